This design comes from an exercise in tuning for small area and a short achievable clock period on the open sky130 flow, not from production work.
RTL that was checked went through simulation tests only; none was proved equivalent to the original.
Runs are listed by start time; runs that overlapped did not see each other's results, and the first one shown may already differ from the original design.
The series may have gaps, and a smaller design here may also do less where the tests do not look.
For runs 1 and 2, only the layout was checked, not whether the RTL still works.
Power is estimated from default activity; no workload was simulated.

==> flow/design.v <==
module adder4bit (
output [3:0] sum,
output c_out,
input [3:0] a,
input [3:0] b,
input c_in);
	wire p0, p1, p2, p3;
	wire g0, g1, g2, g3;
	wire c1, c2, c3, c4;
	wire x1, x2, x3, x4;
	wire y1, y2, y3, z0, z1, z2;
	wire temp1, temp2, temp3, temp4, temp5;
	xor xor0 (p0, a[0], b[0]);
	xor xor1 (p1, a[1], b[1]);
	xor xor2 (p2, a[2], b[2]);
	xor xor3 (p3, a[3], b[3]);
	and and0 (g0, a[0], b[0]);
	and and1 (g1, a[1], b[1]);
	and and2 (g2, a[2], b[2]);
	and and3 (g3, a[3], b[3]);
	assign c0 = c_in;
	and and4 (x1, p0, c_in);  
	and and5 (x2, p1, x1);  
	and and6 (x3, p2, x2);  
	and and7 (x4, p3, x3);  
	and and8 (y1, p1, g0);  
	and and9 (y2, p2, y1);  
	and and10 (y3, p3, y2);  
	and and11 (z0, p2, g1);  
	and and12 (z1, p3, z0);  
	and and13 (z2, p3, g2);  
	or or1 (c1, g0, x1); 
	or or2 (temp, y1, x2);
	or or3 (c2, g1, temp);
	or or4 (temp1, y2, x3);
	or or5 (temp2, temp1, z0);
	or or6 (c3, g2, temp2);
	or or7 (temp3, y3, x4);
	or or8 (temp4, z1, temp3);
	or or9 (temp5, z2, temp4);
	or or10 (c4, g3, temp5);
	xor xor4 (sum[0], p0, c0);
	xor xor5 (sum[1], p1, c1);
	xor xor6 (sum[2], p2, c2);
	xor xor7 (sum[3], p3, c3);
	or or11 (c_out, c4, 0);
endmodule
module adder32bit (
output [31:0] sum, 
output c_out, 
input [31:0] a, 
input [31:0] b, 
input cin);
	wire c0, c1, c2, c3, c4, c5, c6;
	adder4bit fa1 (sum[3:0], c0, a[3:0], b[3:0], cin);
	adder4bit fa2 (sum[7:4], c1, a[7:4], b[7:4], c0);
	adder4bit fa3 (sum[11:8], c2, a[11:8], b[11:8], c1);
	adder4bit fa4 (sum[15:12], c3, a[15:12], b[15:12], c2);
	adder4bit fa5 (sum[19:16], c4, a[19:16], b[19:16], c3);
	adder4bit fa6 (sum[23:20], c5, a[23:20], b[23:20], c4);
	adder4bit fa7 (sum[27:24], c6, a[27:24], b[27:24], c5);
	adder4bit fa8 (sum[31:28], c_out, a[31:28], b[31:28], c6);
endmodule
module substract(output [31:0] diff, 
output borrow, 
input [31:0] a, 
input [31:0] b);
	wire [31:0] k;
	not not1 (k[0], b[0]);
	not not2 (k[1], b[1]);
	not not3 (k[2], b[2]);
	not not4 (k[3], b[3]);
	not not5 (k[4], b[4]);
	not not6 (k[5], b[5]);
	not not7 (k[6], b[6]);
	not not8 (k[7], b[7]);
	not not9 (k[8], b[8]);
	not not10 (k[9], b[9]);
	not not11 (k[10], b[10]);
	not not12 (k[11], b[11]);
	not not13 (k[12], b[12]);
	not not14 (k[13], b[13]);
	not not15 (k[14], b[14]);
	not not16 (k[15], b[15]);
	not not17 (k[16], b[16]);
	not not18 (k[17], b[17]);
	not not19 (k[18], b[18]);
	not not20 (k[19], b[19]);
	not not21 (k[20], b[20]);
	not not22 (k[21], b[21]);
	not not23 (k[22], b[22]);
	not not24 (k[23], b[23]);
	not not25 (k[24], b[24]);
	not not26 (k[25], b[25]);
	not not27 (k[26], b[26]);
	not not28 (k[27], b[27]);
	not not29 (k[28], b[28]);
	not not30 (k[29], b[29]);
	not not31 (k[30], b[30]);
	not not32 (k[31], b[31]);
	adder32bit sub_op (diff[31:0], borrow, a[31:0], k[31:0], 1'b1);
endmodule
module set_on_less_than(output [31:0] result, input [31:0] A, input [31:0] B);
  wire [31:0] diff;
  wire borrow;
  substract sub1 (diff[31:0], borrow, A[31:0], B[31:0]);
  not a0(result[0], borrow);
  not a1(result[1], 1'b1);
  not a2(result[2], 1'b1);
  not a3(result[3], 1'b1);
  not a4(result[4], 1'b1);
  not a5(result[5], 1'b1);
  not a6(result[6],1'b1);
  not a7(result[7], 1'b1);
  not a8(result[8], 1'b1);
  not a9(result[9], 1'b1);
  not a10(result[10], 1'b1);
  not a11(result[11], 1'b1);
  not a12(result[12], 1'b1);
  not a13(result[13], 1'b1);
  not a14(result[14], 1'b1);
  not a15(result[15], 1'b1);
  not a16(result[16], 1'b1);
  not a17(result[17],1'b1);
  not a18(result[18],1'b1);
  not a19(result[19], 1'b1);
  not a20(result[20], 1'b1);
  not a21(result[21], 1'b1);
  not a22(result[22], 1'b1);
  not a23(result[23], 1'b1);
  not a24(result[24], 1'b1);
  not a25(result[25],1'b1);
  not a26(result[26],1'b1);
  not a27(result[27], 1'b1);
  not a28(result[28],1'b1);
  not a29(result[29], 1'b1);
  not a30(result[30], 1'b1);
  not a31(result[31], 1'b1);
endmodule
module my_and_32bit (output [31:0] y, input [31:0] a, input [31:0] b);
 and and1 (y[0], a[0], b[0]);
 and and2 (y[1], a[1], b[1]);
 and and3 (y[2], a[2], b[2]);
 and and4 (y[3], a[3], b[3]);
 and and5 (y[4], a[4], b[4]);
 and and6 (y[5], a[5], b[5]);
 and and7 (y[6], a[6], b[6]);
 and and8 (y[7], a[7], b[7]);
 and and9 (y[8], a[8], b[8]);
 and and10 (y[9], a[9], b[9]);
 and and11 (y[10], a[10], b[10]);
 and and12 (y[11], a[11], b[11]);
 and and13 (y[12], a[12], b[12]);
 and and14 (y[13], a[13], b[13]);
 and and15 (y[14], a[14], b[14]);
 and and16 (y[15], a[15], b[15]);
 and and17 (y[16], a[16], b[16]);
 and and18 (y[17], a[17], b[17]);
 and and19 (y[18], a[18], b[18]);
 and and20 (y[19], a[19], b[19]);
 and and21 (y[20], a[20], b[20]);
 and and22 (y[21], a[21], b[21]);
 and and23 (y[22], a[22], b[22]);
 and and24 (y[23], a[23], b[23]);
 and and25 (y[24], a[24], b[24]);
 and and26 (y[25], a[25], b[25]);
 and and27 (y[26], a[26], b[26]);
 and and28 (y[27], a[27], b[27]);
 and and29 (y[28], a[28], b[28]);
 and and30 (y[29], a[29], b[29]);
 and and31 (y[30], a[30], b[30]);
 and and32 (y[31], a[31], b[31]);
endmodule 
module my_or_32bit (output [31:0] y, input [31:0] a, input [31:0] b);
	or or1 (y[0], a[0], b[0]);
	or or2 (y[1], a[1], b[1]);
	or or3 (y[2], a[2], b[2]);
	or or4 (y[3], a[3], b[3]);
	or or5 (y[4], a[4], b[4]);
	or or6 (y[5], a[5], b[5]);
	or or7 (y[6], a[6], b[6]);
	or or8 (y[7], a[7], b[7]);
	or or9 (y[8], a[8], b[8]);
	or or10 (y[9], a[9], b[9]);
	or or11 (y[10], a[10], b[10]);
	or or12 (y[11], a[11], b[11]);
	or or13 (y[12], a[12], b[12]);
	or or14 (y[13], a[13], b[13]);
	or or15 (y[14], a[14], b[14]);
	or or16 (y[15], a[15], b[15]);
	or or17 (y[16], a[16], b[16]);
	or or18 (y[17], a[17], b[17]);
	or or19 (y[18], a[18], b[18]);
	or or20 (y[19], a[19], b[19]);
	or or21 (y[20], a[20], b[20]);
	or or22 (y[21], a[21], b[21]);
	or or23 (y[22], a[22], b[22]);
	or or24 (y[23], a[23], b[23]);
	or or25 (y[24], a[24], b[24]);
	or or26 (y[25], a[25], b[25]);
	or or27 (y[26], a[26], b[26]);
	or or28 (y[27], a[27], b[27]);
	or or29 (y[28], a[28], b[28]);
	or or30 (y[29], a[29], b[29]);
	or or31 (y[30], a[30], b[30]);
	or or32 (y[31], a[31], b[31]);
endmodule
module mux8x1(input D0, D1, D2, D3, D4, D5, D6, S0, S1, S2, output out);
wire t0,t1,t2;
wire [15:0] d;
wire temp1,temp2,temp3,temp4,temp5,temp6,temp7,temp8;
wire or_temp1,or_temp2,or_temp3,or_temp4,or_temp5,or_temp6,or_temp7,or_temp8;
not not1(t0,S0);
not not2(t1,S1);
not not3(t2,S2);
and and0(d[0],D0,t0);
and and1(d[1],t1,t2);
and and2(temp1,d[0],d[1]);
and and3(d[2],D1,S0);
and and4(d[3],t1,t2);
and and5(temp2,d[2],d[3]);
and and6(d[4],D2,t0);
and and7(d[5],S1,t2);
and and8(temp3,d[4],d[5]);
and and9(d[6],D3,S0);
and and10(d[7],S1,t2);
and and11(temp4,d[6],d[7]);
and and12(d[8],D4,t0);
and and13(d[9],t1,S2);
and and14(temp5,d[8],d[9]);
and and15(d[10],D5,S0);
and and16(d[11],t1,S2);
and and17(temp6,d[10],d[11]);
and and18(d[12],D6,t0);
and and19(d[13],S1,S2);
and and20(temp7,d[12],d[13]);
and and21(d[14],1'b0,S0);
and and22(d[15],S1,S2);
and and23(temp8,d[14],d[15]);
or or1(or_temp1,temp1,temp2);
or or2(or_temp2,temp3,temp4);
or or3(or_temp3,temp5,temp6);
or or4(or_temp4,temp7,temp8);
or or5(or_temp5,or_temp1,or_temp2);
or or6(or_temp6,or_temp3,or_temp4);
or or7(out,or_temp5,or_temp6); 
endmodule
module mux32bit (input[31:0] and_result,or_result,xor_result,nor_result,slt_result,add_result,sub_result,
input[2:0] op_code,
output[31:0] out);
mux8x1 m0(and_result[0], or_result[0], xor_result[0], nor_result[0], slt_result[0], add_result[0], sub_result[0], op_code[0], op_code[1], op_code[2], out[0]);
mux8x1 m1(and_result[1], or_result[1], xor_result[1], nor_result[1], slt_result[1], add_result[1], sub_result[1], op_code[0], op_code[1], op_code[2], out[1]);
mux8x1 m2(and_result[2], or_result[2], xor_result[2], nor_result[2], slt_result[2], add_result[2], sub_result[2], op_code[0], op_code[1], op_code[2], out[2]);
mux8x1 m3(and_result[3], or_result[3], xor_result[3], nor_result[3], slt_result[3], add_result[3], sub_result[3], op_code[0], op_code[1], op_code[2], out[3]);
mux8x1 m4(and_result[4], or_result[4], xor_result[4], nor_result[4], slt_result[4], add_result[4], sub_result[4], op_code[0], op_code[1], op_code[2], out[4]);
mux8x1 m5(and_result[5], or_result[5], xor_result[5], nor_result[5], slt_result[5], add_result[5], sub_result[5], op_code[0], op_code[1], op_code[2], out[5]);
mux8x1 m6(and_result[6], or_result[6], xor_result[6], nor_result[6], slt_result[6], add_result[6], sub_result[6], op_code[0], op_code[1], op_code[2], out[6]);
mux8x1 m7(and_result[7], or_result[7], xor_result[7], nor_result[7], slt_result[7], add_result[7], sub_result[7], op_code[0], op_code[1], op_code[2], out[7]);
mux8x1 m8(and_result[8], or_result[8], xor_result[8], nor_result[8], slt_result[8], add_result[8], sub_result[8], op_code[0], op_code[1], op_code[2], out[8]);
mux8x1 m9(and_result[9], or_result[9], xor_result[9], nor_result[9], slt_result[9], add_result[9], sub_result[9], op_code[0], op_code[1], op_code[2], out[9]);
mux8x1 m10(and_result[10], or_result[10], xor_result[10], nor_result[10], slt_result[10], add_result[10], sub_result[10], op_code[0], op_code[1], op_code[2], out[10]);
mux8x1 m11(and_result[11], or_result[11], xor_result[11], nor_result[11], slt_result[11], add_result[11], sub_result[11], op_code[0], op_code[1], op_code[2], out[11]);
mux8x1 m12(and_result[12], or_result[12], xor_result[12], nor_result[12], slt_result[12], add_result[12], sub_result[12], op_code[0], op_code[1], op_code[2], out[12]);
mux8x1 m13(and_result[13], or_result[13], xor_result[13], nor_result[13], slt_result[13], add_result[13], sub_result[13], op_code[0], op_code[1], op_code[2], out[13]);
mux8x1 m14(and_result[14], or_result[14], xor_result[14], nor_result[14], slt_result[14], add_result[14], sub_result[14], op_code[0], op_code[1], op_code[2], out[14]);
mux8x1 m15(and_result[15], or_result[15], xor_result[15], nor_result[15], slt_result[15], add_result[15], sub_result[15], op_code[0], op_code[1], op_code[2], out[15]);
mux8x1 m16(and_result[16], or_result[16], xor_result[16], nor_result[16], slt_result[16], add_result[16], sub_result[16], op_code[0], op_code[1], op_code[2], out[16]);
mux8x1 m17(and_result[17], or_result[17], xor_result[17], nor_result[17], slt_result[17], add_result[17], sub_result[17], op_code[0], op_code[1], op_code[2], out[17]);
mux8x1 m18(and_result[18], or_result[18], xor_result[18], nor_result[18], slt_result[18], add_result[18], sub_result[18], op_code[0], op_code[1], op_code[2], out[18]);
mux8x1 m19(and_result[19], or_result[19], xor_result[19], nor_result[19], slt_result[19], add_result[19], sub_result[19], op_code[0], op_code[1], op_code[2], out[19]);
mux8x1 m20(and_result[20], or_result[20], xor_result[20], nor_result[20], slt_result[20], add_result[20], sub_result[20], op_code[0], op_code[1], op_code[2], out[20]);
mux8x1 m21(and_result[21], or_result[21], xor_result[21], nor_result[21], slt_result[21], add_result[21], sub_result[21], op_code[0], op_code[1], op_code[2], out[21]);
mux8x1 m22(and_result[22], or_result[22], xor_result[22], nor_result[22], slt_result[22], add_result[22], sub_result[22], op_code[0], op_code[1], op_code[2], out[22]);
mux8x1 m23(and_result[23], or_result[23], xor_result[23], nor_result[23], slt_result[23], add_result[23], sub_result[23], op_code[0], op_code[1], op_code[2], out[23]);
mux8x1 m24(and_result[24], or_result[24], xor_result[24], nor_result[24], slt_result[24], add_result[24], sub_result[24], op_code[0], op_code[1], op_code[2], out[24]);
mux8x1 m25(and_result[25], or_result[25], xor_result[25], nor_result[25], slt_result[25], add_result[25], sub_result[25], op_code[0], op_code[1], op_code[2], out[25]);
mux8x1 m26(and_result[26], or_result[26], xor_result[26], nor_result[26], slt_result[26], add_result[26], sub_result[26], op_code[0], op_code[1], op_code[2], out[26]);
mux8x1 m27(and_result[27], or_result[27], xor_result[27], nor_result[27], slt_result[27], add_result[27], sub_result[27], op_code[0], op_code[1], op_code[2], out[27]);
mux8x1 m28(and_result[28], or_result[28], xor_result[28], nor_result[28], slt_result[28], add_result[28], sub_result[28], op_code[0], op_code[1], op_code[2], out[28]);
mux8x1 m29(and_result[29], or_result[29], xor_result[29], nor_result[29], slt_result[29], add_result[29], sub_result[29], op_code[0], op_code[1], op_code[2], out[29]);
mux8x1 m30(and_result[30], or_result[30], xor_result[30], nor_result[30], slt_result[30], add_result[30], sub_result[30], op_code[0], op_code[1], op_code[2], out[30]);
mux8x1 m31(and_result[31], or_result[31], xor_result[31], nor_result[31], slt_result[31], add_result[31], sub_result[31], op_code[0], op_code[1], op_code[2], out[31]);
endmodule
module mux2bit(output Y, input D0, D1, S);
	wire T1, T2, Sbar;
	and (T1, D1, S);
	and (T2, D0, Sbar);
	not (Sbar, S);
	or (Y, T1, T2);
endmodule
module mux32x1(output [31:0] out, input [31:0] in1, in2, input ALUsrc);
	mux2bit m1(out[31], in1[31], in2[31], ALUsrc);
	mux2bit m2(out[30], in1[30], in2[30], ALUsrc);
	mux2bit m3(out[29], in1[29], in2[29], ALUsrc);
	mux2bit m4(out[28], in1[28], in2[28], ALUsrc);
	mux2bit m5(out[27], in1[27], in2[27], ALUsrc);
	mux2bit m6(out[26], in1[26], in2[26], ALUsrc);
	mux2bit m7(out[25], in1[25], in2[25], ALUsrc);
	mux2bit m8(out[24], in1[24], in2[24], ALUsrc);
	mux2bit m9(out[23], in1[23], in2[23], ALUsrc);
	mux2bit m10(out[22], in1[22], in2[22], ALUsrc);
	mux2bit m11(out[21], in1[21], in2[21], ALUsrc);
	mux2bit m12(out[20], in1[20], in2[20], ALUsrc);
	mux2bit m13(out[19], in1[19], in2[19], ALUsrc);
	mux2bit m14(out[18], in1[18], in2[18], ALUsrc);
	mux2bit m15(out[17], in1[17], in2[17], ALUsrc);
	mux2bit m16(out[16], in1[16], in2[16], ALUsrc);
	mux2bit m17(out[15], in1[15], in2[15], ALUsrc);
	mux2bit m18(out[14], in1[14], in2[14], ALUsrc);
	mux2bit m19(out[13], in1[13], in2[13], ALUsrc);
	mux2bit m20(out[12], in1[12], in2[12], ALUsrc);
	mux2bit m21(out[11], in1[11], in2[11], ALUsrc);
	mux2bit m22(out[10], in1[10], in2[10], ALUsrc);
	mux2bit m23(out[9], in1[9], in2[9], ALUsrc);
	mux2bit m24(out[8], in1[8], in2[8], ALUsrc);
	mux2bit m25(out[7], in1[7], in2[7], ALUsrc);
	mux2bit m26(out[6], in1[6], in2[6], ALUsrc);
	mux2bit m27(out[5], in1[5], in2[5], ALUsrc);
	mux2bit m28(out[4], in1[4], in2[4], ALUsrc);
	mux2bit m29(out[3], in1[3], in2[3], ALUsrc);
	mux2bit m30(out[2], in1[2], in2[2], ALUsrc);
	mux2bit m31(out[1], in1[1], in2[1], ALUsrc);
	mux2bit m32(out[0], in1[0], in2[0], ALUsrc);
endmodule
module sign_extend(
output [31:0] sign_ext_imm,
input [15:0] imm);
	and o1(sign_ext_imm[31], 1'b1, 1'b0);
	and o2(sign_ext_imm[30], 1'b1, 1'b0);
	and o3(sign_ext_imm[29], 1'b1, 1'b0);
	and o4(sign_ext_imm[28], 1'b1, 1'b0);
	and o5(sign_ext_imm[27], 1'b1, 1'b0);
	and o6(sign_ext_imm[26], 1'b1, 1'b0);
	and o7(sign_ext_imm[25], 1'b1, 1'b0);
	and o8(sign_ext_imm[24], 1'b1, 1'b0);
	and o9(sign_ext_imm[23], 1'b1, 1'b0);
	and o10(sign_ext_imm[22], 1'b1, 1'b0);
	and o11(sign_ext_imm[21], 1'b1, 1'b0);
	and o12(sign_ext_imm[20], 1'b1, 1'b0);
	and o13(sign_ext_imm[19], 1'b1, 1'b0);
	and o14(sign_ext_imm[18], 1'b1, 1'b0);
	and o15(sign_ext_imm[17], 1'b1, 1'b0);
	and o16(sign_ext_imm[16], 1'b1, 1'b0);
	or o17(sign_ext_imm[15],imm[15], 0);
	or o18(sign_ext_imm[14],imm[14], 0);
	or o19(sign_ext_imm[13],imm[13], 0);
	or o20(sign_ext_imm[12],imm[12], 0);
	or o21(sign_ext_imm[11],imm[11], 0);
	or o22(sign_ext_imm[10],imm[10], 0);
	or o23(sign_ext_imm[9],imm[9], 0);
	or o24(sign_ext_imm[8],imm[8], 0);
	or o25(sign_ext_imm[7],imm[7], 0);
	or o26(sign_ext_imm[6],imm[6], 0);
	or o27(sign_ext_imm[5],imm[5], 0);
	or o28(sign_ext_imm[4],imm[4], 0);
	or o29(sign_ext_imm[3],imm[3], 0);
	or o30(sign_ext_imm[2],imm[2], 0);
	or o31(sign_ext_imm[1],imm[1], 0);
	or o32(sign_ext_imm[0],imm[0], 0);
endmodule
module alu(
output [31:0] alu_result,
output zero_bit,
input [31:0] alu_src1,
input [31:0] alu_src2,
input [2:0] alu_ctr);
	wire [31:0] addResult, subResult, orResult, andResult, xorResult, nor_result;
	wire [31:0] sltResult;
	wire barrow, c_out;
	assign xorResult = alu_src1 ^ alu_src2;
	assign nor_result = ~(alu_src1 | alu_src2);
	my_and_32bit function1 (andResult, alu_src1, alu_src2);
	my_or_32bit function2 (orResult, alu_src1, alu_src2);
	adder32bit function5 (addResult, c_out, alu_src1, alu_src2, 1'b0);
	substract function6 (subResult, barrow, alu_src1, alu_src2);
	set_on_less_than function7 (sltResult, alu_src1, alu_src2); 
   mux32bit mux1(
	.and_result(andResult),
	.or_result(orResult),
	.xor_result(xorResult),
	.nor_result(nor_result),
	.slt_result(sltResult),
	.add_result(addResult),
	.sub_result(subResult),
	.op_code(alu_ctr),
	.out(alu_result));
	nor xor1(zero_bit,alu_result[0],alu_result[1],alu_result[2],alu_result[3],alu_result[4],alu_result[5],alu_result[6],alu_result[7],alu_result[8],alu_result[9]
  ,alu_result[10],alu_result[11],alu_result[12],alu_result[13],alu_result[14],alu_result[15],alu_result[16],alu_result[17],alu_result[18],alu_result[19],alu_result[20]
  ,alu_result[21],alu_result[22],alu_result[23],alu_result[24],alu_result[25],alu_result[26],alu_result[27],alu_result[28],alu_result[29],alu_result[30],alu_result[31]);
endmodule
module alu_control(
output [2:0] alu_ctr,
input [5:0] function_code,
input [2:0] ALUop);
	wire [2:0] ALUop_not;
	wire [5:0] func_not;
	wire rAnd, rAdd, rSub, rOr, rSlt;
	wire addi, andi, subi, ori, beg, bne, slti, lw, sw, lb, sb;
	wire rType, not_rType;
	not alu_op_not0(ALUop_not[0], ALUop[0]);
	not alu_op_not1(ALUop_not[1], ALUop[1]);
	not alu_op_not2(ALUop_not[2], ALUop[2]);
	not func_not0(func_not[0], function_code[0]);
	not func_not1(func_not[1], function_code[1]);
	not func_not2(func_not[2], function_code[2]);
	not func_not3(func_not[3], function_code[3]);
	not func_not4(func_not[4], function_code[4]);
	not func_not5(func_not[5], function_code[5]);
	and isrType(rType, ALUop[2], ALUop[1], ALUop[0]);
	not notrType (not_rType, rType);
	and is_r_and(rAnd, rType, func_not[5], func_not[4], func_not[3], function_code[2], func_not[1], func_not[0]);
	and is_r_add(rAdd, rType, func_not[5], func_not[4], func_not[3], func_not[2], function_code[1], func_not[0]);
	and is_r_sub(rSub, rType, func_not[5], func_not[4], func_not[3], func_not[2], function_code[1], function_code[0]);
	and is_r_or(rOr, rType, func_not[5], func_not[4], func_not[3], function_code[2], func_not[1], function_code[0]);
	and is_r_slt (rSlt, rType, func_not[5], func_not[4], func_not[3], function_code[2], function_code[1], function_code[0]);
	and is_andi(andi, not_rType, ALUop_not[2], ALUop_not[1], ALUop_not[0]);
	and is_ori(ori, not_rType, ALUop_not[2], ALUop_not[1], ALUop[0]);
	and is_slti(slti, not_rType, ALUop[2], ALUop_not[1], ALUop_not[0]);
	and is_addi(addi, not_rType, ALUop[2], ALUop_not[1], ALUop[0]);
	and is_lw(lw, not_rType, ALUop[2], ALUop_not[1], ALUop[0]);
	and is_sw(sw, lw, 1'b1);
	and is_lb(lb, not_rType, ALUop[2], ALUop_not[1], ALUop[0]);
	and is_sb(sb, not_rType, ALUop[2], ALUop_not[1], ALUop[0]);
	and is_subi(subi, not_rType, ALUop[2], ALUop[1], ALUop_not[0]);
	and is_beq(beq, not_rType, ALUop[2], ALUop[1], ALUop_not[0]);
	and is_bne(bne, beq, 1'b1);
or alu_ctr2(alu_ctr[2], slti, rSub, rAdd, addi, lw, sw, lb, sb, subi, rSlt, beq, bne, 1'b0);
or alu_ctr1(alu_ctr[1], subi, rSub, beq, bne, 1'b0);
or alu_ctr0(alu_ctr[0], ori, rOr, rAdd, addi, lw, sw, lb, sb, 1'b0);
endmodule
module control_unit(
output regDst,
output branch,
output memRead,
output memWrite,
output [2:0] ALUop, 
output ALUsrc,
output regWrite,
output jump,
output byteOperations,
output move, 
input [5:0] opcode);
	wire addi, subi, andi, ori,lw, sw, lb, sb, slti, beq, bnq;
	wire r_type, i_type, j_type;
	wire [5:0] opcode_not;
	not not5(opcode_not[5], opcode[5]);
	not not4(opcode_not[4], opcode[4]);
	not not3(opcode_not[3], opcode[3]);
	not not2(opcode_not[2], opcode[2]);
	not not1(opcode_not[1], opcode[1]);
	not not0(opcode_not[0], opcode[0]); 
	and is_r (r_type, opcode_not[5], opcode_not[4], opcode_not[3], opcode_not[2], opcode_not[1], opcode_not[0]);
	and is_addi (addi, opcode_not[5], opcode_not[4], opcode_not[3], opcode_not[2], opcode[1], opcode_not[0]);
	and is_subi (subi, opcode_not[5], opcode_not[4], opcode_not[3], opcode_not[2], opcode_not[1], opcode[0]);
	and is_andi (andi, opcode_not[5], opcode_not[4], opcode_not[3], opcode[2], opcode_not[1], opcode_not[0]);
	and is_ori (ori, opcode_not[5], opcode_not[4], opcode_not[3], opcode[2], opcode_not[1], opcode[0]);
	and is_lw (lw, opcode_not[5], opcode_not[4], opcode[3], opcode_not[2], opcode_not[1], opcode_not[0]);
	and is_sw (sw, opcode_not[5], opcode[4], opcode_not[3], opcode_not[2], opcode_not[1], opcode_not[0]);
	and is_lb (lb, opcode_not[5], opcode_not[4], opcode[3], opcode_not[2], opcode_not[1], opcode[0]);
	and is_sb (sb, opcode_not[5], opcode[4], opcode_not[3], opcode_not[2], opcode_not[1], opcode[0]);
	and is_slti (slti, opcode_not[5], opcode_not[4], opcode_not[3], opcode[2], opcode[1], opcode[0]);
	and is_beq (beq, opcode[5], opcode_not[4], opcode_not[3], opcode_not[2], opcode[1], opcode[0]);
	and is_bnq (bnq, opcode[5], opcode_not[4], opcode_not[3], opcode[2], opcode[1], opcode[0]);
	or is_i(i_type, addi, subi, andi, ori, lw, sw,lb, sb, slti, beq, bnq, 1'b0);
and is_move(move, opcode[5], opcode_not[4], opcode_not[3], opcode_not[2], opcode[1], opcode_not[0]);
and is_regDst(regDst, r_type, 1'b1);
or is_branch(branch, beq, 1'b0);
or is_mem_read(memRead, lw, lb, 1'b0);
or is_mem_write(memWrite, sw, sb, 1'b0);
or is_alu_src(ALUsrc, addi, subi, andi, ori, lw, sw, lb, sb, slti, 1'b0);
or is_reg_write(regWrite, r_type, addi, subi, andi, ori, lw, lb, slti, move, 1'b0);
and is_jump(jump, 1'b0, 1'b0);
or is_byteOperations(byteOperations, sb,lb, 1'b0);
or ALUop2(ALUop[2], slti, addi, lb, sb,lw, sw, r_type, subi, beq, bnq, 1'b0);
or ALUop1(ALUop[1], subi, beq, bnq, r_type, 1'b0);
or ALUop0(ALUop[0], ori, addi, lb, sb, lw, sw, r_type, 1'b0);
endmodule
module register_block(
output [31:0] read_data1,
output [31:0] read_data2,
input clk,
input [31:0] write_data,
input [4:0] read_reg1,
input [4:0] read_reg2,
input [4:0] write_reg,
input regWrite);
reg [31:0] registers [31:1];
	always @(posedge clk) begin
		if (regWrite && write_reg != 5'b0)
			registers[write_reg] <= write_data;
	end
	assign read_data1 = (read_reg1 == 5'b0) ? 32'b0 : registers[read_reg1];
	assign read_data2 = (read_reg2 == 5'b0) ? 32'b0 : registers[read_reg2];
endmodule
module mips(
	input clk,
	input rst,
	output [31:0] imem_addr,
	input [31:0] imem_data,
	output [17:0] dmem_addr,
	output [31:0] dmem_wdata,
	output dmem_we,
	output dmem_re,
	input [31:0] dmem_rdata,
	output wb_en,
	output [4:0] wb_addr,
	output [31:0] wb_data);
	wire [31:0] instruction;
	wire [5:0] opcode, functioncode, not_opcode;
	wire [4:0] rs, rt, rd, shamt;
	wire [17:0] address;
	wire [15:0] immediate_value;
	wire [31:0] sign_ext_imm;
	wire [2:0] ALUop;
	wire regDst, branch, memRead, memWrite, ALUsrc, regWrite, jump, byteOperations, move; 
	wire [4:0] writeRegister;
	wire [31:0] read_data1, read_data2, read_data_temp, write_data;
	wire [2:0] alu_ctr;
	wire [31:0] alu_result;
	wire zero_bit, notzerobit;
	wire cout, cout2;
	wire [31:0] mux_result;
	wire regWriteEn;
	wire [31:0] pc_sum, pc_sum2;
	wire [31:0] alu_src1, alu_src2;
	reg [31:0] pc;
	wire [31:0] new_pc;
	wire [31:0] move_result;
	wire bne;
	wire [31:0] sb_data, sb_or_read_data2, lb_data, lb_or_read_data;
	wire or_branch, zerobne, aa;
	assign instruction = imem_data;
	assign imem_addr = pc;
	or o1(opcode[5], instruction[31], 0);  
	or o2(opcode[4], instruction[30], 0);	
	or o3(opcode[3], instruction[29], 0);	
	or o4(opcode[2], instruction[28], 0);	
	or o5(opcode[1], instruction[27], 0);	
	or o6(opcode[0], instruction[26], 0);
	or o7(rs[4], instruction[25], 0); 
	or o8(rs[3], instruction[24], 0);	
	or o9(rs[2], instruction[23], 0);	
	or o10(rs[1], instruction[22], 0);	
	or o11(rs[0], instruction[21], 0);
	or o12(rt[4], instruction[20], 0); 
	or o13(rt[3], instruction[19], 0);	
	or o14(rt[2], instruction[18], 0);
	or o15(rt[1], instruction[17], 0);	
	or o16(rt[0], instruction[16], 0);
	or o17(rd[4], instruction[15], 0); 
	or o18(rd[3], instruction[14], 0);	
	or o19(rd[2], instruction[13], 0);	
	or o20(rd[1], instruction[12], 0);	
	or o21(rd[0], instruction[11], 0);	
	or o22(shamt[4], instruction[10], 0); 
	or o23(shamt[3], instruction[9], 0);	
	or o24(shamt[2], instruction[8], 0);	
	or o25(shamt[1], instruction[7], 0);	
	or o26(shamt[0], instruction[6], 0);	
	or o27(functioncode[5], instruction[5], 0); 
	or o28(functioncode[4], instruction[4], 0);	
	or o29(functioncode[3], instruction[3], 0);	
	or o30(functioncode[2], instruction[2], 0);	
	or o31(functioncode[1], instruction[1], 0);
	or o32(functioncode[0], instruction[0], 0);
	or o47(immediate_value[15], instruction[15]); 
	or o48(immediate_value[14], instruction[14]);	
	or o33(immediate_value[13], instruction[13]);	
	or o34(immediate_value[12], instruction[12]);
	or o35(immediate_value[11], instruction[11]);	
	or o36(immediate_value[10], instruction[10]);
	or o37(immediate_value[9], instruction[9]); 
	or o38(immediate_value[8], instruction[8]);	
	or o39(immediate_value[7], instruction[7]);	
	or o40(immediate_value[6], instruction[6]);
	or o41(immediate_value[5], instruction[5]);	
	or o42(immediate_value[4], instruction[4]);
	or o43(immediate_value[3], instruction[3]); 
	or o44(immediate_value[2], instruction[2]);	
	or o45(immediate_value[1], instruction[1]);	
	or o46(immediate_value[0], instruction[0]);
	not n1(not_opcode[0], opcode[0]);
	not n2(not_opcode[1], opcode[1]);
	not n3(not_opcode[2], opcode[2]);
	not n4(not_opcode[3], opcode[3]);
	not n5(not_opcode[4], opcode[4]);
	not n6(not_opcode[5], opcode[5]);
	and is_bne(bne, opcode[5], not_opcode[4], not_opcode[3], opcode[2], opcode[1], opcode[0]);
	sign_extend se(sign_ext_imm, immediate_value);
	control_unit ctrl(regDst, branch, memRead, memWrite, ALUop, ALUsrc, regWrite, jump, byteOperations, move, opcode);
	mux2bit m1(writeRegister[4], rt[4], rd[4], regDst);
	mux2bit m2(writeRegister[3], rt[3], rd[3], regDst);
	mux2bit m3(writeRegister[2], rt[2], rd[2], regDst);
	mux2bit m4(writeRegister[1], rt[1], rd[1], regDst);
	mux2bit m5(writeRegister[0], rt[0], rd[0], regDst);
	assign regWriteEn = regWrite & ~rst & (writeRegister != 5'b0);
	assign wb_en = regWriteEn;
	assign wb_addr = writeRegister;
	assign wb_data = move_result;
	register_block registerblck(read_data1, read_data2, clk, move_result, rs, rt, writeRegister, regWriteEn);
	mux32x1 m6(alu_src2, read_data2, sign_ext_imm, ALUsrc);  
	alu_control alu_ctrl(alu_ctr, functioncode, ALUop);	
	alu alu32(alu_result, zero_bit, read_data1, alu_src2, alu_ctr);
	and a1 (address[17], alu_result[17], 1'b1);
	and a2 (address[16], alu_result[16], 1'b1);
	and a3 (address[15], alu_result[15], 1'b1);
	and a4 (address[14], alu_result[14], 1'b1);
	and a5 (address[13], alu_result[13], 1'b1);
	and a6 (address[12], alu_result[12], 1'b1);
	and a7 (address[11], alu_result[11], 1'b1);
	and a8 (address[10], alu_result[10], 1'b1);
	and a9 (address[9], alu_result[9], 1'b1);
	and a10 (address[8], alu_result[8], 1'b1);
	and a11 (address[7], alu_result[7], 1'b1);
	and a12 (address[6], alu_result[6], 1'b1);
	and a13 (address[5], alu_result[5], 1'b1);
	and a14 (address[4], alu_result[4], 1'b1);
	and a15 (address[3], alu_result[3], 1'b1);
	and a16 (address[2], alu_result[2], 1'b1);
	and a17 (address[1], alu_result[1], 1'b1);
	and a18 (address[0], alu_result[0], 1'b1);
	assign sb_data[7:0] = read_data2[7:0];
	assign sb_data[31:8] = 24'b0;
	mux32x1 m8 (sb_or_read_data2, read_data2, sb_data, byteOperations);
	assign dmem_addr = address;
	assign dmem_wdata = sb_or_read_data2;
	assign dmem_we = memWrite & ~rst;
	assign dmem_re = memRead;
	assign read_data_temp = dmem_rdata;
	assign lb_data[7:0] = read_data_temp[7:0];
	assign lb_data[31:8] = 24'b0;
	mux32x1 m9(lb_or_read_data, read_data_temp, lb_data, byteOperations);
	mux32x1 m10(mux_result, alu_result, lb_or_read_data, memRead);
	adder32bit adder1(pc_sum, cout, 32'b1, pc, 1'b0);
	adder32bit adder2(pc_sum2, cout2, sign_ext_imm, pc_sum, 1'b0);
	and andddd(aa, zero_bit, branch);
	not not22(notzerobit, zero_bit);
	and anddd(zerobne, bne, notzerobit);
	or orb(or_branch, zerobne, aa);
	mux32x1 m11 (new_pc, pc_sum, pc_sum2, or_branch);
	mux32x1 m12 (move_result, mux_result, read_data1, move);
	always @(posedge clk) begin
		if (rst)
			pc <= 32'b0;
		else
			pc <= new_pc;
	end
endmodule
==> flow/run.sh <==
#!/bin/bash
# synth_recipe.tcl (not shown) runs the flow's synth.tcl, then flattens the netlist and writes it again
# the make line also repeats each setting of config.mk as NAME=value (left out here)
make -C /OpenROAD-flow-scripts/flow DESIGN_CONFIG=/design/flow/config.mk WORK_HOME=/design/flow/orfs CLKGATE_MAP_FILE= SYNTH_SCRIPT=/design/flow/synth_recipe.tcl finish
==> flow/config.mk <==
export PLATFORM = sky130hd
export DESIGN_NAME = mips
export DESIGN_NICKNAME = mips
export VERILOG_FILES = /design/flow/design.v
export SDC_FILE = /design/flow/constraint.sdc
export NUM_CORES = 4
export LEC_CHECK = 0
export CAP_MARGIN = 20
export CORE_MARGIN = 2
export CORE_UTILIZATION = 40
export SETUP_SLACK_MARGIN = 3
export SLEW_MARGIN = 20
==> flow/constraint.sdc <==
create_clock -name core_clock -period 16.0 [get_ports {clk}]
set_input_delay 3.2000 -clock core_clock [delete_from_list [all_inputs] [get_ports {clk}]]
set_output_delay 3.2000 -clock core_clock [all_outputs]
set_load 0.01 [all_outputs]
==> qor.yml, run 1 <==
outcome:
  status: "finished clean"
timing:
  skew_ns: 0.04737
  min_period_over_period_pct: 94.71
  rsz0062_at_grt: "yes"
  slew_headroom_pct: 2.461
  fin_tns_setup_ns: 0
  setup_viol: 0
  slew_violations: 0
  worst_pin_slew_ns: 1.459
  post-route-min-period_ns: 15.15
  finalHoldViolCount: 0
  fmax_mhz: 65.99
synth:
  yosys.area.top_type: "edfxtp_1"
  ys_types: 84
  synth.most_common_cell: "edfxtp_1"
  ys.flop_type: "edfxtp_1"
  synth_edf_count: 992
  yosys_warnings: 5
  synth-async-reset-ratio_pct: 0
  ys_seq_elements: 1024
  yosysTopAreaCellShare_pct: 54.32
  syn_area_mm2: 0.05484
  syn_inst: 3432
  synth-seq-area-share_pct: 55.49
  synth.area.top_cells: "edfxtp_1 (54%), mux4_2 (20%), ha_1 (4.1%)"
  synth_common_cells: "edfxtp_1 (992), mux4_2 (484), ha_1 (178)"
  syn_avg_cell_area_um2: 15.98
route:
  drt_iter0_markers: 4041
  routed_wirelength_mm: 179.9
  post-route-drc-count: 0
  via_count: 34947
  ant_nets: 0
  viasPerCell: 6.302
  wl_per_cell_um: 32.45
  drt_pass1_iterations: 5
global_route:
  grt_first_pass_wirelength_mm: 253.7
  grt_usage_pct: 25.28
  antenna_found_initial: 7
  grt-ovfl-total: 0
  grt_pass1_vias: 34532
  grt_start_max_net_pins: 66
die:
  die_h_um: 374.3
  initial_core_util_pct: 40.38
  core-area_mm2: 0.1358
  die_area_mm2: 0.1401
  rows: 135
  ios: 188
  die_x_um: 374.3
final_layout:
  fillerInstances: 11604
  multi_input_area_mm2: 0.02312
  finalNetCount: 3944
  drive_gt1_share_pct: 32.91
  final_cells: 5545
  seq_area_mm2: 0.03043
  fin_util_pct: 47.17
  syn2layout_area_growth_pct: 16.83
setup_path:
  cp_max_fo: 6
  cp_data_required_time_ns: 12.80
  worstPathArrival_ns: 11.95
  path_common_cell: "a21o_1"
  crit_path_start_kind: "input port"
  worst-setup-path-type: "in2out"
  end_kind: "output pin"
  max_stage_delay_ns: 0.53
  crit_slowest_cell: "mux4_2"
pwr:
  vdd_ir_drop_max_uv: 93.30
  p_per_area_mw_per_mm2: 106.4
  p_leak_uw: 0.02215
  finalPower_uw: 6817
cts:
  cts_sinks: 1024
  cts_max_level: 3
  cts_root_buffer: "clkbuf_16"
  cts_made_buffers: 110
  clkTransAtPathRegs_ns: 0.07
  clkLatencyLatePin_ns: 0.74
  clockBufferDepth: 3
  cts_tree: "built"
placement:
  gp_congestion: 0.9069
  post-place-cells: 5259
  port_buffers: 187
  dpl.hpwl_mm: 112.9
flow_run:
  max-cap-violations: 0
worst_hold_path:
  hp-class: "reg2reg"
## state kept, by name (all words and copies together), names as in the netlist
register	cells
registerblck.registers	992
pc	32
## per-stage QoR
stage	setup WS, ns	cell area, µm²	hold slack, ns
4_1_cts	0.9196	63720	0.5963
5_1_grt	0.3520	64060	0.6394
6_report	0.8467	64070	0.5840
2_1_floorplan	1.281	55410	0.5332
3_3_place_gp	0.2124	59400	0.5602
3_5_place_dp	0.1435	59400	0.5749
## area by class of cell
cell class / count / share of cell area [%]
repair buffers: 497 / 7.021
clock buffers: 136 / 4.482
flip-flops and latches: 1024 / 47.50
multi-input cells: 1923 / 36.09
inverters: 125 / 0.7324
diodes: 2 / 0.007812
well taps: 1781 / 3.478
clock inverters: 57 / 0.6933
## path summary, 6_finish.rpt
kind	slack [ns]	cells past startpoint	endpoint	startpoint
setup reg to reg	5.92	62	pc[12]	registerblck.registers[24][1]
hold / removal	0.58	2	pc[0]	pc[0]
hold reg to reg	0.58	2	pc[0]	pc[0]
setup / recovery	0.85	57	wb_data[31]	imem_data[16]
## per-layer routing
metal	vias up	wire length [µm]	track usage (%)
li1	14260	-	-
met1	18386	71200	34.62
met2	1948	82790	39.25
met3	349	19130	6.073
met4	4	6775	9.343
met5	-	26	0
## kinds of logic after synthesis
group                      synth area share, %
DFF                                      55.49
muxes                                    24.49
AOI/OAI and AO/OA                        6.081
buffers and inverters                    4.367
and+or+nand+nor                          3.952
adders and majority gates                4.755
xor gates and xnor gates                0.8625
## worst max-delay path, delay by kind of cell
kind            cells  cell delay [ns]
fa+ha+maj           9             1.55
compound gates     25             3.93
mux                 3             1.24
simple gates       14             1.20
xor+xnor            1             0.13
buf+inv             5             0.68
## layout by cell type, fill, tap and decap left out, drive strengths merged, types with 68 or more instances in the layout
cell,synthesis,layout
edfxtp,992,992
mux4,484,484
buf,204,333
ha,178,178
mux2i,176,176
a21oi,166,166
nor2,158,158
clkdlybuf4s50,0,154
clkbuf,157,139
inv,124,129
o21ai,109,109
nand2,84,84
mux2,68,68
## power by group
part           internal [µW]  leakage (µW)  switching [µW]
Sequential              3070       0.00930            2.54
Combinational            574        0.0113             775
Clock                   1330       0.00160            1060
Total                   4980        0.0222            1840
## what timing repair did
item / 4_1_cts / 5_1_grt
setup buffers: 69 / 19
pin swaps: 52 / 61
hold buffers: 0 / 0
gates cloned: 2 / 1
setup endpoints to repair: 39 / 58
resized for setup: 156 / 60
==> run 2, diff against run 1 <==
==> flow/design.v (replaced) <==
module mips(
	input clk,
	input rst,
	output [31:0] imem_addr,
	input [31:0] imem_data,
	output [17:0] dmem_addr,
	output [31:0] dmem_wdata,
	output dmem_we,
	output dmem_re,
	input [31:0] dmem_rdata,
	output wb_en,
	output [4:0] wb_addr,
	output [31:0] wb_data);
	wire [5:0] op = imem_data[31:26];
	wire [4:0] rs = imem_data[25:21];
	wire [4:0] rt = imem_data[20:16];
	wire [4:0] rd = imem_data[15:11];
	wire [5:0] fn = imem_data[5:0];
	wire [31:0] zimm = {16'b0, imem_data[15:0]};
	wire r_type = (op == 6'b000000);
	wire i_addi = (op == 6'b000010);
	wire i_subi = (op == 6'b000001);
	wire i_andi = (op == 6'b000100);
	wire i_ori  = (op == 6'b000101);
	wire i_slti = (op == 6'b000111);
	wire i_lw   = (op == 6'b001000);
	wire i_lb   = (op == 6'b001001);
	wire i_sw   = (op == 6'b010000);
	wire i_sb   = (op == 6'b010001);
	wire i_move = (op == 6'b100010);
	wire i_beq  = (op == 6'b100011);
	wire i_bne  = (op == 6'b100111);
	wire f_add = (fn == 6'b000010);
	wire f_sub = (fn == 6'b000011);
	wire f_or  = (fn == 6'b000101);
	wire f_slt = (fn == 6'b000111);
	wire load  = i_lw | i_lb;
	wire store = i_sw | i_sb;
	wire reg_write = r_type | i_addi | i_subi | i_andi | i_ori | i_slti | load | i_move;
	wire [4:0] waddr = r_type ? rd : rt;
	wire do_sum = (r_type & (f_add | f_sub)) | i_addi | i_subi | load | store;
	wire do_slt = (r_type & f_slt) | i_slti;
	wire do_or  = (r_type & f_or) | i_ori;
	wire sub    = (r_type & (f_sub | f_slt)) | i_subi | i_slti | i_beq | i_bne;
	wire use_rt = op[5] | r_type;
	reg [31:0] regs [1:31];
	wire [31:1] sa, sb;
	wire [31:0] ra, rb;
	genvar k, m;
	generate
		for (k = 1; k < 32; k = k + 1) begin : g_sel
			assign sa[k] = (rs == k);
			assign sb[k] = (rt == k);
		end
		for (m = 0; m < 32; m = m + 1) begin : g_rd
			wire [31:1] col;
			for (k = 1; k < 32; k = k + 1) begin : g_col
				assign col[k] = regs[k][m];
			end
			rf_rdbit rd_a (.sel(sa), .d(col), .q(ra[m]));
			rf_rdbit rd_b (.sel(sb), .d(col), .q(rb[m]));
		end
	endgenerate
	wire [31:0] a  = ra;
	wire [31:0] b  = use_rt ? rb : zimm;
	wire [31:0] bx = b ^ {32{sub}};
	wire [32:0] sum = {1'b0, a} + {1'b0, bx} + {32'd0, sub};
	wire lt = ~sum[32];
	wire eq = (ra == rb);
	wire [31:0] alu = do_sum ? sum[31:0] :
	                  do_or  ? (a | b) :
	                  do_slt ? {31'd0, lt} :
	                           (a & b);
	wire [31:0] ldata = i_lb ? {24'd0, dmem_rdata[7:0]} : dmem_rdata;
	wire [31:0] wdata = i_move ? ra : load ? ldata : alu;
	wire we = reg_write & ~rst & (waddr != 5'd0);
	generate
		for (k = 1; k < 32; k = k + 1) begin : g_reg
			always @(posedge clk)
				if (we && waddr == k)
					regs[k] <= wdata;
		end
	endgenerate
	reg [31:0] pc;
	wire [31:0] pc1 = pc + 32'd1;
	wire [31:0] pcb = pc1 + zimm;
	wire taken = (i_beq & eq) | (i_bne & ~eq);
	always @(posedge clk)
		if (rst)
			pc <= 32'd0;
		else
			pc <= taken ? pcb : pc1;
	assign imem_addr  = pc;
	assign dmem_addr  = sum[17:0];
	assign dmem_wdata = i_sb ? {24'd0, rb[7:0]} : rb;
	assign dmem_we    = store & ~rst;
	assign dmem_re    = load;
	assign wb_en      = we;
	assign wb_addr    = waddr;
	assign wb_data    = wdata;
endmodule
module rf_rdbit(
	input [31:1] sel,
	input [31:1] d,
	output q);
	assign q = |(sel & d);
endmodule
--- a/flow/config.mk
+++ b/flow/config.mk
@@ -10,3 +10,4 @@
 export CORE_UTILIZATION = 40
-export SETUP_SLACK_MARGIN = 3
+export SETUP_SLACK_MARGIN = 5
 export SLEW_MARGIN = 20
+export SYNTH_HIERARCHICAL = 1
==> qor.yml, run 2 <==
synth:
  yosys.area.top_type: "edfxtp_1"
  synth.most_common_cell: "edfxtp_1"
  ys_seq_elements: 1024
  syn_avg_cell_area_um2: 13.65
  synth.area.top_cells: "edfxtp_1 (63%), a22oi_1 (12%), a221oi_2 (2.0%)"
  synth-async-reset-ratio_pct: 0
  ys_types: 75
  syn_inst: 3472
  synth_common_cells: "edfxtp_1 (992), a22oi_1 (771), nor2_1 (203)"
  synth-seq-area-share_pct: 64.20
  yosys_warnings: 8
  synth_edf_count: 992
  syn_area_mm2: 0.04740
  ys.flop_type: "edfxtp_1"
  yosysTopAreaCellShare_pct: 62.84
route:
  drt_iter0_markers: 7060
  post-route-drc-count: 0
  wl_per_cell_um: 37.72
  drt_pass1_iterations: 9
  ant_nets: 0
  routed_wirelength_mm: 218.9
  viasPerCell: 7.088
  via_count: 41122
pwr:
  vdd_ir_drop_max_uv: 90.73
  p_per_area_mw_per_mm2: 111.5
  p_leak_uw: 0.02060
timing:
  slew_headroom_pct: 22.96
  finalHoldViolCount: 0
  rsz0062_at_grt: "yes"
  setup_ws_ns: 4.307
  worst_pin_slew_ns: 1.153
  slew_violations: 0
  setup_viol: 0
  hold_ws_ns: 0.5836
  post-route-min-period_ns: 11.69
  min_period_over_period_pct: 73.08
  skew_ns: 0.03482
  fmax_mhz: 85.52
  fin_tns_setup_ns: 0
cts:
  cts_tree: "built"
  cts_root_buffer: "clkbuf_16"
  clkLatencyLatePin_ns: 0.72
  hold_buffers: 0
  clockBufferDepth: 3
  cts_max_level: 3
  cts_made_buffers: 106
  cts_sinks: 1024
  clkTransAtPathRegs_ns: 0.06
final_layout:
  fillerInstances: 9637
  regMostFlops: "regs"
  fin_util_pct: 52.54
  largest_reg_flops: 992
  finalNetCount: 4291
  drive_gt1_share_pct: 25.33
  syn2layout_area_growth_pct: 30.53
  layout_commonest_cell: "edfxtp_1"
  top_regs: "regs: 992 flops, pc: 32 flops"
  most-common-layout-cells: "edfxtp_1 (992), a22oi_1 (762), buf_4 (342)"
global_route:
  antenna_found_initial: 18
  grt_pass1_vias: 38602
  grt-ovfl-total: 0
  grt_first_pass_wirelength_mm: 297.1
  grt_usage_pct: 35.03
  grt_start_max_net_pins: 45
setup_path:
  worst-setup-path-type: "in2out"
  crit_slowest_cell: "a222oi_1"
  path_common_cell: "buf_6"
  cp_max_fo: 6
  cp_data_required_time_ns: 12.80
  max_stage_delay_ns: 0.88
  end_kind: "output pin"
  crit_path_start_kind: "input port"
  worstPathArrival_ns: 8.49
die:
  ios: 188
  rows: 126
  die_x_um: 348.2
  initial_core_util_pct: 40.25
  core-area_mm2: 0.1178
  die_h_um: 348.2
  die_area_mm2: 0.1213
worst_hold_path:
  hp-class: "reg2reg"
placement:
  gp_congestion: 0.9796
  dpl.hpwl_mm: 132.5
  pre_cts_ws_ns: 1.920
  port_buffers: 187
flow_run:
  max-cap-violations: 0
outcome:
  status: "finished clean"
==> run 2: layout make-up <==
cell class,count,area [µm²],area share (%)
clock buffer,136,2808,4.538
antenna,6,15.01,0.02427
tap,1536,1922,3.106
sequential,1024,30430,49.18
inverter,27,101.3,0.1638
multi-input combinational,2353,19200,31.04
clock inverter,57,496.7,0.8028
timing repair buffer,663,6894,11.14
==> run 2: final timing paths <==
| path | cells after the start | slack (ns) | to | start |
|---|---|---|---|---|
| min | 1 | 0.58 | pc[0] | pc[0] |
| max | 25 | 4.31 | wb_data[19] | imem_data[16] |
| max reg2reg | 31 | 10.40 | regs[15][4] | regs[5][0] |
| min reg2reg | 1 | 0.58 | pc[0] | pc[0] |
==> run 2: per-module statistics from Yosys (local to each module, per instance) <==
module | flip-flops and latches | times used | cell area [µm²] | cells inside
mips | 1024 | 1 | 37550 | 2192
rf_rdbit | 0 | 64 | 153.9 | 20
==> run 2: timing repair <==
action                                  in CTS  in global routing
buffers inserted                           247                 38
gates cloned                                23                  4
gates resized for setup                    560                121
endpoints found under the setup margin      49                 45
pin swaps                                  219                103
==> run 2: report_power, final <==
part           total (µW)  internal, µW  switching (µW)
Sequential           3030          3030            3.88
Combinational        1450           607             841
Clock                2420          1350            1070
==> run 2: cells by family after synthesis <==
family / after synthesis / synth area share [%]
AOI/OAI and AO/OA: 1299 / 21.29
DFF: 1024 / 64.20
and+or+nand+nor: 835 / 9.173
xor gates and xnor gates: 142 / 2.624
buffers and inverters: 99 / 0.8737
adders and majority gates: 50 / 1.352
muxes: 23 / 0.4962
==> run 2: critical path, delay by kind of cell <==
family | cells | cell delay, ns
and+or+nand+nor | 5 | 1.04
buffers and inverters | 8 | 1.13
AOI/OAI and AO/OA | 8 | 2.28
xor gates and xnor gates | 2 | 0.25
adders and majority gates | 1 | 0.34
muxes | 1 | 0.21
==> run 2: routing by layer <==
layer / up-vias / routed length, µm / GRT usage (%)
met1: 20265 / 76680 / 44.38
met5: - / 67 / 0
met3: 849 / 34810 / 13.56
met2: 3695 / 91040 / 50.49
li1: 16301 / - / -
met4: 12 / 16260 / 21.33
==> run 2: metrics by stage <==
stage	std cells	instance area, µm²	total power (µW)
2_1_floorplan	3472	47940	3571
3_3_place_gp	5288	53140	4030
3_5_place_dp	5289	53160	4034
4_1_cts	5752	60840	6739
5_1_grt	5796	61860	7049
6_report	5802	61870	6899
==> run 3, diff against run 2 <==
==> flow/design.v (replaced) <==
module mips(
	input clk,
	input rst,
	output [31:0] imem_addr,
	input [31:0] imem_data,
	output [17:0] dmem_addr,
	output [31:0] dmem_wdata,
	output dmem_we,
	output dmem_re,
	input [31:0] dmem_rdata,
	output wb_en,
	output [4:0] wb_addr,
	output [31:0] wb_data);
	wire [5:0] op = imem_data[31:26];
	wire [4:0] rs = imem_data[25:21];
	wire [4:0] rt = imem_data[20:16];
	wire [4:0] rd = imem_data[15:11];
	wire [5:0] fn = imem_data[5:0];
	wire [15:0] imm = imem_data[15:0];
	wire r_type = (op == 6'b000000);
	wire i_addi = (op == 6'b000010);
	wire i_subi = (op == 6'b000001);
	wire i_andi = (op == 6'b000100);
	wire i_ori  = (op == 6'b000101);
	wire i_slti = (op == 6'b000111);
	wire i_lw   = (op == 6'b001000);
	wire i_lb   = (op == 6'b001001);
	wire i_sw   = (op == 6'b010000);
	wire i_sb   = (op == 6'b010001);
	wire i_move = (op == 6'b100010);
	wire i_beq  = (op == 6'b100011);
	wire i_bne  = (op == 6'b100111);
	wire f_add = (fn == 6'b000010);
	wire f_sub = (fn == 6'b000011);
	wire f_or  = (fn == 6'b000101);
	wire f_slt = (fn == 6'b000111);
	wire f_and = ~(f_add | f_sub | f_or | f_slt);
	wire load  = i_lw | i_lb;
	wire store = i_sw | i_sb;
	wire reg_write = r_type | i_addi | i_subi | i_andi | i_ori | i_slti | load | i_move;
	wire [4:0] waddr = r_type ? rd : rt;
	wire s_sum = (r_type & (f_add | f_sub)) | i_addi | i_subi;
	wire s_or  = (r_type & f_or) | i_ori;
	wire s_and = (r_type & f_and) | i_andi;
	wire s_slt = (r_type & f_slt) | i_slti;
	wire sub, use_rt;
	ctl_fast u_ctl (.op(op), .fn0(fn[0]), .sub(sub), .use_rt(use_rt));
	reg [31:0] regs [1:31];
	wire [31:1] sa, sb;
	wire [31:0] ra_n, rb_n;
	rf_dec dec_a (.a(rs), .sel(sa));
	rf_dec dec_b (.a(rt), .sel(sb));
	genvar k, m;
	generate
		for (m = 0; m < 32; m = m + 1) begin : g_rd
			wire [31:1] col;
			for (k = 1; k < 32; k = k + 1) begin : g_col
				assign col[k] = regs[k][m];
			end
			rf_rdbit rd_a (.sel(sa), .d(col), .q_n(ra_n[m]));
			rf_rdbit rd_b (.sel(sb), .d(col), .q_n(rb_n[m]));
		end
	endgenerate
	wire [31:0] wdata;
	wire [17:0] sum;
	wire eq;
	alu_dp dp (
		.a_n(ra_n), .rb_n(rb_n), .imm(imm), .use_rt(use_rt), .sub(sub),
		.s_sum(s_sum), .s_or(s_or), .s_and(s_and), .s_slt(s_slt),
		.s_mv(i_move), .s_ld(load), .lb(i_lb), .rdata(dmem_rdata),
		.wdata(wdata), .sum(sum), .eq(eq));
	wire we = reg_write & ~rst & (waddr != 5'd0);
	generate
		for (k = 1; k < 32; k = k + 1) begin : g_reg
			always @(posedge clk)
				if (we && waddr == k)
					regs[k] <= wdata;
		end
	endgenerate
	reg [31:0] pc;
	wire [31:0] pc_next;
	wire taken = (i_beq & eq) | (i_bne & ~eq);   
	pc_step u_pc (.pc(pc), .imm(imm), .taken(taken), .pc_next(pc_next));
	always @(posedge clk)
		if (rst)
			pc <= 32'd0;
		else
			pc <= pc_next;
	assign imem_addr  = pc;
	assign dmem_addr  = sum[17:0];
	assign dmem_wdata = {i_sb ? 24'd0 : ~rb_n[31:8], ~rb_n[7:0]};
	assign dmem_we    = store & ~rst;
	assign dmem_re    = load;
	assign wb_en      = we;
	assign wb_addr    = waddr;
	assign wb_data    = wdata;
endmodule
module pc_step(
	input [31:0] pc,
	input [15:0] imm,
	input taken,
	output [31:0] pc_next);
	wire [15:0] lo1, lob, hi1;
	wire c1, cb, ch;
	pc_inc16 u_lo1 (.a(pc[15:0]), .y(lo1), .co(c1));
	pc_add16 u_lob (.a(pc[15:0]), .b(imm), .y(lob), .co(cb));
	pc_inc16 u_hi1 (.a(pc[31:16]), .y(hi1), .co(ch));
	wire up = taken ? cb : c1;
	assign pc_next = {up ? hi1 : pc[31:16], taken ? lob : lo1};
endmodule
module pc_inc16(
	input [15:0] a,
	output [15:0] y,
	output co);
	wire [16:0] c;
	assign c[0] = 1'b1;
	genvar i;
	generate
		for (i = 0; i < 16; i = i + 1) begin : g_ha
			pc_ha u (.a(a[i]), .b(c[i]), .s(y[i]), .co(c[i+1]));
		end
	endgenerate
	assign co = c[16];
endmodule
module pc_add16(
	input [15:0] a,
	input [15:0] b,
	output [15:0] y,
	output co);
	wire [16:0] c;
	assign c[0] = 1'b1;
	genvar i;
	generate
		for (i = 0; i < 16; i = i + 1) begin : g_fa
			pc_fa u (.a(a[i]), .b(b[i]), .ci(c[i]), .s(y[i]), .co(c[i+1]));
		end
	endgenerate
	assign co = c[16];
endmodule
module pc_ha(input a, input b, output s, output co);
	assign s = a ^ b;
	assign co = a & b;
endmodule
module pc_fa(input a, input b, input ci, output s, output co);
	assign s = a ^ b ^ ci;
	assign co = (a & b) | (a & ci) | (b & ci);
endmodule
module ctl_fast(
	input [5:0] op,
	input fn0,
	output sub,
	output use_rt);
	wire r_type = ~|op;
	assign sub = (op[0] & ~op[3] & ~op[4]) | (r_type & fn0);
	assign use_rt = op[5] | ~|op[4:0];
endmodule
module rf_dec(
	input [4:0] a,
	output [31:1] sel);
	genvar k;
	generate
		for (k = 1; k < 32; k = k + 1) begin : g_sel
			assign sel[k] = (a == k);
		end
	endgenerate
endmodule
module rf_rdbit(
	input [31:1] sel,
	input [31:1] d,
	output q_n);
	wire [10:0] t;
	genvar k;
	generate
		for (k = 0; k < 10; k = k + 1) begin : g_aoi
			rf_aoi222 u (.a0(sel[3*k+1]), .b0(d[3*k+1]), .a1(sel[3*k+2]), .b1(d[3*k+2]),
				.a2(sel[3*k+3]), .b2(d[3*k+3]), .y(t[k]));
		end
	endgenerate
	rf_nand2 u_n (.a(sel[31]), .b(d[31]), .y(t[10]));
	wire [2:0] u;
	rf_nand4 u_0 (.a(t[0]), .b(t[1]), .c(t[2]), .d(t[3]), .y(u[0]));
	rf_nand4 u_1 (.a(t[4]), .b(t[5]), .c(t[6]), .d(t[7]), .y(u[1]));
	rf_nand3 u_2 (.a(t[8]), .b(t[9]), .c(t[10]), .y(u[2]));
	rf_nor3 u_3 (.a(u[0]), .b(u[1]), .c(u[2]), .y(q_n));
endmodule
module rf_aoi222(input a0, input b0, input a1, input b1, input a2, input b2, output y);
	assign y = ~((a0 & b0) | (a1 & b1) | (a2 & b2));
endmodule
module rf_nand2(input a, input b, output y);
	assign y = ~(a & b);
endmodule
module rf_nand3(input a, input b, input c, output y);
	assign y = ~(a & b & c);
endmodule
module rf_nand4(input a, input b, input c, input d, output y);
	assign y = ~(a & b & c & d);
endmodule
module rf_nor3(input a, input b, input c, output y);
	assign y = ~(a | b | c);
endmodule
module rf_inv(input a, output y);
	assign y = ~a;
endmodule
module rf_nor2(input a, input b, output y);
	assign y = ~(a | b);
endmodule
module rf_aoi21(input a0, input a1, input b, output y);
	assign y = ~((a0 & a1) | b);
endmodule
module rf_oai21(input a0, input a1, input b, output y);
	assign y = ~((a0 | a1) & b);
endmodule
module alu_dp(
	input [31:0] a_n,
	input [31:0] rb_n,
	input [15:0] imm,
	input use_rt,
	input sub,
	input s_sum,
	input s_or,
	input s_and,
	input s_slt,
	input s_mv,
	input s_ld,
	input lb,
	input [31:0] rdata,
	output [31:0] wdata,
	output [17:0] sum,
	output eq);
	wire [31:0] k1 = {32{use_rt}} | {16'd0, imm};
	wire [31:0] k0 = {32{~use_rt}} & {16'd0, imm};
	wire [31:0] ai, bi, p, g;
	wire [32:1] c_n;
	wire eq_n;
	dp_xor32 u_ai (.a(a_n), .b({32{~sub}}), .y(ai));
	dp_mux32 u_bi (.s(rb_n), .d0(k1), .d1(k0), .y(bi));
	dp_xor32 u_p (.a(ai), .b(bi), .y(p));
	dp_and32 u_g (.a(ai), .b(bi), .y(g));
	dp_carry u_c (.p(p), .g(g), .c_n(c_n), .eq_n(eq_n));
	dp_wb u_wb (.a_n(a_n), .bi(bi), .p(p), .c_n(c_n), .sub(sub), .s_sum(s_sum), .s_or(s_or),
		.s_and(s_and), .s_slt(s_slt), .s_mv(s_mv), .s_ld(s_ld), .lb(lb),
		.rdata(rdata), .wdata(wdata), .sum(sum));
	assign eq = ~eq_n;
endmodule
module dp_mux32(
	input [31:0] s,
	input [31:0] d0,
	input [31:0] d1,
	output [31:0] y);
	assign y = (s & d1) | (~s & d0);
endmodule
module dp_xor32(
	input [31:0] a,
	input [31:0] b,
	output [31:0] y);
	assign y = a ^ b;
endmodule
module dp_and32(
	input [31:0] a,
	input [31:0] b,
	output [31:0] y);
	assign y = a & b;
endmodule
module dp_carry(
	input [31:0] p,
	input [31:0] g,
	output [32:1] c_n,
	output eq_n);
	wire [31:0] G [0:5];
	wire [31:0] P [0:5];
	assign G[0] = g;
	assign P[0] = p;
	genvar l, i;
	generate
		for (l = 0; l < 5; l = l + 1) begin : g_lvl
			for (i = 0; i < 32; i = i + 1) begin : g_bit
				if (i >= (1 << l)) begin : g_op
					if (l % 2 == 0) begin : g_aoi
						rf_aoi21 ug (.a0(P[l][i]), .a1(G[l][i - (1 << l)]), .b(G[l][i]), .y(G[l+1][i]));
					end else begin : g_oai
						rf_oai21 ug (.a0(P[l][i]), .a1(G[l][i - (1 << l)]), .b(G[l][i]), .y(G[l+1][i]));
					end
					if (i >= (2 << l) || i + 1 == (2 << l) || (i == 31 && l == 4)) begin : g_p
						if (l % 2 == 0) begin : g_nand
							rf_nand2 up (.a(P[l][i]), .b(P[l][i - (1 << l)]), .y(P[l+1][i]));
						end else begin : g_nor
							rf_nor2 up (.a(P[l][i]), .b(P[l][i - (1 << l)]), .y(P[l+1][i]));
						end
					end
				end else begin : g_pass
					rf_inv ug (.a(G[l][i]), .y(G[l+1][i]));
				end
			end
		end
	endgenerate
	assign c_n = G[5];
	assign eq_n = P[5][31];
endmodule
module dp_wb(
	input [31:0] a_n,
	input [31:0] bi,
	input [31:0] p,
	input [32:1] c_n,
	input sub,
	input s_sum,
	input s_or,
	input s_and,
	input s_slt,
	input s_mv,
	input s_ld,
	input lb,
	input [31:0] rdata,
	output [31:0] wdata,
	output [17:0] sum);
	wire s_add = s_sum & ~sub;
	wire s_sbr = s_sum & sub;
	wire [31:0] ld = {lb ? 24'd0 : rdata[31:8], rdata[7:0]};
	wire [31:0] a = ~a_n;
	wire [31:0] x_common = ({32{s_mv}} & a) | ({32{s_ld}} & ld) |
	                       ({32{s_or}} & (a | bi)) | ({32{s_and}} & (a & bi));
	wire [31:0] x0 = x_common | ({32{s_add}} & p) | ({32{s_sbr}} & ~p);
	wire [31:0] x1 = x_common | ({32{s_add}} & ~p) | ({32{s_sbr}} & p);
	wire [31:1] wsel;
	dp_mux31 u_w (.s(c_n[31:1]), .d0(x1[31:1]), .d1(x0[31:1]), .y(wsel));
	assign wdata = {wsel, s_slt ? ~c_n[32] : x0[0]};
	assign sum = {p[17:1] ^ ~c_n[17:1], p[0]};
endmodule
module dp_mux31(
	input [31:1] s,
	input [31:1] d0,
	input [31:1] d1,
	output [31:1] y);
	assign y = (s & d1) | (~s & d0);
endmodule
==> flow/flow/run.sh (new file) <==
#!/bin/bash
set -euo pipefail
bash standard.sh SETUP_SLACK_MARGIN=6 \
	"BUFFER_PORTS_ARGS=-buffer_cell sky130_fd_sc_hd__buf_2" \
	finish > flow_make.log 2>&1
==> flow/standard.sh (new file) <==
#!/bin/bash
# synth_recipe.tcl (not shown) runs the flow's synth.tcl, then flattens the netlist and writes it again
# the make line also repeats each setting of config.mk as NAME=value (left out here)
make -C /OpenROAD-flow-scripts/flow DESIGN_CONFIG=/design/flow/config.mk WORK_HOME=/design/flow/orfs CLKGATE_MAP_FILE= SYNTH_SCRIPT=/design/flow/synth_recipe.tcl "${@:-finish}"
--- a/flow/config.mk
+++ b/flow/config.mk
@@ -9,5 +9,8 @@
 export CORE_MARGIN = 2
-export CORE_UTILIZATION = 40
-export SETUP_SLACK_MARGIN = 5
+export CORE_UTILIZATION = 50
+export CTS_CLUSTER_DIAMETER = 80
+export CTS_CLUSTER_SIZE = 20
+export PLACE_DENSITY = 0.6
 export SLEW_MARGIN = 20
 export SYNTH_HIERARCHICAL = 1
+export TNS_END_PERCENT = 5
removed: flow/run.sh
==> qor.yml, run 3 <==
cts:
  cts_root_buffer: "clkbuf_16"
  hold_buffers: 0
  cts_max_level: 2
  clockBufferDepth: 3
  cts_sinks: 1024
  cts_tree: "built"
  clkTransAtPathRegs_ns: 0.08
  cts_made_buffers: 59
  clkLatencyLatePin_ns: 0.75
setup_path:
  cp_max_fo: 32
  rrSetupSlack_ns: 8.34
  end_kind: "output pin"
  worst-setup-path-type: "in2out"
  worstPathArrival_ns: 7.62
  crit_path_start_kind: "input port"
  r2r-start: "pc[0]"
  r2r_cells: 19
  regToRegEndpoint: "pc[19]"
  cp_data_required_time_ns: 12.80
global_route:
  grt_first_pass_wirelength_mm: 294.5
  antenna_found_initial: 30
  grt-ovfl-total: 0
  grt_start_max_net_pins: 49
  grt_usage_pct: 43.74
  grt_pass1_vias: 37161
pwr:
  p_per_area_mw_per_mm2: 105.4
  p_leak_uw: 0.01895
  vdd_ir_drop_max_uv: 103.0
final_layout:
  drive_gt1_share_pct: 31.14
  finalNetCount: 3769
  syn2layout_area_growth_pct: 20.67
  regMostFlops: "regs"
  top_regs: "regs: 992 flops, pc: 32 flops"
  layout_commonest_cell: "edfxtp_1"
  largest_reg_flops: 992
  most-common-layout-cells: "edfxtp_1 (992), a222oi_1 (640), buf_4 (250)"
  final_cells: 4946
  fillerInstances: 7133
placement:
  dpl.hpwl_mm: 120.2
  port_buffers: 187
  pre_cts_ws_ns: 4.144
  gp_congestion: 1.018
  post-place-cells: 4618
timing:
  fin_tns_setup_ns: 0
  hold_ws_ns: 0.6411
  worst_pin_slew_ns: 1.089
  slew_violations: 0
  setup_viol: 0
  slew_headroom_pct: 25.32
  rsz0062_at_grt: "yes"
  fmax_mhz: 92.39
  finalHoldViolCount: 0
  setup_ws_ns: 5.176
  post-route-min-period_ns: 10.82
  min_period_over_period_pct: 67.65
  skew_ns: 0.05908
flow_run:
  max-cap-violations: 0
synth:
  syn_avg_cell_area_um2: 15.17
  ys.flop_type: "edfxtp_1"
  synth.area.top_cells: "edfxtp_1 (63%), a222oi_1 (14%), mux2_4 (2.3%)"
  syn_inst: 3100
  yosys.area.top_type: "edfxtp_1"
  synth_edf_count: 992
  ys_types: 76
  synth.most_common_cell: "edfxtp_1"
  yosysTopAreaCellShare_pct: 63.34
  yosys_warnings: 9
  synth-seq-area-share_pct: 64.71
  ys_seq_elements: 1024
  synth-async-reset-ratio_pct: 0
  synth_common_cells: "edfxtp_1 (992), a222oi_1 (640), nand2_1 (170)"
  syn_area_mm2: 0.04703
route:
  wl_per_cell_um: 44.38
  via_count: 39878
  routed_wirelength_mm: 219.5
  viasPerCell: 8.063
  drt_pass1_iterations: 17
  drt_iter0_markers: 10549
  post-route-drc-count: 0
  ant_nets: 0
die:
  ios: 188
  die_h_um: 310.7
  rows: 112
  core-area_mm2: 0.09333
  initial_core_util_pct: 50.39
  die_area_mm2: 0.09652
  die_x_um: 310.7
worst_hold_path:
  hp-class: "reg2reg"
  hold_end: "pc[25]"
  holdCritStartpoint: "pc[25]"
  min_path_cells: 2
outcome:
  status: "finished clean"
## run 3: cell count changes after synthesis, sizes merged, moves of 68 or more
cell    change
a22oi     -770
mux2       +93
nand2      +68
nor2b      +80
a221oi     -74
a222oi    +573
## run 3: routing by layer
layer	GRT usage, %	vias to the layer above	share of wire [%]	wire [µm]
met5	0	-	0.31	691
met4	19.92	36	6.0	13060
met3	24.60	824	20	43470
met2	61.28	4196	41	89300
met1	54.96	19836	33	72970
li1	-	14986	-	-
## run 3: cell families after synthesis
| family | after synthesis | share of synthesized area, % |
|---|---|---|
| mux | 101 | 3.017 |
| simple gates | 820 | 9.706 |
| buf+inv | 95 | 1.035 |
| xor+xnor | 114 | 2.123 |
| other cells | 4 | 0.03192 |
| flops | 1024 | 64.71 |
| compound gates | 894 | 17.85 |
| fa+ha+maj | 48 | 1.533 |
## run 3: final cells by class
cell class | instances | area [µm²] | area share [%]
clock inverters | 9 | 147.6 | 0.2602
multi-input cells | 2025 | 18730 | 33.01
repair buffers | 499 | 4093 | 7.212
diodes | 21 | 52.55 | 0.09261
flip-flops and latches | 1024 | 30430 | 53.63
well taps | 1254 | 1569 | 2.765
clock buffers | 68 | 1510 | 2.661
inverters | 46 | 212.7 | 0.3748
## run 3: per-module statistics from Yosys, one instance, submodules excluded, a selection
module | area [µm²] | flops+latches | cells
mips | 31660 | 1024 | 1229
dp_wb | 1916 | 0 | 267
pc_step | 456.7 | 0 | 36
dp_xor32 | 280.3 | 0 | 32
alu_dp | 241.5 | 0 | 38
dp_and32 | 200.2 | 0 | 32
pc_fa | 20.02 | 0 | 1
rf_aoi222 | 10.01 | 0 | 1
rf_nor3 | 10.01 | 0 | 1
rf_aoi21 | 8.758 | 0 | 1
rf_nand4 | 6.256 | 0 | 1
rf_inv | 3.754 | 0 | 1
rf_nand2 | 3.754 | 0 | 1
pc_inc16 | 3.754 | 0 | 1
pc_add16 | 3.754 | 0 | 1
## run 3: repair_timing
item / in CTS / in global routing
pin swaps: 164 / 60
setup endpoints to repair: 50 / 65
setup buffers: 158 / 30
gates cloned: 40 / 2
gates resized for setup: 362 / 45
## run 3: how the worst max path moves through the flow
stage | from | end | slack [ns] | depth (start not counted)
global route | imem_data[16] | wb_data[11] | 5.19 | 16
detailed placement | imem_data[19] | wb_data[10] | 4.14 | 16
finish | imem_data[19] | wb_data[29] | 5.18 | 14
floorplan | imem_data[18] | wb_data[0] | 6.00 | 13
CTS | imem_data[17] | wb_data[18] | 5.54 | 16
global placement | imem_data[19] | wb_data[10] | 4.11 | 16
## run 3: stage by stage
stage / util [%] / instance area (µm²) / total power, µW
after floorplan: - / 47300 / 3595
after global placement: 54.25 / 50630 / 3961
after detailed placement: 54.25 / 50630 / 3967
after CTS: 60.23 / 56210 / 5844
after global routing: 60.75 / 56700 / 6075
final: 60.80 / 56740 / 5982
## run 3: where the power goes
| part | total (µW) | internal (µW) | switching (µW) | leakage (µW) |
|---|---|---|---|---|
| combinational | 1420 | 467 | 950 | 0.00871 |
| sequential | 2980 | 2980 | 2.83 | 0.00944 |
| clock | 1580 | 692 | 893 | 0.000802 |
## run 3: critical path, cell delays in order
cell and delay [ns]:
buf_8 0.13, nand2b_4 0.28, buf_4 0.18, nor2_4 0.04
buf_8 0.19, a222oi_1 0.45, nand4_1 0.52, nor3_4 0.47
mux2_4 0.36, xor2_2 0.31, xnor2_1 0.13, o211ai_1 0.80
mux2_4 0.34, buf_2 0.14
==> run 4, diff against run 3 <==
==> flow/flow/run.sh (replaced) <==
#!/bin/bash
set -euo pipefail
bash standard.sh SETUP_SLACK_MARGIN=7 \
	"BUFFER_PORTS_ARGS=-buffer_cell sky130_fd_sc_hd__buf_2" \
	finish > flow_make.log 2>&1
==> qor.yml, run 4 <==
outcome:
  status: "finished clean"
global_route:
  grt_start_max_net_pins: 49
  grt-ovfl-total: 0
  grt_first_pass_wirelength_mm: 291.3
  grt_usage_pct: 43.00
  grt_pass1_vias: 36692
  antenna_found_initial: 12
worst_hold_path:
  hold_end: "pc[16]"
  holdCritStartpoint: "pc[16]"
  hp-class: "reg2reg"
  min_path_cells: 2
cts:
  clockBufferDepth: 3
  cts_root_buffer: "clkbuf_16"
  clkLatencyLatePin_ns: 0.75
  cts_max_level: 2
  cts_made_buffers: 60
  cts_tree: "built"
  clkTransAtPathRegs_ns: 0.07
  hold_buffers: 0
  cts_sinks: 1024
timing:
  rsz0062_at_grt: "yes"
  finalHoldViolCount: 0
  fmax_mhz: 91.88
  post-route-min-period_ns: 10.88
  slew_violations: 0
  worst_pin_slew_ns: 1.179
  hold_ws_ns: 0.6234
  slew_headroom_pct: 21.38
  setup_viol: 0
  min_period_over_period_pct: 68.03
  skew_ns: 0.05453
  setup_ws_ns: 5.116
  fin_tns_setup_ns: 0
die:
  die_x_um: 310.7
  die_area_mm2: 0.09652
  core-area_mm2: 0.09333
  ios: 188
  rows: 112
  initial_core_util_pct: 50.39
  die_h_um: 310.7
pwr:
  p_per_area_mw_per_mm2: 105.2
  p_sw_share_pct: 30.63
  p_switching_uw: 1846
  p_int_uw: 4181
  p_leak_uw: 0.01911
  combPwrFrac_pct: 23.5
  vdd_ir_drop_max_uv: 101.8
  power_frac_clock_pct: 27.1
  seqPwrFrac_pct: 49.4
placement:
  pre_cts_ws_ns: 4.073
  gp_congestion: 1.051
  dpl.hpwl_mm: 122.4
  port_buffers: 187
  post-place-cells: 4621
  postPlaceCellArea_mm2: 0.05102
synth:
  synth-async-reset-ratio_pct: 0
  synth-seq-area-share_pct: 64.71
  yosys_warnings: 9
  ys.flop_type: "edfxtp_1"
  syn_avg_cell_area_um2: 15.17
  ys_types: 76
  yosys.area.top_type: "edfxtp_1"
  syn_area_mm2: 0.04703
  synth_edf_count: 992
  synth.area.top_cells: "edfxtp_1 (63%), a222oi_1 (14%), mux2_4 (2.3%)"
  synth.most_common_cell: "edfxtp_1"
  syn_inst: 3100
  yosysTopAreaCellShare_pct: 63.34
  synth_common_cells: "edfxtp_1 (992), a222oi_1 (640), nand2_1 (170)"
  ys_seq_elements: 1024
final_layout:
  top_regs: "regs: 992 flops, pc: 32 flops"
  design_area_mm2: 0.05726
  final_cells: 4951
  layout_commonest_cell: "edfxtp_1"
  regMostFlops: "regs"
  syn2layout_area_growth_pct: 21.77
  finalNetCount: 3788
  largest_reg_flops: 992
  drive_gt1_share_pct: 31.90
  most-common-layout-cells: "edfxtp_1 (992), a222oi_1 (640), buf_4 (245)"
setup_path:
  crit_start: "imem_data[19]"
  regToRegEndpoint: "pc[30]"
  worstPathArrival_ns: 7.68
  crit_path_start_kind: "input port"
  max_stage_delay_ns: 0.72
  rrSetupSlack_ns: 8.26
  worst-setup-path-type: "in2out"
  r2r-start: "pc[0]"
  end_kind: "output pin"
  cp_max_fo: 9
  crit_slowest_cell: "nand4_1"
  r2r_cells: 19
  crit_chain: "buf_12, nand2b_4, buf_4, nor2_4, buf_12, a222oi_1, nand4_1, nor3_4, buf_6, mux2_4, xor2_4, a21oi_4, o21ai_2, a21oi_2, o21ai_1, a21oi_2, mux2_4, buf_6"
  cp_data_required_time_ns: 12.80
route:
  ant_nets: 0
  wl_per_cell_um: 43.89
  routed_wirelength_mm: 217.3
  viasPerCell: 7.968
  drt_iter0_markers: 9990
  via_count: 39452
  drt_pass1_iterations: 12
  post-route-drc-count: 0
flow_run:
  max-cap-violations: 0
[run 4: repair_timing]
| item | in CTS | in global routing |
|---|---|---|
| cloned | 34 | 8 |
| endpoints found under the setup margin | 99 | 82 |
| pin swaps | 183 | 65 |
| setup buffers | 162 | 41 |
| gates resized for setup | 372 | 40 |
[run 4: cell families (layout without fill, tap and decap cells)]
group / count (synthesis) / count (layout) / share of synthesized area (%)
AO/OA/AOI/OAI: 894 / 894 / 17.85
XOR/XNOR: 114 / 114 / 2.123
adder cells (fa/ha/maj): 48 / 48 / 1.533
buffers and inverters: 95 / 649 / 1.035
flip-flops: 1024 / 1024 / 64.71
multiplexers: 101 / 128 / 3.017
other: 4 / 20 / 0.03192
AND/OR/NAND/NOR: 820 / 820 / 9.706
[run 4: cell type report]
class	instances	area [µm²]
Fill cell	7029	36060
Sequential cell	1024	30430
Multi-Input combinational cell	2023	18920
Timing Repair Buffer	519	4415
Clock buffer	73	1593
Tap cell	1254	1569
Inverter	46	200.2
Clock inverter	11	136.4
Antenna cell	1	2.502
[run 4: worst max path at each step]
stage / cells past startpoint / endpoint / slack (ns)
6_report: 18 / wb_data[23] / 5.12
5_1_grt: 18 / wb_data[23] / 5.20
4_1_cts: 18 / wb_data[10] / 5.53
3_5_place_dp: 16 / wb_data[10] / 4.07
3_3_place_gp: 16 / wb_data[10] / 4.15
2_1_floorplan: 19 / pc[20] / 6.32
[run 4: metal layers]
metal / vias to the layer above / track usage, % / part of all wire [%]
met3: 817 / 15.67 / 17
met1: 19495 / 54.83 / 33
met2: 4150 / 61.95 / 41
met5: - / 0 / 0.021
li1: 14982 / - / -
met4: 8 / 27.92 / 8.6
[run 4: through the flow]
| stage | power, µW | utilization (%) |
|---|---|---|
| final | 6027 | 61.36 |
| after global routing | 6135 | 61.36 |
| after CTS | 5910 | 60.57 |
| after detailed placement | 3997 | 54.66 |
| after global placement | 3988 | 54.66 |
| after floorplan | 3612 | - |
[run 4: power groups by stage]
stage	Sequential [µW]	Combinational (µW)	Clock, µW
2_1_floorplan	3040	571	0
3_3_place_gp	3040	947	0
3_5_place_dp	3040	956	0
4_1_cts	2980	1300	1630
5_1_grt	2980	1430	1720
6_report	2980	1420	1630
[run 4: critical path: cells and delay by family]
kind / cells / cell delay (ns)
buffers and inverters: 5 / 0.75
AND/OR/NAND/NOR: 4 / 1.40
AO/OA/AOI/OAI: 6 / 1.29
multiplexers: 2 / 0.78
XOR/XNOR: 1 / 0.23
[run 4: per-module statistics from Yosys, one instance, submodules excluded, excerpt]
module / flops+latches / area, µm² / cells
ctl_fast: 0 / 38.79 / 5
dp_xor32: 0 / 280.3 / 32
mips: 1024 / 31660 / 1229
pc_add16: 0 / 3.754 / 1
pc_ha: 0 / 12.51 / 1
rf_aoi21: 0 / 8.758 / 1
rf_aoi222: 0 / 10.01 / 1
rf_inv: 0 / 3.754 / 1
rf_nand2: 0 / 3.754 / 1
rf_nor2: 0 / 3.754 / 1
==> run 5, diff against run 4 <==
==> flow/run.sh (new file) <==
#!/bin/bash
# synth_recipe.tcl (not shown) runs the flow's synth.tcl, then flattens the netlist and writes it again
# the make line also repeats each setting of config.mk as NAME=value (left out here)
make -C /OpenROAD-flow-scripts/flow DESIGN_CONFIG=/design/flow/config.mk WORK_HOME=/design/flow/orfs CLKGATE_MAP_FILE= SYNTH_SCRIPT=/design/flow/synth_recipe.tcl finish
--- a/flow/config.mk
+++ b/flow/config.mk
@@ -13,2 +13,3 @@
 export PLACE_DENSITY = 0.6
+export SETUP_SLACK_MARGIN = 5
 export SLEW_MARGIN = 20
removed: flow/flow/run.sh
removed: flow/standard.sh
==> qor.yml, run 5 <==
timing:
  worst_pin_slew_ns: 1.143
  fin_tns_setup_ns: 0
  skew_ns: 0.1032
  slew_violations: 0
  min_period_over_period_pct: 70.22
  rsz0062_at_grt: "yes"
  fmax_mhz: 89.01
  finalHoldViolCount: 0
  slew_headroom_pct: 21.62
  post-route-min-period_ns: 11.23
  setup_viol: 0
  hold_ws_ns: 0.6404
worst_hold_path:
  min_path_cells: 2
  hp-class: "reg2reg"
synth:
  syn_inst: 3100
  yosys_warnings: 9
  ys_types: 76
  synth_edf_count: 992
  synth.area.top_cells: "edfxtp_1 (63%), a222oi_1 (14%), mux2_4 (2.3%)"
  synth-seq-area-share_pct: 64.71
  synth.most_common_cell: "edfxtp_1"
  syn_avg_cell_area_um2: 15.17
  synth-async-reset-ratio_pct: 0
  yosysTopAreaCellShare_pct: 63.34
  synth_common_cells: "edfxtp_1 (992), a222oi_1 (640), nand2_1 (170)"
  ys_seq_elements: 1024
  syn_area_mm2: 0.04703
  ys.flop_type: "edfxtp_1"
  yosys.area.top_type: "edfxtp_1"
route:
  post-route-drc-count: 0
  viasPerCell: 7.943
  via_count: 39157
  drt_iter0_markers: 9845
  routed_wirelength_mm: 214.7
  drt_pass1_iterations: 15
  ant_nets: 0
  wl_per_cell_um: 43.55
setup_path:
  crit_path_start_kind: "input port"
  cp_max_fo: 32
  worst-setup-path-type: "in2out"
  worstPathArrival_ns: 8.03
  r2r_cells: 19
  rrSetupSlack_ns: 7.95
  cp_data_required_time_ns: 12.80
  end_kind: "output pin"
final_layout:
  drive_gt1_share_pct: 26.16
  syn2layout_area_growth_pct: 21.12
  largest_reg_flops: 992
  most-common-layout-cells: "edfxtp_1 (992), a222oi_1 (640), buf_4 (262)"
  top_regs: "regs: 992 flops, pc: 32 flops"
  fillerInstances: 7172
  multi_input_area_mm2: 0.01856
  seq_area_mm2: 0.03043
  layout_commonest_cell: "edfxtp_1"
  final_cells: 4930
  regMostFlops: "regs"
  finalNetCount: 3767
die:
  core-area_mm2: 0.09333
  ios: 188
  rows: 112
  die_x_um: 310.7
  die_area_mm2: 0.09652
  initial_core_util_pct: 50.39
  die_h_um: 310.7
cts:
  cts_made_buffers: 60
  hold_buffers: 0
  cts_sinks: 1024
  clockBufferDepth: 3
  cts_tree: "built"
  clkLatencyLatePin_ns: 0.76
  clkTransAtPathRegs_ns: 0.08
  cts_max_level: 2
  cts_root_buffer: "clkbuf_16"
outcome:
  status: "finished clean"
global_route:
  grt_first_pass_wirelength_mm: 288.0
  grt-ovfl-total: 0
  grt_start_max_net_pins: 35
  grt_usage_pct: 42.70
  grt_pass1_vias: 35874
  antenna_found_initial: 22
placement:
  port_buffers: 187
  dpl.hpwl_mm: 120.6
  post-place-cells: 4634
  gp_congestion: 0.9955
pwr:
  p_leak_uw: 0.01880
  vdd_ir_drop_max_uv: 107.4
  p_per_area_mw_per_mm2: 106.4
flow_run:
  max-cap-violations: 0
-- run 5: cell count changes in the layout (fill, tap and decap cells not counted), sizes merged, moves of 3 or more --
cell	before	now
bufbuf	8	1
clkdlybuf4s50	0	154
diode	1	14
dlygate4sd2	0	17
clkbuf	81	72
dlymetal6s2s	0	6
buf	503	307
clkinvlp	4	7
-- run 5: metrics by stage --
stage | power [µW] | setup WS [ns] | area (µm²) | util (%)
floorplan | 3592 | 5.171 | 47080 | -
global placement | 4036 | 3.140 | 51610 | 55.30
detailed placement | 4041 | 3.121 | 51610 | 55.30
CTS | 5926 | 4.813 | 56380 | 60.41
global route | 6159 | 4.830 | 56930 | 61.00
finish | 6063 | 4.765 | 56960 | 61.03
-- run 5: routing by layer --
layer	share of wire, %	global-route usage [%]	vias up
li1	-	-	14956
met5	0.076	0.2964	-
met4	5.8	17.90	24
met2	40	59.57	3951
met3	20	23.45	780
met1	34	54.86	19446
-- run 5: logic make-up (layout without fill, tap and decap cells) --
| group | Yosys count | count (layout) | share of synthesized area [%] |
|---|---|---|---|
| DFF | 1024 | 1024 | 64.71 |
| xor gates and xnor gates | 114 | 114 | 2.123 |
| and+or+nand+nor | 820 | 820 | 9.706 |
| buffers and inverters | 95 | 613 | 1.035 |
| muxes | 101 | 130 | 3.017 |
| other | 4 | 33 | 0.03192 |
| adders and majority gates | 48 | 48 | 1.533 |
| AOI/OAI and AO/OA | 894 | 894 | 17.85 |
-- run 5: final timing paths --
check,startpoint,to
max,imem_data[19],wb_data[7]
min,pc[30],pc[30]
max reg2reg,pc[0],pc[17]
min reg2reg,pc[30],pc[30]
-- run 5: final cells by class --
cell class | count | share of cell area, %
flip-flops and latches | 1024 | 53.42
multi-input cells | 2025 | 32.59
clock buffers | 61 | 2.643
well taps | 1254 | 2.755
inverters | 46 | 0.3647
clock inverters | 10 | 0.2966
diodes | 14 | 0.06151
repair buffers | 496 | 7.869
-- run 5: timing repair --
| item | 4_1_cts | 5_1_grt |
|---|---|---|
| cloned | 30 | 3 |
| setup buffers | 144 | 34 |
| resized for setup | 317 | 89 |
| endpoints found under the setup margin | 50 | 65 |
| pin swaps | 157 | 49 |
-- run 5: Yosys stat by module, one instance, submodules excluded, excerpt --
module     flops+latches  copies in the design
rf_nand3               0                    64
pc_step                0                     1
dp_mux31               0                     1
pc_inc16               0                     2
rf_oai21               0                    54
rf_dec                 0                     2
pc_fa                  0                    16
alu_dp                 0                     1
dp_and32               0                     1
pc_add16               0                     1
rf_inv                 0                    31
mips                1024                     1
rf_aoi222              0                   640
-- run 5: power by group --
part	switching [µW]	internal [µW]	total, µW	leakage (µW)
sequential	2.86	2980	2980	0.00944
combinational	959	535	1490	0.00854
clock	903	686	1590	0.000814
-- run 5: worst max-delay path: stages --
cell and delay [ns]:
clkbuf_4 0.28, nand2b_4 0.27, buf_4 0.14, nor2_4 0.03
buf_4 0.29, a222oi_1 0.33, nand4_1 0.55, nor3_2 0.41
mux2_4 0.38, xor2_4 0.29, buf_4 0.17, xnor2_1 0.09
nand2_1 0.09, nand3_1 0.42, mux2_4 0.51, clkdlybuf4s50_1 0.53
==> run 6, diff against run 5 <==
==> flow/flow/run.sh (new file) <==
#!/bin/bash
set -euo pipefail
bash standard.sh SETUP_SLACK_MARGIN=6 \
	"BUFFER_PORTS_ARGS=-buffer_cell sky130_fd_sc_hd__buf_2" \
	finish > flow_make.log 2>&1
==> flow/standard.sh (new file) <==
#!/bin/bash
# synth_recipe.tcl (not shown) runs the flow's synth.tcl, then flattens the netlist and writes it again
# the make line also repeats each setting of config.mk as NAME=value (left out here)
make -C /OpenROAD-flow-scripts/flow DESIGN_CONFIG=/design/flow/config.mk WORK_HOME=/design/flow/orfs CLKGATE_MAP_FILE= SYNTH_SCRIPT=/design/flow/synth_recipe.tcl "${@:-finish}"
--- a/flow/config.mk
+++ b/flow/config.mk
@@ -9,7 +9,6 @@
 export CORE_MARGIN = 2
-export CORE_UTILIZATION = 50
+export CORE_UTILIZATION = 60
 export CTS_CLUSTER_DIAMETER = 80
 export CTS_CLUSTER_SIZE = 20
-export PLACE_DENSITY = 0.6
-export SETUP_SLACK_MARGIN = 5
+export PLACE_DENSITY = 0.72
 export SLEW_MARGIN = 20
removed: flow/run.sh
==> qor.yml, run 6 <==
outcome:
  status: "finished clean"
route:
  post-route-drc-count: 0
  via_count: 40157
  routed_wirelength_mm: 204.0
  ant_nets: 0
  wl_per_cell_um: 43.29
  drt_pass1_iterations: 17
  viasPerCell: 8.520
  drt_iter0_markers: 11477
placement:
  dpl.hpwl_mm: 107.4
  port_buffers: 187
  pre_cts_ws_ns: 4.599
  gp_congestion: 0.9927
timing:
  setup_viol: 0
  worst_pin_slew_ns: 1.040
  slew_violations: 0
  rsz0062_at_grt: "yes"
  slew_headroom_pct: 28.67
  setup_ws_ns: 5.221
  post-route-min-period_ns: 10.78
  min_period_over_period_pct: 67.37
  skew_ns: 0.07056
  fmax_mhz: 92.77
  fin_tns_setup_ns: 0
  finalHoldViolCount: 0
setup_path:
  end_kind: "output pin"
  crit_start: "imem_data[19]"
  crit_end: "wb_data[15]"
  cp_max_fo: 9
  r2r-start: "pc[0]"
  r2r_cells: 19
  regToRegEndpoint: "pc[19]"
  cp_data_required_time_ns: 12.80
  worstPathArrival_ns: 7.58
  worst-setup-path-type: "in2out"
  crit_path_start_kind: "input port"
  rrSetupSlack_ns: 8.30
cts:
  cts_tree: "built"
  cts_max_level: 2
  hold_buffers: 0
  clkLatencyLatePin_ns: 0.72
  clockBufferDepth: 3
  cts_sinks: 1024
  clkTransAtPathRegs_ns: 0.08
  cts_root_buffer: "clkbuf_16"
  cts_made_buffers: 59
die:
  rows: 102
  die_x_um: 284.0
  die_h_um: 284.0
  core-area_mm2: 0.07747
  ios: 188
  initial_core_util_pct: 60.71
  die_area_mm2: 0.08063
flow_run:
  max-cap-violations: 0
synth:
  synth-async-reset-ratio_pct: 0
  syn_inst: 3100
  ys_types: 76
  yosysTopAreaCellShare_pct: 63.34
  ys.flop_type: "edfxtp_1"
  synth.most_common_cell: "edfxtp_1"
  synth_edf_count: 992
  synth.area.top_cells: "edfxtp_1 (63%), a222oi_1 (14%), mux2_4 (2.3%)"
  ys_seq_elements: 1024
  yosys.area.top_type: "edfxtp_1"
  syn_area_mm2: 0.04703
  yosys_warnings: 9
  syn_avg_cell_area_um2: 15.17
  synth_common_cells: "edfxtp_1 (992), a222oi_1 (640), nand2_1 (170)"
  synth-seq-area-share_pct: 64.71
final_layout:
  layout_commonest_cell: "edfxtp_1"
  syn2layout_area_growth_pct: 19.34
  top_regs: "regs: 992 flops, pc: 32 flops"
  most-common-layout-cells: "edfxtp_1 (992), a222oi_1 (640), buf_4 (233)"
  finalNetCount: 3761
  fillerInstances: 4941
  regMostFlops: "regs"
  largest_reg_flops: 992
  drive_gt1_share_pct: 30.97
  multi_input_area_mm2: 0.01859
  seq_area_mm2: 0.03043
global_route:
  grt_usage_pct: 48.58
  grt_pass1_vias: 37878
  grt-ovfl-total: 0
  grt_start_max_net_pins: 49
  grt_first_pass_wirelength_mm: 276.1
  antenna_found_initial: 15
worst_hold_path:
  hp-class: "reg2reg"
pwr:
  vdd_ir_drop_max_uv: 113.7
  p_per_area_mw_per_mm2: 105.9
  p_leak_uw: 0.01884
==> run 6: cell counts after synthesis <==
No cell type changed its count.
==> run 6: worst min path at each step <==
stage | startpoint | endpoint | slack, ns | cells after the start
2_1_floorplan | pc[16] | pc[16] | 0.66 | 2
3_3_place_gp | pc[16] | pc[16] | 0.60 | 2
3_5_place_dp | pc[30] | pc[30] | 0.62 | 2
4_1_cts | pc[30] | pc[30] | 0.64 | 2
5_1_grt | pc[20] | pc[20] | 0.69 | 2
6_report | pc[30] | pc[30] | 0.64 | 2
==> run 6: logic make-up (layout without fill, tap and decap cells) <==
| kind of cell | Yosys count | in the layout | synth area share [%] |
|---|---|---|---|
| compound gates | 894 | 894 | 17.85 |
| other cells | 4 | 27 | 0.03192 |
| xor+xnor | 114 | 114 | 2.123 |
| flops | 1024 | 1024 | 64.71 |
| simple gates | 820 | 820 | 9.706 |
| buf+inv | 95 | 616 | 1.035 |
| mux | 101 | 130 | 3.017 |
| fa+ha+maj | 48 | 48 | 1.533 |
==> run 6: metal layers <==
| metal | vias to the layer above | global-route usage, % | share of wire, % |
|---|---|---|---|
| met1 | 19281 | 59.04 | 30 |
| met4 | 33 | 25.40 | 8.0 |
| li1 | 14930 | - | - |
| met5 | - | 6.786 | 0.48 |
| met3 | 1223 | 28.88 | 22 |
| met2 | 4690 | 67.21 | 40 |
==> run 6: metrics by stage <==
stage	std cells	hold slack (ns)	area (µm²)	total power (µW)	util (%)
finish	4713	0.6383	56120	5945	72.44
global route	4708	0.6851	56110	6032	72.43
CTS	4656	0.6378	55120	5775	71.15
detailed placement	4398	0.6198	50250	3939	64.87
global placement	4398	0.6039	50250	3927	64.86
floorplan	3115	0.6625	47300	3595	-
==> run 6: worst max-delay path, cell delays in order <==
cell and delay (ns):
buf_12 0.13, nand2b_4 0.22, buf_4 0.16, nor2_4 0.08, clkbuf_16 0.20, a222oi_1 0.40
nand4_1 0.63, nor3_4 0.47, mux2_4 0.37, and2_1 0.19, a21oi_2 0.25, o21ai_2 0.11
a21oi_2 0.26, o21ai_4 0.13, inv_4 0.13, mux2_4 0.38, buf_2 0.22
==> run 6: power breakdown <==
part | switching [µW] | internal (µW)
sequential | 2.84 | 2980
combinational | 918 | 473
clock | 879 | 696
==> run 6: area by class of cell <==
| cell class | count | area share (%) |
|---|---|---|
| flip-flops and latches | 1024 | 54.22 |
| multi-input cells | 2025 | 33.12 |
| repair buffers | 491 | 6.974 |
| clock buffers | 70 | 2.704 |
| well taps | 1040 | 2.319 |
| inverters | 46 | 0.3456 |
| clock inverters | 9 | 0.2831 |
| diodes | 8 | 0.03567 |
==> run 6: repair_timing <==
action / 4_1_cts / 5_1_grt
pin swaps: 186 / 81
buffers inserted: 149 / 38
cloned: 30 / 10
gates resized for setup: 311 / 97
setup endpoints to repair: 49 / 65
==> run 6: modules after synthesis, one instance, submodules excluded, excerpt <==
module	times used	area [µm²]
mips	1	31660
rf_dec	2	217.7
pc_add16	1	3.754
dp_xor32	2	280.3
alu_dp	1	241.5
pc_step	1	456.7
ctl_fast	1	38.79
rf_nand2	121	3.754
rf_nand4	128	6.256
pc_fa	16	20.02
dp_mux31	1	465.4
pc_inc16	2	3.754
rf_oai21	54	5.005
rf_nor3	64	10.01

## separate check: timing with driven ports
How much do the figures lean on ideal ports? The routed layouts below were timed once more, with nothing changed but the port constraints.
Step 1: set_driving_cell puts a clkbuf_16 on clk and a buf_2 on each other input, an assumption about the parent block.
Step 2 times the ports against the registers' clock, not the clock port: input delays grow and output delays shrink by t, the midpoint of the rising clock arrivals with the driver on.
Slacks: ideal ports / drivers / drivers and shift; pairs: ideal ports / drivers.
run	shift t [ns]	setup slack, ns	hold slack, ns	pins driven straight from the clock port
run 1	0.796	0.847 / 0.759 / 0.759	0.584 / 0.584 / 0.584	1
run 2	0.784	4.307 / 4.148 / 4.148	0.584 / 0.584 / 0.584	1
run 3	0.789	5.176 / 5.100 / 5.100	0.641 / 0.641 / 0.641	1
run 4	0.793	5.116 / 5.016 / 5.016	0.623 / 0.623 / 0.623	1
run 5	0.778	4.765 / 4.729 / 4.403	0.640 / 0.640 / 0.640	1
run 6	0.758	5.221 / 5.102 / 5.102	0.638 / 0.638 / 0.638	1
After both steps every run listed still meets setup and hold. For run 5, which loses most, drivers alone change the setup slack by -0.036 ns; drivers and shift together by -0.362 ns.
